This is an optimization exercise on Yosys and OpenROAD, whose aim is a short achievable clock period and few clock cycles, not a production implementation. In this exercise RTL edits were held to simulation tests only and were not proved equivalent to the original. Order is by start time. A run may have started before the one above it ended, and the first run may already hold edits. The series may have gaps, and a smaller design here may also do less where the tests do not look. Power figures rest on the tool's default switching activity, not on a simulated workload.

**design/flow/config.mk**
```make
export PLATFORM = sky130hd
export DESIGN_NAME = CPU
export DESIGN_NICKNAME = CPU
export VERILOG_FILES = /design/flow/design.v
export SDC_FILE = /design/flow/constraint.sdc
export NUM_CORES = 4
export LEC_CHECK = 0
export CAP_MARGIN = 20
export CORE_MARGIN = 2
export CORE_UTILIZATION = 40
export SLEW_MARGIN = 20
```
**design/flow/constraint.sdc**
```tcl
create_clock -name core_clock -period 35.0 [get_ports {clk}]
set_input_delay 7.0000 -clock core_clock [delete_from_list [all_inputs] [get_ports {clk}]]
set_output_delay 7.0000 -clock core_clock [all_outputs]
set_load 0.01 [all_outputs]
```
**design/flow/design.v**
```verilog
`timescale 1ns / 1ps
module ALU(
    input  [15:0] A,
    input  [15:0] B,
    input  [6:0]  op,    
    output reg [15:0] result,
    output reg [15:0] hi,
    output reg [15:0] lo,
    output reg        zero_flag,
    output reg        sign_flag
);
    wire [3:0] opcode = op[6:3];
    wire [2:0] funct  = op[2:0];
    function automatic [15:0] ror16(input [15:0] value, input [3:0] shamt);
        ror16 = (shamt == 0) ? value : ((value >> shamt) | (value << (16 - shamt)));
    endfunction
    function automatic [15:0] rol16(input [15:0] value, input [3:0] shamt);
        rol16 = (shamt == 0) ? value : ((value << shamt) | (value >> (16 - shamt)));
    endfunction
    always @(*) begin
        hi = 16'b0;
        lo = 16'b0;
        result = 16'b0;
        case (opcode)
            4'b0000: begin   
                case (funct)
                    3'b000: result = A + B;                          
                    3'b001: result = A - B;                          
                    3'b010: {hi, lo} = A * B;                        
                    3'b011: if (B != 0) begin                        
                                 lo = A / B;
                                 hi = A % B;
                             end
                    3'b100: result = A & B;                          
                    3'b101: result = A | B;                          
                    3'b110: result = ~(A | B);                       
                    3'b111: result = A ^ B;                          
                endcase
            end
            4'b0001: begin   
                case (funct)
                    3'b000: result = $signed(A) + $signed(B);         
                    3'b001: result = $signed(A) - $signed(B);         
                    3'b010: {hi, lo} = $signed(A) * $signed(B);       
                    3'b011: if (B != 0) begin                         
                                 lo = $signed(A) / $signed(B);
                                 hi = $signed(A) % $signed(B);
                             end
                    3'b100: result = ($signed(A) < $signed(B));       
                    3'b101: result = (A == B);                        
                    3'b110: result = (A < B);                         
                    3'b111: result = A;                               
                endcase
            end
            4'b0010: begin   
                case (funct)
                    3'b000: result = B >> A[3:0];                     
                    3'b001: result = B << A[3:0];                     
                    3'b010: result = ror16(B, A[3:0]);                
                    3'b011: result = rol16(B, A[3:0]);                
                    default: result = 16'b0;
                endcase
            end
            4'b0011: result = $signed(A) + $signed(B);                
            4'b0100: result = ($signed(A) < $signed(B));              
            4'b0101: result = (A != B) ? 16'h0001 : 16'h0000;         
            4'b0110: result = ($signed(A) > 0) ? 16'h0001 : 16'h0000; 
            4'b1000,
            4'b1001: result = A + B;                                  
            default: result = A + B;
        endcase
        zero_flag = (result == 16'b0);
        sign_flag = result[15];
    end
endmodule
`timescale 1ns / 1ps
module ControlUnit(
    input  [15:0] instruction,
    output reg [6:0] alu_op,
    output reg       reg_write,
    output reg       mem_read,
    output reg       mem_write,
    output reg       branch_bneq,
    output reg       branch_bgtz,
    output reg       jump_abs,
    output reg       jump_reg,
    output reg [1:0] alu_src,
    output reg       mem_to_reg,
    output reg       mtsr_write,
    output reg [2:0] special_sel,
    output reg       mfsr_read,
    output reg       rd_is_dest,
    output reg       halt
);
    wire [3:0] opcode = instruction[15:12];
    wire [2:0] funct  = instruction[2:0];
    always @(*) begin
        alu_op       = 7'b0;
        reg_write    = 1'b0;
        mem_read     = 1'b0;
        mem_write    = 1'b0;
        branch_bneq  = 1'b0;
        branch_bgtz  = 1'b0;
        jump_abs     = 1'b0;
        jump_reg     = 1'b0;
        alu_src      = 2'b00;   
        mem_to_reg   = 1'b0;
        mtsr_write   = 1'b0;
        special_sel  = 3'b000;
        mfsr_read    = 1'b0;
        rd_is_dest   = 1'b1;
        halt         = 1'b0;
        case (opcode)
            4'b0000,
            4'b0001,
            4'b0010: begin
                alu_op     = {opcode, funct};
                reg_write  = (opcode != 4'b0001 || funct != 3'b111);   
                rd_is_dest = 1'b1;
                jump_reg   = (opcode == 4'b0001 && funct == 3'b111);
            end
            4'b0011,
            4'b0100: begin
                alu_op     = {opcode, 3'b000};
                reg_write  = 1'b1;
                rd_is_dest = 1'b0;      
                alu_src    = 2'b01;
            end
            4'b0101: begin
                alu_op      = {opcode, 3'b000};
                branch_bneq = 1'b1;
                rd_is_dest  = 1'b0;
            end
            4'b0110: begin
                alu_op      = {opcode, 3'b000};
                branch_bgtz = 1'b1;
                alu_src     = 2'b10;  
                rd_is_dest  = 1'b0;
            end
            4'b0111: begin
                jump_abs = 1'b1;
                rd_is_dest = 1'b0;
            end
            4'b1000: begin
                alu_op     = {opcode, 3'b000};
                mem_read   = 1'b1;
                mem_to_reg = 1'b1;
                reg_write  = 1'b1;
                rd_is_dest = 1'b0;    
                alu_src    = 2'b01;
            end
            4'b1001: begin
                alu_op     = {opcode, 3'b000};
                mem_write  = 1'b1;
                rd_is_dest = 1'b0;
                alu_src    = 2'b01;
            end
            4'b1010: begin
                reg_write   = 1'b1;
                rd_is_dest  = 1'b1;
                mfsr_read   = 1'b1;
                special_sel = funct;
            end
            4'b1011: begin
                mtsr_write  = 1'b1;
                rd_is_dest  = 1'b0;
                special_sel = funct;
            end
            4'b1111: begin
                halt = 1'b1;
            end
        endcase
    end
endmodule
`timescale 1ns / 1ps
module RegisterFile(
    input        clk,
    input        reset,
    input  [2:0] rs_addr,
    input  [2:0] rt_addr,
    input  [2:0] rd_addr,
    input        rd_write_en,
    input  [15:0] rd_write_data,
    input        mtsr_write_en,
    input  [2:0] mtsr_sel,
    input  [15:0] mtsr_data,
    input        hi_we,
    input        lo_we,
    input  [15:0] hi_data,
    input  [15:0] lo_data,
    input  [2:0]  special_sel,
    input  [15:0] pc_value,
    output [15:0] rs_data,
    output [15:0] rt_data,
    output reg [15:0] special_read_data
);
    reg [15:0] gpr [0:7];
    reg [15:0] ra_reg;
    reg [15:0] at_reg;
    reg [15:0] hi_reg;
    reg [15:0] lo_reg;
    integer i;
    always @(posedge clk or posedge reset) begin
        if (reset) begin
            for (i = 0; i < 8; i = i + 1) begin
                gpr[i] <= 16'h0000;
            end
            ra_reg <= 16'h0000;
            at_reg <= 16'h0000;
            hi_reg <= 16'h0000;
            lo_reg <= 16'h0000;
        end else begin
            if (rd_write_en && (rd_addr != 3'b000)) begin
                gpr[rd_addr] <= rd_write_data;
            end
            if (mtsr_write_en) begin
                case (mtsr_sel)
                    3'b010: ra_reg <= mtsr_data;
                    3'b011: at_reg <= mtsr_data;
                    3'b100: hi_reg <= mtsr_data;
                    3'b101: lo_reg <= mtsr_data;
                    default: ;
                endcase
            end
            if (hi_we) begin
                hi_reg <= hi_data;
            end
            if (lo_we) begin
                lo_reg <= lo_data;
            end
        end
    end
    assign rs_data = (rs_addr == 3'b000) ? 16'h0000 :
                     (rd_write_en && rd_addr == rs_addr) ? rd_write_data : gpr[rs_addr];
    assign rt_data = (rt_addr == 3'b000) ? 16'h0000 :
                     (rd_write_en && rd_addr == rt_addr) ? rd_write_data : gpr[rt_addr];
    always @(*) begin
        case (special_sel)
            3'b000: special_read_data = 16'h0000;      
            3'b001: special_read_data = pc_value;      
            3'b010: special_read_data = ra_reg;
            3'b011: special_read_data = at_reg;
            3'b100: special_read_data = hi_reg;
            3'b101: special_read_data = lo_reg;
            default: special_read_data = 16'h0000;
        endcase
    end
endmodule
`timescale 1ns / 1ps
module Datapath(
    input         clk,
    input         reset,
    input  [15:0] instruction,
    input  [6:0]  alu_op,
    input         reg_write,
    input         mem_read,
    input         mem_write,
    input         branch_bneq,
    input         branch_bgtz,
    input         jump_abs,
    input         jump_reg,
    input  [1:0]  alu_src,
    input         mem_to_reg,
    input         mtsr_write,
    input         mfsr_read,
    input  [2:0]  special_sel,
    input         rd_is_dest,
    input         halt_decode,
    output [15:0] dmem_addr,
    output [15:0] dmem_wdata,
    output        dmem_we,
    output        dmem_re,
    input  [15:0] dmem_rdata,
    output [15:0] id_instruction,
    output [15:0] pc_out,
    output        halt
);
    reg [15:0] pc_q;
    reg [15:0] IF_ID_instr;
    reg [15:0] IF_ID_pc_plus2;
    wire [15:0] pc_plus2 = pc_q + 16'd2;
    reg [3:0]  ID_EX_opcode;
    reg [2:0]  ID_EX_funct;
    reg [2:0]  ID_EX_rs_addr;
    reg [2:0]  ID_EX_rt_addr;
    reg [2:0]  ID_EX_rd_addr;
    reg [2:0]  ID_EX_dest_addr;
    reg [5:0]  ID_EX_imm6;
    reg [11:0] ID_EX_jump_addr;
    reg [15:0] ID_EX_rs_data;
    reg [15:0] ID_EX_rt_data;
    reg [6:0]  ID_EX_alu_op;
    reg [1:0]  ID_EX_alu_src;
    reg        ID_EX_reg_write;
    reg        ID_EX_mem_read;
    reg        ID_EX_mem_write;
    reg        ID_EX_branch_bneq;
    reg        ID_EX_branch_bgtz;
    reg        ID_EX_jump_abs;
    reg        ID_EX_jump_reg;
    reg        ID_EX_mem_to_reg;
    reg        ID_EX_mtsr_write;
    reg        ID_EX_mfsr_read;
    reg [2:0]  ID_EX_special_sel;
    reg [15:0] ID_EX_pc_plus2;
    reg        ID_EX_halt;
    reg [15:0] EX_MEM_result;
    reg [15:0] EX_MEM_rt_data;
    reg [2:0]  EX_MEM_dest_addr;
    reg        EX_MEM_reg_write;
    reg        EX_MEM_mem_read;
    reg        EX_MEM_mem_write;
    reg        EX_MEM_mem_to_reg;
    reg        EX_MEM_mtsr_write;
    reg [2:0]  EX_MEM_special_sel;
    reg [15:0] EX_MEM_special_bus;
    reg [15:0] MEM_WB_result;
    reg [15:0] MEM_WB_mem_data;
    reg [2:0]  MEM_WB_dest_addr;
    reg        MEM_WB_reg_write;
    reg        MEM_WB_mem_to_reg;
    reg        MEM_WB_mtsr_write;
    reg [2:0]  MEM_WB_special_sel;
    reg [15:0] MEM_WB_special_bus;
    wire [3:0] opcode_if = IF_ID_instr[15:12];
    wire [2:0] rs_if     = IF_ID_instr[11:9];
    wire [2:0] rt_if     = IF_ID_instr[8:6];
    wire [2:0] rd_if     = IF_ID_instr[5:3];
    wire [2:0] funct_if  = IF_ID_instr[2:0];
    wire [5:0] imm6_if   = IF_ID_instr[5:0];
    wire [11:0] jump_addr_if = IF_ID_instr[11:0];
    wire [15:0] rs_data;
    wire [15:0] rt_data;
    wire [15:0] special_read_data;
    wire [15:0] data_mem_rdata = dmem_rdata;
    wire [15:0] wb_data = MEM_WB_mem_to_reg ? MEM_WB_mem_data : MEM_WB_result;
    wire [15:0] forward_from_ex = EX_MEM_result;
    wire [15:0] forward_from_wb = wb_data;
    wire hit_ex_a = EX_MEM_reg_write && (EX_MEM_dest_addr == ID_EX_rs_addr) && (EX_MEM_dest_addr != 3'b000);
    wire hit_wb_a = MEM_WB_reg_write && (MEM_WB_dest_addr == ID_EX_rs_addr) && (MEM_WB_dest_addr != 3'b000);
    wire hit_ex_b = EX_MEM_reg_write && (EX_MEM_dest_addr == ID_EX_rt_addr) && (EX_MEM_dest_addr != 3'b000);
    wire hit_wb_b = MEM_WB_reg_write && (MEM_WB_dest_addr == ID_EX_rt_addr) && (MEM_WB_dest_addr != 3'b000);
    wire [15:0] alu_a =
        hit_ex_a ? forward_from_ex :
        hit_wb_a ? forward_from_wb :
        ID_EX_rs_data;
    wire [15:0] rt_forward =
        hit_ex_b ? forward_from_ex :
        hit_wb_b ? forward_from_wb :
        ID_EX_rt_data;
    wire [15:0] imm_ext = {{10{ID_EX_imm6[5]}}, ID_EX_imm6};
    wire [15:0] alu_b =
        (ID_EX_alu_src == 2'b00) ? rt_forward :
        (ID_EX_alu_src == 2'b01) ? imm_ext :
                                   16'h0000;   
    wire [15:0] alu_result;
    wire [15:0] alu_hi;
    wire [15:0] alu_lo;
    wire        zero_flag;
    wire        sign_flag;
    ALU alu_inst(
        .A(alu_a),
        .B(alu_b),
        .op(ID_EX_alu_op),
        .result(alu_result),
        .hi(alu_hi),
        .lo(alu_lo),
        .zero_flag(zero_flag),
        .sign_flag(sign_flag)
    );
    wire branch_taken = (ID_EX_branch_bneq && alu_result[0]) ||
                        (ID_EX_branch_bgtz && alu_result[0]);
    wire jump_taken   = ID_EX_jump_abs;
    wire jr_taken     = ID_EX_jump_reg;
    wire flush_pipe   = branch_taken || jump_taken || jr_taken || ID_EX_halt;
    wire [15:0] branch_target = ID_EX_pc_plus2 + {{9{ID_EX_imm6[5]}}, ID_EX_imm6, 1'b0};
    wire [15:0] jump_target   = {ID_EX_pc_plus2[15:13], ID_EX_jump_addr, 1'b0};
    wire [15:0] jr_target     = alu_a;
    wire [15:0] next_pc_seq = pc_plus2;
    wire [15:0] pc_next =
        jr_taken     ? jr_target   :
        jump_taken   ? jump_target :
        branch_taken ? branch_target :
                       next_pc_seq;
    wire load_stall = ID_EX_mem_read &&
                      ((ID_EX_dest_addr == rs_if) ||
                       (ID_EX_dest_addr == rt_if));
    reg halt_latched;
    always @(posedge clk or posedge reset) begin
        if (reset) begin
            pc_q              <= 16'h0000;
            IF_ID_instr       <= 16'h0000;
            IF_ID_pc_plus2    <= 16'h0000;
            ID_EX_opcode      <= 4'b0000;
            ID_EX_funct       <= 3'b000;
            ID_EX_rs_addr     <= 3'b000;
            ID_EX_rt_addr     <= 3'b000;
            ID_EX_rd_addr     <= 3'b000;
            ID_EX_dest_addr   <= 3'b000;
            ID_EX_imm6        <= 6'b000000;
            ID_EX_jump_addr   <= 12'h000;
            ID_EX_rs_data     <= 16'h0000;
            ID_EX_rt_data     <= 16'h0000;
            ID_EX_alu_op      <= 6'b000000;
            ID_EX_alu_src     <= 2'b00;
            ID_EX_reg_write   <= 1'b0;
            ID_EX_mem_read    <= 1'b0;
            ID_EX_mem_write   <= 1'b0;
            ID_EX_branch_bneq <= 1'b0;
            ID_EX_branch_bgtz <= 1'b0;
            ID_EX_jump_abs    <= 1'b0;
            ID_EX_jump_reg    <= 1'b0;
            ID_EX_mem_to_reg  <= 1'b0;
            ID_EX_mtsr_write  <= 1'b0;
            ID_EX_mfsr_read   <= 1'b0;
            ID_EX_special_sel <= 3'b000;
            ID_EX_pc_plus2    <= 16'h0000;
            ID_EX_halt        <= 1'b0;
            EX_MEM_result     <= 16'h0000;
            EX_MEM_rt_data    <= 16'h0000;
            EX_MEM_dest_addr  <= 3'b000;
            EX_MEM_reg_write  <= 1'b0;
            EX_MEM_mem_read   <= 1'b0;
            EX_MEM_mem_write  <= 1'b0;
            EX_MEM_mem_to_reg <= 1'b0;
            EX_MEM_mtsr_write <= 1'b0;
            EX_MEM_special_sel<= 3'b000;
            EX_MEM_special_bus<= 16'h0000;
            MEM_WB_result     <= 16'h0000;
            MEM_WB_mem_data   <= 16'h0000;
            MEM_WB_dest_addr  <= 3'b000;
            MEM_WB_reg_write  <= 1'b0;
            MEM_WB_mem_to_reg <= 1'b0;
            MEM_WB_mtsr_write <= 1'b0;
            MEM_WB_special_sel<= 3'b000;
            MEM_WB_special_bus<= 16'h0000;
            halt_latched      <= 1'b0;
        end else begin
            if (!halt_latched && !load_stall) begin
                pc_q <= pc_next;
            end
            if (!load_stall && !halt_latched) begin
                IF_ID_instr    <= flush_pipe ? 16'h0000 : instruction;
                IF_ID_pc_plus2 <= pc_plus2;
            end
            if (load_stall || flush_pipe || halt_latched) begin
                ID_EX_opcode      <= 4'b0000;
                ID_EX_funct       <= 3'b000;
                ID_EX_reg_write   <= 1'b0;
                ID_EX_mem_read    <= 1'b0;
                ID_EX_mem_write   <= 1'b0;
                ID_EX_branch_bneq <= 1'b0;
                ID_EX_branch_bgtz <= 1'b0;
                ID_EX_jump_abs    <= 1'b0;
                ID_EX_jump_reg    <= 1'b0;
                ID_EX_mem_to_reg  <= 1'b0;
                ID_EX_mtsr_write  <= 1'b0;
                ID_EX_mfsr_read   <= 1'b0;
                ID_EX_halt        <= 1'b0;
            end else begin
                ID_EX_opcode      <= opcode_if;
                ID_EX_funct       <= funct_if;
                ID_EX_rs_addr     <= rs_if;
                ID_EX_rt_addr     <= rt_if;
                ID_EX_rd_addr     <= rd_if;
                ID_EX_dest_addr   <= rd_is_dest ? rd_if : rt_if;
                ID_EX_rs_data     <= rs_data;
                ID_EX_rt_data     <= rt_data;
                ID_EX_imm6        <= imm6_if;
                ID_EX_jump_addr   <= jump_addr_if;
                ID_EX_alu_op      <= alu_op;
                ID_EX_alu_src     <= alu_src;
                ID_EX_reg_write   <= reg_write;
                ID_EX_mem_read    <= mem_read;
                ID_EX_mem_write   <= mem_write;
                ID_EX_branch_bneq <= branch_bneq;
                ID_EX_branch_bgtz <= branch_bgtz;
                ID_EX_jump_abs    <= jump_abs;
                ID_EX_jump_reg    <= jump_reg;
                ID_EX_mem_to_reg  <= mem_to_reg;
                ID_EX_mtsr_write  <= mtsr_write;
                ID_EX_mfsr_read   <= mfsr_read;
                ID_EX_special_sel <= special_sel;
                ID_EX_pc_plus2    <= IF_ID_pc_plus2;
                ID_EX_halt        <= halt_decode;
            end
            EX_MEM_result      <= ID_EX_mfsr_read ? special_read_data : alu_result;
            EX_MEM_rt_data     <= rt_forward;
            EX_MEM_dest_addr   <= ID_EX_dest_addr;
            EX_MEM_reg_write   <= ID_EX_reg_write;
            EX_MEM_mem_read    <= ID_EX_mem_read;
            EX_MEM_mem_write   <= ID_EX_mem_write;
            EX_MEM_mem_to_reg  <= ID_EX_mem_to_reg;
            EX_MEM_mtsr_write  <= ID_EX_mtsr_write;
            EX_MEM_special_sel <= ID_EX_special_sel;
            EX_MEM_special_bus <= rt_forward;
            MEM_WB_result      <= EX_MEM_result;
            MEM_WB_mem_data    <= data_mem_rdata;
            MEM_WB_dest_addr   <= EX_MEM_dest_addr;
            MEM_WB_reg_write   <= EX_MEM_reg_write;
            MEM_WB_mem_to_reg  <= EX_MEM_mem_to_reg;
            MEM_WB_mtsr_write  <= EX_MEM_mtsr_write;
            MEM_WB_special_sel <= EX_MEM_special_sel;
            MEM_WB_special_bus <= EX_MEM_special_bus;
            if (!halt_latched && ID_EX_halt) begin
                halt_latched <= 1'b1;
            end
        end
    end
    assign dmem_addr  = EX_MEM_result;
    assign dmem_wdata = EX_MEM_rt_data;
    assign dmem_we    = EX_MEM_mem_write;
    assign dmem_re    = EX_MEM_mem_read;
    wire ex_is_mul = (ID_EX_opcode == 4'b0000 || ID_EX_opcode == 4'b0001) && (ID_EX_funct == 3'b010);
    wire ex_is_div = (ID_EX_opcode == 4'b0000 || ID_EX_opcode == 4'b0001) && (ID_EX_funct == 3'b011);
    wire hi_lo_we  = ex_is_mul || ex_is_div;
    RegisterFile rf_inst(
        .clk(clk),
        .reset(reset),
        .rs_addr(rs_if),
        .rt_addr(rt_if),
        .rd_addr(MEM_WB_dest_addr),
        .rd_write_en(MEM_WB_reg_write),
        .rd_write_data(wb_data),
        .mtsr_write_en(ID_EX_mtsr_write),
        .mtsr_sel(ID_EX_special_sel),
        .mtsr_data(rt_forward),
        .hi_we(hi_lo_we),
        .lo_we(hi_lo_we),
        .hi_data(alu_hi),
        .lo_data(alu_lo),
        .special_sel(ID_EX_special_sel),
        .pc_value(ID_EX_pc_plus2),
        .rs_data(rs_data),
        .rt_data(rt_data),
        .special_read_data(special_read_data)
    );
    assign id_instruction = IF_ID_instr;
    assign pc_out = pc_q;
    assign halt   = halt_latched;
endmodule
`timescale 1ns / 1ps
module CPU (
    input         clk,
    input         reset,
    output [15:0] imem_addr,
    input  [15:0] imem_data,
    output [15:0] dmem_addr,
    output [15:0] dmem_wdata,
    output        dmem_we,
    output        dmem_re,
    input  [15:0] dmem_rdata,
    output        halt
);
    wire [15:0] pc;
    wire [15:0] id_instruction;
    wire [6:0] alu_op;
    wire       reg_write;
    wire       mem_read;
    wire       mem_write;
    wire       branch_bneq;
    wire       branch_bgtz;
    wire       jump_abs;
    wire       jump_reg;
    wire [1:0] alu_src;
    wire       mem_to_reg;
    wire       mtsr_write;
    wire       mfsr_read;
    wire [2:0] special_sel;
    wire       rd_is_dest;
    wire       halt_decode;
    assign imem_addr = pc;
    ControlUnit cu(
        .instruction(id_instruction),
        .alu_op(alu_op),
        .reg_write(reg_write),
        .mem_read(mem_read),
        .mem_write(mem_write),
        .branch_bneq(branch_bneq),
        .branch_bgtz(branch_bgtz),
        .jump_abs(jump_abs),
        .jump_reg(jump_reg),
        .alu_src(alu_src),
        .mem_to_reg(mem_to_reg),
        .mtsr_write(mtsr_write),
        .special_sel(special_sel),
        .mfsr_read(mfsr_read),
        .rd_is_dest(rd_is_dest),
        .halt(halt_decode)
    );
    Datapath dp(
        .clk(clk),
        .reset(reset),
        .instruction(imem_data),
        .alu_op(alu_op),
        .reg_write(reg_write),
        .mem_read(mem_read),
        .mem_write(mem_write),
        .branch_bneq(branch_bneq),
        .branch_bgtz(branch_bgtz),
        .jump_abs(jump_abs),
        .jump_reg(jump_reg),
        .alu_src(alu_src),
        .mem_to_reg(mem_to_reg),
        .mtsr_write(mtsr_write),
        .mfsr_read(mfsr_read),
        .special_sel(special_sel),
        .rd_is_dest(rd_is_dest),
        .halt_decode(halt_decode),
        .dmem_addr(dmem_addr),
        .dmem_wdata(dmem_wdata),
        .dmem_we(dmem_we),
        .dmem_re(dmem_re),
        .dmem_rdata(dmem_rdata),
        .id_instruction(id_instruction),
        .pc_out(pc),
        .halt(halt)
    );
endmodule
```
**design/flow/run.sh**
```bash
#!/bin/bash
# synth_recipe.tcl (not shown) runs the flow's synth.tcl, then flattens the netlist and writes it again
# the make line also repeats each setting of config.mk as NAME=value (left out here)
make -C /OpenROAD-flow-scripts/flow DESIGN_CONFIG=/design/flow/config.mk WORK_HOME=/design/flow/orfs CLKGATE_MAP_FILE= SYNTH_SCRIPT=/design/flow/synth_recipe.tcl finish
```
==> results of run 1 <==
## path summary, 6_finish.rpt
path	from	end	slack, ns	cells past startpoint
max	dp.EX_MEM_dest_addr[2]$_DFF_PP0_	dp.rf_inst.hi_reg[14]$_DFFE_PP0P_	1.35	177
min	dp.ID_EX_reg_write$_DFF_PP0_	dp.EX_MEM_reg_write$_DFF_PP0_	0.35	0
max reg2reg	dp.EX_MEM_dest_addr[2]$_DFF_PP0_	dp.rf_inst.hi_reg[14]$_DFFE_PP0P_	1.35	177
min reg2reg	dp.ID_EX_reg_write$_DFF_PP0_	dp.EX_MEM_reg_write$_DFF_PP0_	0.35	0
max in group asynchronous	reset	dp.ID_EX_rt_data[5]$_DFFE_PP0N_	25.95	4
min in group asynchronous	reset	dp.ID_EX_dest_addr[0]$_DFFE_PP0N_	6.90	2
## metrics by stage
stage                     setup WS, ns   util  hold WS (ns)  setup TNS [ns]  area (um2)
after global placement          -0.233  0.439         0.338           -1.24       60300
after floorplan                 0.0144      -         0.331               0       55500
after CTS                       0.0147  0.452         0.355               0       62100
after detailed placement         -1.13  0.439         0.336          -20.42       60300
final                             1.35  0.463         0.352               0       63600
after global routing            -0.400  0.463         0.358           -5.51       63600
## cell usage after synthesis, types with 41 or more instances
library cell / instances
or3_1: 67
inv_1: 563
nor3_1: 180
nor2_1: 650
nand2_1: 824
o211ai_1: 68
nor2b_1: 44
a21oi_1: 431
nand2b_1: 45
mux2i_1: 159
a211oi_1: 79
mux2_2: 77
ha_1: 498
dfrtp_1: 390
nand3_1: 113
xnor2_1: 217
a31oi_1: 80
o22ai_1: 71
clkbuf_1: 293
buf_1: 46
o21ai_0: 506
a21o_1: 104
fa_1: 371
xor2_1: 78
a22oi_1: 49
buf_2: 41
o21a_1: 145
## cell usage in the layout, fill, tap and decap left out, types with 45 or more instances in the layout
master / instances
fa_1: 370
ha_1: 487
xnor2_1: 206
buf_4: 433
inv_1: 558
mux2i_1: 147
nor2_1: 638
mux2_2: 77
o22ai_1: 69
clkdlybuf4s50_1: 84
clkbuf_16: 46
dfrtp_1: 377
o21a_1: 139
nor3_1: 162
a21oi_1: 400
nand3_1: 108
xor2_1: 75
o21ai_0: 464
a21o_1: 101
nand2b_1: 45
a31oi_1: 72
or3_1: 60
o211ai_1: 68
nand2_1: 818
a211oi_1: 69
a22oi_1: 48
## cell families (layout without fill, tap and decap cells)
kind of cell | after synthesis | in the layout | share of synthesized area
XOR/XNOR | 295 | 295 | 0.0466
flip-flops | 390 | 390 | 0.176
adder cells (fa/ha/maj) | 869 | 869 | 0.246
AO/OA/AOI/OAI | 2007 | 2007 | 0.238
AND/OR/NAND/NOR | 2151 | 2151 | 0.173
buffers and inverters | 968 | 1202 | 0.0672
multiplexers | 259 | 259 | 0.0537
## metal layers
metal  global-route usage  wire [um]  vias to the layer above
met1                0.444      96800                    27238
met2                0.506     103000                     3028
met5                    0         94                        -
li1                     -          -                    24924
met3               0.0629      24100                      737
met4                0.172      15600                       14
## layout make-up
class,instances,share of cell area
multi-input combinational,5581,0.683
sequential,390,0.154
clock inverter,18,0.00399
timing repair buffer,538,0.0690
tap,1794,0.0353
clock buffer,67,0.0209
inverter,579,0.0343
## worst reg2reg max path, delay by kind of cell, from the launching register on
| kind | cells | cell delay, ns |
|---|---|---|
| AOI/OAI and AO/OA | 84 | 15.77 |
| and+or+nand+nor | 55 | 8.77 |
| adders and majority gates | 15 | 4.29 |
| buffers and inverters | 17 | 2.64 |
| muxes | 5 | 1.40 |
| DFF | 1 | 0.45 |
| xor gates and xnor gates | 1 | 0.17 |
## repair_timing
item                                    4_1_cts  5_1_grt
pin swaps                                     5       79
endpoints found under the setup margin       31       32
gates resized for setup                      36      277
setup buffers                                 6       45
cloned                                        0        2
==> results.txt, run 1 <==
outcome complete, no violations; largest net degree at the start of global routing ~180; Initial DRC Count 6801; register area ~0.01 mm2; # hold bufs at CTS 0; worst-path maximum fanout 24; Final Setup Violations 0; fin crit share 0.962; area grow syn2layout 14.6%; Residual DRC 0; clock network latency to the later pin of the worst-skew pair between 0.6 and 0.7 ns; max incr delay on CP 0.61 ns; Mapped Cells 6939; CTS buffer count 46; drt via density about 6.2; ant diodes 0; Die H ~380 um; Reg with most FFs dp.rf_inst.gpr; CP Class flop to flop; critical path's slowest cell o211ai_1; Pins Over Slew Limit 0; # IOs 85; Yosys top cell area share 0.176; GPL Wtd Cong roughly 1.0; core box area around 0.14 mm2; Post-DP HPWL around 180 mm; Buf+Inv Stages, Crit Path 17; GRT Total Usage 0.331; Clock Tree Root clkbuf_16; sequential fraction of the synthesis area 0.176; Worst Tran Pin Value 1.19 ns; Yosys warnings 5; Worst setup SP type flop; die width 376 um; max reg flops 112; WP data required 35.47 ns; placed cell count 8828; vias in the first global route about 54000; min Tclk post-route around 34 ns; critical path capture point type flop; post-synth cell types about 110; Slew headroom 0.208; DR vias ~56000; routed wire length between 200 and 250 mm; Finished Layout Cells ~9000; nets 8039; Top FF cell, synth dfrtp_1; initial antenna violation count 7; share of cells above drive strength 1 0.135; mapped cell area 0.0555 mm2; Die ar. 0.142 mm2; Fillers 13613; first-pass GRT wire length around 360 mm; initial core utilization 0.404; PortBufs between 80 and 90; EDFF count, synth 0; remaining global-route overflow 0; Synth Register Bits just under 400; Post-Syn Nets approximately 7800; Worst-path clk slew around 0.06 ns; Clock Sinks between 300 and 400; Hold WC Path Type flop to flop; drt first pass iters 6; Synth area leaders dfrtp_1 (18%), fa_1 (13%), ha_1 (11%); Detail Route Antenna Nets 0; H-tree lvl count 2; clock tree buffer depth 3; WL/cell roughly 27 um; maxcap violations 0; multi-input gate area in the final layout between 0.04 and 0.05 mm2; CTS tree built; max frequency between 20 and 30 MHz; Syn Area/Cell approximately 8 um2; cell taking the most area after synthesis dfrtp_1; gate family responsible for the most delay along the worst path compound AO/OA/AOI/OAI gates; final-report hold violation count 0; Clock Skew about 0.042 ns; FFs w/ async S/R, synth 1.00; arrival time worst endpoint approximately 34 ns; Rows between 100 and 150
Testbench counts, summed over its fixed seeds: cycles 214,151.
Power of run 1 is not shown: default switching activity piles up to over one toggle a cycle in this logic, so the estimate is an artifact.
==> run 2: changes to the inputs <==
==> design/flow/design.v (replaced) <==
`timescale 1ns / 1ps
module CPU (
    input         clk,
    input         reset,
    output [15:0] imem_addr,
    input  [15:0] imem_data,
    output [15:0] dmem_addr,
    output [15:0] dmem_wdata,
    output        dmem_we,
    output        dmem_re,
    input  [15:0] dmem_rdata,
    output        halt
);
    reg [15:0] pc_q;
    reg [15:0] ir;
    reg        ir_v;
    reg [15:0] ir_pc2;
    reg [15:0] gpr [1:7];
    reg [15:0] ra_q, at_q, hi_q, lo_q;
    reg [15:0] m_addr, m_wdata;
    reg        m_we, m_re;
    reg [2:0]  m_ld_rt;
    reg        halt_q;
    reg        dv_busy;
    reg [1:0]  dv_cnt;
    reg        dv_qneg, dv_rneg, dv_bz;
    reg [15:0] dv_rem, dv_quo, dv_dvs;
    wire [3:0] op   = ir[15:12];
    wire [2:0] rs   = ir[11:9];
    wire [2:0] rt   = ir[8:6];
    wire [2:0] rd   = ir[5:3];
    wire [2:0] fn   = ir[2:0];
    wire [15:0] imm = {{10{ir[5]}}, ir[5:0]};
    wire [15:0] A = (rs == 3'd0) ? 16'h0000 : gpr[rs];
    wire [15:0] B = (rt == 3'd0) ? 16'h0000 : gpr[rt];
    wire is_r0   = (op == 4'h0);
    wire is_r1   = (op == 4'h1);
    wire is_sh_o = (op == 4'h2);
    wire is_addi = (op == 4'h3);
    wire is_slti = (op == 4'h4);
    wire is_bneq = (op == 4'h5);
    wire is_bgtz = (op == 4'h6);
    wire is_j    = (op == 4'h7);
    wire is_lh   = (op == 4'h8);
    wire is_sh   = (op == 4'h9);
    wire is_mfsr = (op == 4'hA);
    wire is_mtsr = (op == 4'hB);
    wire is_halt = (op == 4'hF);
    wire is_rr   = is_r0 | is_r1;
    wire is_mul  = is_rr & (fn == 3'd2);
    wire is_div  = is_rr & (fn == 3'd3);
    wire is_jr   = is_r1 & (fn == 3'd7);
    wire uses_rs = is_rr | is_sh_o | is_addi | is_slti | is_bneq | is_bgtz | is_lh | is_sh;
    wire uses_rt = (is_rr & ~is_jr) | is_sh_o | is_bneq | is_sh | is_mtsr;
    wire hilo_use = is_mul | is_div |
                    ((is_mfsr | is_mtsr) & (fn == 3'd4 || fn == 3'd5));
    wire ld_hazard = (m_ld_rt != 3'd0) &&
                     ((uses_rs && rs == m_ld_rt) || (uses_rt && rt == m_ld_rt));
    wire dv_hazard = dv_busy & hilo_use;
    wire x_stall   = ir_v & (ld_hazard | dv_hazard);
    wire x_go      = ir_v & ~ld_hazard & ~dv_hazard & ~halt_q;
    wire x_halt    = x_go & is_halt;
    wire [15:0] sum   = A + B;
    wire [15:0] diff  = A - B;
    wire [15:0] sumi  = A + imm;
    wire        slt_s = ($signed(A) < $signed(B));
    wire        slt_u = (A < B);
    wire        sltis = ($signed(A) < $signed(imm));
    reg [15:0] shres;
    always @(*) begin
        case (fn)
            3'd0: shres = B >> A[3:0];
            3'd1: shres = B << A[3:0];
            3'd2: shres = (B >> A[3:0]) | (B << (5'd16 - {1'b0, A[3:0]}));
            3'd3: shres = (B << A[3:0]) | (B >> (5'd16 - {1'b0, A[3:0]}));
            default: shres = 16'h0000;
        endcase
    end
    reg [15:0] special;
    always @(*) begin
        case (fn)
            3'd1: special = ir_pc2;
            3'd2: special = ra_q;
            3'd3: special = at_q;
            3'd4: special = hi_q;
            3'd5: special = lo_q;
            default: special = 16'h0000;
        endcase
    end
    reg [15:0] xres;
    always @(*) begin
        xres = 16'h0000;
        if (is_r0) begin
            case (fn)
                3'd0: xres = sum;
                3'd1: xres = diff;
                3'd4: xres = A & B;
                3'd5: xres = A | B;
                3'd6: xres = ~(A | B);
                3'd7: xres = A ^ B;
                default: xres = 16'h0000;
            endcase
        end else if (is_r1) begin
            case (fn)
                3'd0: xres = sum;
                3'd1: xres = diff;
                3'd4: xres = {15'h0, slt_s};
                3'd5: xres = {15'h0, A == B};
                3'd6: xres = {15'h0, slt_u};
                default: xres = 16'h0000;
            endcase
        end else if (is_sh_o) begin
            xres = shres;
        end else if (is_addi) begin
            xres = sumi;
        end else if (is_slti) begin
            xres = {15'h0, sltis};
        end else if (is_mfsr) begin
            xres = special;
        end
    end
    wire       x_wr   = is_r0 | (is_r1 & ~is_jr) | is_sh_o | is_addi | is_slti | is_mfsr;
    wire [2:0] x_dst  = (is_addi | is_slti) ? rt : rd;
    wire       x_wen  = x_go & x_wr & (x_dst != 3'd0);
    wire        msg = is_r1;
    wire [33:0] prod = $signed({msg & A[15], A}) * $signed({msg & B[15], B});
    wire        b_ne    = (A != B);
    wire        b_gt    = ~A[15] & (A != 16'h0000);
    wire [15:0] b_tgt   = ir_pc2 + {imm[14:0], 1'b0};
    wire [15:0] j_tgt   = {ir_pc2[15:13], ir[11:0], 1'b0};
    wire        b_take  = (is_bneq & b_ne) | (is_bgtz & b_gt);
    wire [15:0] x_next  = is_jr  ? A :
                          is_j   ? j_tgt :
                          b_take ? b_tgt : ir_pc2;
    wire        redirect = x_go & ~is_halt & (x_next != pc_q);
    wire [15:0] seq   = pc_q + 16'd2;
    wire [3:0]  f_op  = imem_data[15:12];
    wire        f_j   = (f_op == 4'h7);
    wire        f_br  = ((f_op == 4'h5) | (f_op == 4'h6)) & imem_data[5];
    wire [15:0] f_btg = seq + {{9{imem_data[5]}}, imem_data[5:0], 1'b0};
    wire [15:0] f_jtg = {seq[15:13], imem_data[11:0], 1'b0};
    wire [15:0] f_next = f_j ? f_jtg : f_br ? f_btg : seq;
    wire f_hold = halt_q | x_halt;
    wire        dsg   = is_r1;
    wire        a_neg = dsg & A[15];
    wire        b_neg = dsg & B[15];
    wire [15:0] a_abs = a_neg ? (16'h0000 - A) : A;
    wire [15:0] b_abs = b_neg ? (16'h0000 - B) : B;
    reg [15:0] st_rem, st_quo;
    reg [16:0] st_t;
    integer k;
    always @(*) begin
        st_rem = dv_rem;
        st_quo = dv_quo;
        for (k = 0; k < 4; k = k + 1) begin
            st_t   = {st_rem, st_quo[15]};
            st_quo = {st_quo[14:0], 1'b0};
            if (st_t >= {1'b0, dv_dvs}) begin
                st_t      = st_t - {1'b0, dv_dvs};
                st_quo[0] = 1'b1;
            end
            st_rem = st_t[15:0];
        end
    end
    wire dv_last = dv_busy & (dv_cnt == 2'd3);
    wire [15:0] dv_hi = dv_bz ? 16'h0000 : dv_rneg ? (16'h0000 - st_rem) : st_rem;
    wire [15:0] dv_lo = dv_bz ? 16'h0000 : dv_qneg ? (16'h0000 - st_quo) : st_quo;
    wire ld_wen = m_re & (m_ld_rt != 3'd0);
    integer i;
    always @(posedge clk or posedge reset) begin
        if (reset) begin
            pc_q    <= 16'h0000;
            ir      <= 16'h0000;
            ir_v    <= 1'b0;
            ir_pc2  <= 16'h0000;
            for (i = 1; i < 8; i = i + 1) gpr[i] <= 16'h0000;
            ra_q    <= 16'h0000;
            at_q    <= 16'h0000;
            hi_q    <= 16'h0000;
            lo_q    <= 16'h0000;
            m_addr  <= 16'h0000;
            m_wdata <= 16'h0000;
            m_we    <= 1'b0;
            m_re    <= 1'b0;
            m_ld_rt <= 3'd0;
            halt_q  <= 1'b0;
            dv_busy <= 1'b0;
            dv_cnt  <= 2'd0;
            dv_qneg <= 1'b0;
            dv_rneg <= 1'b0;
            dv_bz   <= 1'b0;
            dv_rem  <= 16'h0000;
            dv_quo  <= 16'h0000;
            dv_dvs  <= 16'h0000;
        end else begin
            if (f_hold) begin
                ir_v <= 1'b0;
            end else if (redirect) begin
                pc_q <= x_next;
                ir_v <= 1'b0;
            end else if (!x_stall) begin
                pc_q   <= f_next;
                ir     <= imem_data;
                ir_v   <= 1'b1;
                ir_pc2 <= seq;
            end
            for (i = 1; i < 8; i = i + 1) begin
                if (x_wen && x_dst == i)
                    gpr[i] <= xres;
                else if (ld_wen && m_ld_rt == i)
                    gpr[i] <= dmem_rdata;
            end
            m_we    <= x_go & is_sh;
            m_re    <= x_go & is_lh;
            m_ld_rt <= (x_go & is_lh) ? rt : 3'd0;
            if (x_go & (is_lh | is_sh)) begin
                m_addr  <= sumi;
                m_wdata <= B;
            end
            if (x_halt) halt_q <= 1'b1;
            if (x_go & is_mtsr) begin
                case (fn)
                    3'd2: ra_q <= B;
                    3'd3: at_q <= B;
                    3'd4: hi_q <= B;
                    3'd5: lo_q <= B;
                    default: ;
                endcase
            end
            if (x_go & is_mul) begin
                hi_q <= prod[31:16];
                lo_q <= prod[15:0];
            end
            if (x_go & is_div) begin
                dv_busy <= 1'b1;
                dv_cnt  <= 2'd0;
                dv_qneg <= a_neg ^ b_neg;
                dv_rneg <= a_neg;
                dv_bz   <= (B == 16'h0000);
                dv_rem  <= 16'h0000;
                dv_quo  <= a_abs;
                dv_dvs  <= b_abs;
            end else if (dv_busy) begin
                dv_cnt <= dv_cnt + 2'd1;
                dv_rem <= st_rem;
                dv_quo <= st_quo;
                if (dv_last) begin
                    dv_busy <= 1'b0;
                    hi_q    <= dv_hi;
                    lo_q    <= dv_lo;
                end
            end
        end
    end
    assign imem_addr  = pc_q;
    assign dmem_addr  = m_addr;
    assign dmem_wdata = m_wdata;
    assign dmem_we    = m_we;
    assign dmem_re    = m_re;
    assign halt       = halt_q;
endmodule
==> run 2 against run 1 <==
Compared with the run above: synthesized area decreased by 28%; via count decreased by 34%; sequential share of layout area increased by 2.9 points; final area decreased by 32%; non-clock buffer count decreased by 327.
==> results.txt, run 2 <==
Yosys top cell area share 0.199; GPL Wtd Cong 0.998; largest net degree at the start of global routing 142; critical path capture point type flop; Fin Hold WS 0.474 ns; TNS Setup 0 ns; Synth Register Bits around 320; Die ar. around 0.10 mm2; Rows approximately 120; sequential fraction of the synthesis area 0.199; DR vias 37139; initial core utilization 0.404; Clock Tree Root clkbuf_16; EDFF count, synth 0; die width about 320 um; met1 WL roughly 65 mm; largest family of logic cells by synthesized area adder cells; Slew headroom 0.210; PortBufs between 80 and 90; commonest non-fill, non-tap cell in the layout nand2_1; Setup Fix Bufs, Post-CTS 0; RSZ-0062 raised after global routing false; Clock Skew 0.0280 ns; arrival time worst endpoint 12.67 ns; Initial DRC Count between 4000 and 5000; mapped cell area around 0.040 mm2; mux share of post-synthesis cell area 0.0951; Top FF cell, synth dfrtp_1; Reg with most FFs gpr; worst-path maximum fanout 25; max frequency 82.2 MHz; Hold WC Path Type flop to flop; H-tree lvl count 2; Compound-Gate Fraction of Synth Area 0.202; FFs w/ async S/R, synth 1.00; Met3 Wirelength between 10 and 15 mm; Residual DRC 0; most frequent cells in the layout nand2_1 (551), nor2_1 (459), inv_1 (396); Fillers slightly below 10000; # hold bufs at CTS 0; adder-cell share of the synthesized area 0.230; cell taking the most area after synthesis dfrtp_1; final-report hold violation count 0; WL/cell roughly 26 um; initial antenna violation count 6; Worst setup SP type flop; WL met2 roughly 70 mm; Worst-path clk slew approximately 0.06 ns; post-route cell area approximately 0.044 mm2; Clock Sinks between 300 and 400; max incr delay on CP a little under 0.6 ns; area grow syn2layout 9.48%; Die H 319 um; multi-input gate area in the final layout slightly below 0.03 mm2; share of cells above drive strength 1 0.101; Pins Over Slew Limit 0; post-synth cell types a little over 100; Commonest cells post-synth nand2_1 (551), nor2_1 (461), inv_1 (397); clock network latency to the later pin of the worst-skew pair between 0.6 and 0.7 ns; drt via density between 6 and 7; top-count cell post-synth nand2_1; Post-Synth Simple-Gate Area 0.156; WP data required 35.51 ns; maxcap violations 0; critical path's slowest cell or4_1; register area 0.00794 mm2; Syn Area/Cell 8.29 um2; min Tclk post-route between 10 and 15 ns; Post-DP HPWL around 120 mm; Worst Tran Pin Value 1.18 ns; Highest Signal Layer met5; CP Class flop to flop; CTS buffer count a little over 40; area share of xor/xnor cells in the synthesized design 0.0464; remaining global-route overflow 0; CTS tree built; Mapped Cells approximately 4800; Post-Syn Nets roughly 5400; max reg flops 112; Detail Route Antenna Nets 0; first-pass GRT wire length 236 mm; drt first pass iters 6; Synth area leaders dfrtp_1 (20%), fa_1 (15%), ha_1 (8.3%); nets about 5300; # IOs 85; Yosys warnings 18; core box area approximately 0.1 mm2; routed wire length roughly 160 mm; GRT Total Usage 0.307; Final Setup Violations 0; clock tree buffer depth 3; vias in the first global route between 30000 and 40000; Critical Path Most Common Cell o21ai_0; post-place instance area roughly 0.042 mm2; Resized cells post-CTS 0; fin crit share 0.348; outcome complete, no violations
run 2: critical path: cells and delay by family (launching register included):
| kind | cells | cell delay [ns] |
|---|---|---|
| AO/OA/AOI/OAI | 22 | 5.21 |
| AND/OR/NAND/NOR | 10 | 2.70 |
| buffers and inverters | 8 | 1.69 |
| adder cells (fa/ha/maj) | 4 | 1.40 |
| multiplexers | 2 | 0.58 |
| flip-flops | 1 | 0.34 |
| XOR/XNOR | 1 | 0.10 |
run 2: kinds of logic (layout without fill, tap and decap cells):
logic type,Yosys count,in the layout
buffers and inverters,715,704
other,0,2
muxes,326,326
xor gates and xnor gates,210,210
AOI/OAI and AO/OA,1267,1267
adders and majority gates,555,555
DFF,317,317
and+or+nand+nor,1407,1407
run 2: layout make-up:
class,instances,share of cell area
timing repair buffer,211,0.0415
clock inverter,13,0.00420
tap,1287,0.0370
multi-input combinational,3765,0.670
clock buffer,61,0.0283
inverter,419,0.0364
sequential,317,0.182
antenna,2,0.000115
run 2: path summary, 6_finish.rpt:
check | start | endpoint | slack [ns] | depth (start not counted)
worst max-delay path | dv_dvs[11]$_DFFE_PP0P_ | lo_q[13]$_DFF_PP0_ | 22.84 | 47
worst min-delay path | m_addr[15]$_DFFE_PP0P_ | m_addr[15]$_DFFE_PP0P_ | 0.47 | 2
worst max register to register | dv_dvs[11]$_DFFE_PP0P_ | lo_q[13]$_DFF_PP0_ | 22.84 | 47
worst min register to register | m_addr[15]$_DFFE_PP0P_ | m_addr[15]$_DFFE_PP0P_ | 0.47 | 2
max in group asynchronous | reset | hi_q[10]$_DFF_PP0_ | 25.95 | 4
min in group asynchronous | reset | ir[5]$_DFFE_PP0P_ | 6.92 | 2
run 2: per-layer routing:
metal	vias up	global-route usage
met3	407	0.0539
met1	18303	0.413
met2	1808	0.474
met5	-	0
li1	16615	-
met4	6	0.158
run 2: metrics by stage:
step	utilization	setup slack [ns]	std cells
after floorplan	-	19.23	4797
after global placement	0.428	23.28	5998
after detailed placement	0.428	23.09	5998
after CTS	0.442	23.04	6072
after global routing	0.442	21.80	6073
final	0.442	22.84	6075
Testbench counts for the RTL of run 2, summed over its fixed seeds: cycles 191,309.
Power of run 2 is left out for the same reason.
==> run 3: changes to the inputs <==
==> design/flow/design.v (replaced) <==
`timescale 1ns / 1ps
module CPU (
    input         clk,
    input         reset,
    output [15:0] imem_addr,
    input  [15:0] imem_data,
    output [15:0] dmem_addr,
    output [15:0] dmem_wdata,
    output        dmem_we,
    output        dmem_re,
    input  [15:0] dmem_rdata,
    output        halt
);
    function automatic [17:0] ks17(input [16:0] a, input [16:0] b, input cin);
        reg [16:0] g, p, gn_, pn_;
        integer s, j;
        begin
            g = a & b;
            p = a ^ b;
            g[0] = g[0] | (p[0] & cin);
            gn_ = g;
            pn_ = p;
            for (s = 1; s < 17; s = s * 2) begin
                for (j = 16; j >= 0; j = j - 1) begin
                    if (j >= s) begin
                        gn_[j] = gn_[j] | (pn_[j] & gn_[j - s]);
                        pn_[j] = pn_[j] & pn_[j - s];
                    end
                end
            end
            ks17[0] = p[0] ^ cin;
            for (j = 1; j < 17; j = j + 1)
                ks17[j] = p[j] ^ gn_[j - 1];
            ks17[17] = gn_[16];
        end
    endfunction
    reg [15:0] pc_q;
    reg [15:0] ir;
    reg        ir_v;
    reg [15:0] ir_pc2;
    reg [15:0] gpr [1:7];
    reg [7:1]  gv;
    reg [15:0] ra_q, at_q, hi_q, lo_q;
    reg        ra_v, at_v, hi_v, lo_v;
    reg        hi_ng, lo_ng;       
    reg [15:0] m_addr, m_wdata;
    reg        m_we, m_re;
    reg [2:0]  m_ld_rt;
    reg        halt_q;
    reg        dv_busy;
    reg [2:0]  dv_cnt;
    reg        dv_qneg, dv_rneg;
    reg [15:0] dv_rem, dv_quo, dv_dvs;
    wire [3:0] op   = ir[15:12];
    wire [2:0] rs   = ir[11:9];
    wire [2:0] rt   = ir[8:6];
    wire [2:0] rd   = ir[5:3];
    wire [2:0] fn   = ir[2:0];
    wire [15:0] imm = {{10{ir[5]}}, ir[5:0]};
    wire [15:0] A = (rs != 3'd0 && gv[rs]) ? gpr[rs] : 16'h0000;
    wire [15:0] B = (rt != 3'd0 && gv[rt]) ? gpr[rt] : 16'h0000;
    wire is_r0   = (op == 4'h0);
    wire is_r1   = (op == 4'h1);
    wire is_sh_o = (op == 4'h2);
    wire is_addi = (op == 4'h3);
    wire is_slti = (op == 4'h4);
    wire is_bneq = (op == 4'h5);
    wire is_bgtz = (op == 4'h6);
    wire is_lh   = (op == 4'h8);
    wire is_sh   = (op == 4'h9);
    wire is_mfsr = (op == 4'hA);
    wire is_mtsr = (op == 4'hB);
    wire is_halt = (op == 4'hF);
    wire is_rr   = is_r0 | is_r1;
    wire is_mul  = is_rr & (fn == 3'd2);
    wire is_div  = is_rr & (fn == 3'd3);
    wire is_jr   = is_r1 & (fn == 3'd7);
    wire uses_rs = is_rr | is_sh_o | is_addi | is_slti | is_bneq | is_bgtz | is_lh | is_sh;
    wire uses_rt = (is_rr & ~is_jr) | is_sh_o | is_bneq | is_sh | is_mtsr;
    wire hilo_use = is_mul | is_div |
                    ((is_mfsr | is_mtsr) & (fn == 3'd4 || fn == 3'd5));
    wire ld_hazard = (m_ld_rt != 3'd0) &&
                     ((uses_rs && rs == m_ld_rt) || (uses_rt && rt == m_ld_rt));
    wire dv_hazard = dv_busy & hilo_use;
    wire x_stall   = ir_v & (ld_hazard | dv_hazard);
    wire x_go      = ir_v & ~ld_hazard & ~dv_hazard & ~halt_q;
    wire x_halt    = x_go & is_halt;
    wire [17:0] add_ab = ks17({1'b0, A}, {1'b0, B}, 1'b0);
    wire [17:0] sub_ab = ks17({1'b0, A}, {1'b1, ~B}, 1'b1);
    wire [17:0] add_ai = ks17({1'b0, A}, {1'b0, imm}, 1'b0);
    wire [17:0] sub_ai = ks17({1'b0, A}, {1'b1, ~imm}, 1'b1);
    wire [15:0] sum   = add_ab[15:0];
    wire [15:0] diff  = sub_ab[15:0];
    wire [15:0] sumi  = add_ai[15:0];
    wire        slt_u = sub_ab[16];
    wire        slt_s = (A[15] ^ B[15]) ? A[15] : sub_ab[15];
    wire        sltis = (A[15] ^ imm[15]) ? A[15] : sub_ai[15];
    reg [15:0] shres;
    always @(*) begin
        case (fn)
            3'd0: shres = B >> A[3:0];
            3'd1: shres = B << A[3:0];
            3'd2: shres = (B >> A[3:0]) | (B << (5'd16 - {1'b0, A[3:0]}));
            3'd3: shres = (B << A[3:0]) | (B >> (5'd16 - {1'b0, A[3:0]}));
            default: shres = 16'h0000;
        endcase
    end
    wire [17:0] hi_neg = ks17(17'h00000, {1'b1, ~hi_q}, 1'b1);
    wire [17:0] lo_neg = ks17(17'h00000, {1'b1, ~lo_q}, 1'b1);
    wire [15:0] hi_val = ~hi_v ? 16'h0000 : hi_ng ? hi_neg[15:0] : hi_q;
    wire [15:0] lo_val = ~lo_v ? 16'h0000 : lo_ng ? lo_neg[15:0] : lo_q;
    reg [15:0] special;
    always @(*) begin
        case (fn)
            3'd1: special = ir_pc2;
            3'd2: special = ra_v ? ra_q : 16'h0000;
            3'd3: special = at_v ? at_q : 16'h0000;
            3'd4: special = hi_val;
            3'd5: special = lo_val;
            default: special = 16'h0000;
        endcase
    end
    reg [15:0] xres;
    always @(*) begin
        xres = 16'h0000;
        if (is_r0) begin
            case (fn)
                3'd0: xres = sum;
                3'd1: xres = diff;
                3'd4: xres = A & B;
                3'd5: xres = A | B;
                3'd6: xres = ~(A | B);
                3'd7: xres = A ^ B;
                default: xres = 16'h0000;
            endcase
        end else if (is_r1) begin
            case (fn)
                3'd0: xres = sum;
                3'd1: xres = diff;
                3'd4: xres = {15'h0, slt_s};
                3'd5: xres = {15'h0, A == B};
                3'd6: xres = {15'h0, slt_u};
                default: xres = 16'h0000;
            endcase
        end else if (is_sh_o) begin
            xres = shres;
        end else if (is_addi) begin
            xres = sumi;
        end else if (is_slti) begin
            xres = {15'h0, sltis};
        end else if (is_mfsr) begin
            xres = special;
        end
    end
    wire       x_wr   = is_r0 | (is_r1 & ~is_jr) | is_sh_o | is_addi | is_slti | is_mfsr;
    wire [2:0] x_dst  = (is_addi | is_slti) ? rt : rd;
    wire       x_wen  = x_go & x_wr & (x_dst != 3'd0);
    wire        msg = is_r1;
    wire [33:0] prod = $signed({msg & A[15], A}) * $signed({msg & B[15], B});
    wire        b_ne     = (A != B);
    wire        b_gt     = ~A[15] & (A != 16'h0000);
    wire [17:0] b_sum    = ks17({1'b0, ir_pc2}, {1'b0, imm[14:0], 1'b0}, 1'b0);
    wire        b_take   = ((is_bneq & b_ne) | (is_bgtz & b_gt)) & (ir[5:0] != 6'd0);
    wire        jr_take  = is_jr & (A != ir_pc2);
    wire        redirect = x_go & (b_take | jr_take);
    wire [15:0] x_next   = is_jr ? A : b_sum[15:0];
    wire [15:0] seq    = pc_q + 16'd2;
    wire        f_isj  = (imem_data[15:12] == 4'h7);
    wire [15:0] f_next = f_isj ? {seq[15:13], imem_data[11:0], 1'b0} : seq;
    wire f_hold = halt_q | x_halt;
    wire f_adv  = ~f_hold & ~x_stall & ~redirect;
    wire ld_wen = m_re & (m_ld_rt != 3'd0);
    wire        dsg   = is_r1;
    wire        a_neg = dsg & A[15];
    wire        b_neg = dsg & B[15];
    wire [17:0] a_ng  = ks17(17'h00000, {1'b1, ~A}, 1'b1);
    wire [17:0] b_ng  = ks17(17'h00000, {1'b1, ~B}, 1'b1);
    wire [15:0] a_abs = a_neg ? a_ng[15:0] : A;
    wire [15:0] b_abs = b_neg ? b_ng[15:0] : B;
    wire        b_z   = (B == 16'h0000);
    reg  [7:0]  lt;
    reg  [17:0] cm;
    integer m;
    always @(*) begin
        for (m = 0; m < 8; m = m + 1) begin
            cm    = ks17({1'b0, a_abs >> (2 * m)}, {1'b1, ~b_abs}, 1'b1);
            lt[m] = cm[16];
        end
    end
    wire        dv_x  = b_z | lt[0];                 
    reg  [2:0]  dv_n;            
    reg  [15:0] dv_r0, dv_q0;
    always @(*) begin
        dv_n  = 3'd7;
        dv_r0 = 16'h0000;
        dv_q0 = a_abs;
        for (m = 7; m >= 1; m = m - 1) begin
            if (lt[m]) begin
                dv_n  = m - 1;
                dv_r0 = a_abs >> (2 * m);
                dv_q0 = a_abs << (16 - 2 * m);
            end
        end
    end
    reg [15:0] st_rem, st_quo;
    reg [16:0] st_t;
    reg [17:0] st_d;
    integer k;
    always @(*) begin
        st_rem = dv_rem;
        st_quo = dv_quo;
        for (k = 0; k < 2; k = k + 1) begin
            st_t   = {st_rem, st_quo[15]};
            st_quo = {st_quo[14:0], 1'b0};
            st_d   = ks17(st_t, {1'b1, ~dv_dvs}, 1'b1);
            if (st_d[17]) begin
                st_t      = st_d[16:0];
                st_quo[0] = 1'b1;
            end
            st_rem = st_t[15:0];
        end
    end
    wire dv_last = dv_busy & (dv_cnt == 3'd0);
    integer i;
    always @(posedge clk or posedge reset) begin
        if (reset) begin
            pc_q    <= 16'h0000;
            ir_v    <= 1'b0;
            gv      <= 7'h00;
            ra_v    <= 1'b0;
            at_v    <= 1'b0;
            hi_v    <= 1'b0;
            lo_v    <= 1'b0;
            m_we    <= 1'b0;
            m_re    <= 1'b0;
            m_ld_rt <= 3'd0;
            halt_q  <= 1'b0;
            dv_busy <= 1'b0;
        end else begin
            if (f_hold) begin
                ir_v <= 1'b0;
            end else if (redirect) begin
                ir_v <= 1'b0;
                pc_q <= x_next;
            end else if (!x_stall) begin
                ir_v <= 1'b1;
                pc_q <= f_next;
            end
            for (i = 1; i < 8; i = i + 1)
                if ((x_wen && x_dst == i) || (ld_wen && m_ld_rt == i))
                    gv[i] <= 1'b1;
            m_we    <= x_go & is_sh;
            m_re    <= x_go & is_lh;
            m_ld_rt <= (x_go & is_lh) ? rt : 3'd0;
            if (x_halt) halt_q <= 1'b1;
            if (x_go & is_mtsr) begin
                case (fn)
                    3'd2: ra_v <= 1'b1;
                    3'd3: at_v <= 1'b1;
                    3'd4: hi_v <= 1'b1;
                    3'd5: lo_v <= 1'b1;
                    default: ;
                endcase
            end
            if (x_go & (is_mul | is_div)) begin
                hi_v <= 1'b1;
                lo_v <= 1'b1;
            end
            if (x_go & is_div & ~dv_x)
                dv_busy <= 1'b1;
            else if (dv_last)
                dv_busy <= 1'b0;
        end
    end
    always @(posedge clk) begin
        if (f_adv) begin
            ir     <= imem_data;
            ir_pc2 <= seq;
        end
        for (i = 1; i < 8; i = i + 1) begin
            if (x_wen && x_dst == i)
                gpr[i] <= xres;
            else if (ld_wen && m_ld_rt == i)
                gpr[i] <= dmem_rdata;
        end
        m_addr  <= sumi;
        m_wdata <= B;
        if (x_go & is_mtsr) begin
            case (fn)
                3'd2: ra_q <= B;
                3'd3: at_q <= B;
                3'd4: begin hi_q <= B; hi_ng <= 1'b0; end
                3'd5: begin lo_q <= B; lo_ng <= 1'b0; end
                default: ;
            endcase
        end
        if (x_go & is_mul) begin
            hi_q  <= prod[31:16];
            lo_q  <= prod[15:0];
            hi_ng <= 1'b0;
            lo_ng <= 1'b0;
        end
        if (x_go & is_div) begin
            dv_qneg <= a_neg ^ b_neg;
            dv_rneg <= a_neg;
            dv_dvs  <= b_abs;
            if (dv_x) begin
                hi_q  <= b_z ? 16'h0000 : A;
                lo_q  <= 16'h0000;
                hi_ng <= 1'b0;
                lo_ng <= 1'b0;
            end else begin
                dv_cnt <= dv_n;
                dv_rem <= dv_r0;
                dv_quo <= dv_q0;
            end
        end else if (dv_busy) begin
            dv_cnt <= dv_cnt - 3'd1;
            dv_rem <= st_rem;
            dv_quo <= st_quo;
            if (dv_last) begin
                hi_q  <= st_rem;
                lo_q  <= st_quo;
                hi_ng <= dv_rneg;
                lo_ng <= dv_qneg;
            end
        end
    end
    assign imem_addr  = pc_q;
    assign dmem_addr  = m_addr;
    assign dmem_wdata = m_wdata;
    assign dmem_we    = m_we;
    assign dmem_re    = m_re;
    assign halt       = halt_q;
endmodule
==> design/flow/flow/run.sh (new file) <==
#!/bin/bash
# Standard ORFS layout (standard.sh, standard synthesis unchanged) with
# setup repair pushed further: the repair steps aim for this much setup
# slack at the design's clock period and constraints (SDC unchanged).
set -euo pipefail
export SETUP_SLACK_MARGIN=${SETUP_SLACK_MARGIN_OVERRIDE:-27}
bash standard.sh > standard.log 2>&1
==> design/flow/standard.sh (new file) <==
#!/bin/bash
# synth_recipe.tcl (not shown) runs the flow's synth.tcl, then flattens the netlist and writes it again
# the make line also repeats each setting of config.mk as NAME=value (left out here)
make -C /OpenROAD-flow-scripts/flow DESIGN_CONFIG=/design/flow/config.mk WORK_HOME=/design/flow/orfs CLKGATE_MAP_FILE= SYNTH_SCRIPT=/design/flow/synth_recipe.tcl "${@:-finish}"
--- a/design/flow/config.mk
+++ b/design/flow/config.mk
@@ -9,3 +9,3 @@
 export CORE_MARGIN = 2
-export CORE_UTILIZATION = 40
+export CORE_UTILIZATION = 30
 export SLEW_MARGIN = 20
removed: design/flow/run.sh
==> run 3 against run 2 <==
Compared with the run above: highest routed layer unchanged; synthesized area fell by 1.5%; worst hold slack got worse by 0.0097 ns; core utilization fell by 8.0 points; via count rose by 1.8%; worst setup slack improved by 3.8 ns; critical endpoint is now hi_q[15]$_DFF_P_.
==> results.txt, run 3 <==
outcome complete, no violations; max incr delay on CP 0.57 ns; largest net degree at the start of global routing slightly below 60; routed wire length 176 mm; critical path's slowest cell fa_1; drt first pass iters 6; final-report hold violation count 0; Critical Path Most Common Cell fa_1; Pins Over Slew Limit 0; Post-Syn Nets 5087; Rows approximately 130; Hold Crit Depth 1; RSZ-0062 raised after global routing true; area grow syn2layout 19.9%; GRT Total Usage 0.257; first-pass GRT wire length roughly 250 mm; Final Setup Violations 0; clock tree buffer depth 3; cell taking the most area after synthesis edfxtp_1; Hold WC Path Type flop to flop; WL/cell approximately 27 um; CTS buffer count 38; Top FF cell, synth edfxtp_1; vias in the first global route ~37000; sequential fraction of the synthesis area 0.232; CTS tree built; initial core utilization 0.302; Slew headroom 0.200; CP Class flop to flop; met3 Use GR 0.0626; WP data required around 36 ns; remaining global-route overflow 0; drt via density about 5.9; DR vias around 38000; VDD IR max 0.0000685 V; maxcap violations 0; commonest non-fill, non-tap cell in the layout nor2_1; Commonest cells post-synth nor2_1 (489), inv_1 (430), nand2_1 (390); Fillers around 13000; met1 Usage GRT 0.321; Clock Sinks 330; reg2reg path depth 30; PortBufs 84; Synth Register Bits 330; most frequent cells in the layout nor2_1 (449), inv_1 (402), nand2_1 (377); Clock Tree Root clkbuf_16; max frequency 119 MHz; Lkg Pwr roughly 19 nW; clock network latency to the later pin of the worst-skew pair 0.65 ns; worst-path maximum fanout 12; PD cells 89.0 mW/mm2; Yosys warnings 18; min Tclk post-route between 8 and 9 ns; # IOs 85; Die H 365 um; mapped cell area 0.0392 mm2; Worst setup SP type flop; max reg flops approximately 110; fin crit share 0.240; nets approximately 5300; share of cells above drive strength 1 0.183; most used routing layer met2; Post-DP HPWL between 100 and 150 mm; Mapped Cells between 4000 and 5000; initial antenna violation count 3; GPL Wtd Cong approximately 1; met2 Use GR 0.382; Reg with most FFs gpr; Yosys top cell area share 0.175; Detail Route Antenna Nets 0; post-synth cell types about 110; top-count cell post-synth nor2_1; core box area 0.130 mm2; Initial DRC Count 4973; EDFF count, synth roughly 230; Die ar. between 0.1 and 0.15 mm2; Worst Tran Pin Value between 1 and 1.5 ns; Worst-path clk slew 0.07 ns; FFs w/ async S/R, synth 0.106; Residual DRC 0; TNS Setup 0 ns; Synth area leaders edfxtp_1 (18%), fa_1 (15%), ha_1 (9.2%); Power Total between 0.004 and 0.005 W; Syn Area/Cell between 8 and 9 um2; H-tree lvl count 2; Clock Skew approximately 0.053 ns; arrival time worst endpoint around 9 ns; # hold bufs at CTS 0; die width 365 um; critical path capture point type flop
## run 3: layout make-up
class	count	area [um2]	area share
clock inverter	25	317	0.00674
multi-input combinational	3425	28300	0.602
antenna	1	2.50	0.0000533
sequential	330	9110	0.194
timing repair buffer	404	4190	0.0891
timing repair inverter	3	23.8	0.000506
inverter	460	1930	0.0410
tap	1742	2180	0.0464
clock buffer	45	977	0.0208
## run 3: what timing repair did
item	4_1_cts	5_1_grt
gates resized for setup	473	97
endpoints found under the setup margin	144	157
gates cloned	19	2
pin swaps	76	40
buffers inserted	161	34
## run 3: where the power goes
group | internal (W) | switching (W) | total (W)
clock network | 0.000236 | 0.000198 | 0.000434
logic | 0.00116 | 0.00200 | 0.00316
registers | 0.000515 | 0.0000790 | 0.000594
## run 3: per-stage QoR
step | instance area (um2) | hold slack (ns) | std cells | utilization | worst slack (ns)
after floorplan | 39900 | 0.430 | 4475 | - | 26.91
after global placement | 42400 | 0.445 | 6147 | 0.327 | 25.69
after detailed placement | 42400 | 0.447 | 6147 | 0.327 | 25.57
final | 47000 | 0.465 | 6435 | 0.362 | 26.60
after CTS | 46300 | 0.464 | 6397 | 0.357 | 26.66
after global routing | 47000 | 0.498 | 6434 | 0.362 | 26.37
## run 3: logic make-up after synthesis
family                     count (synthesis)  synth area share
and+or+nand+nor                         1263             0.145
muxes                                    244            0.0720
buffers and inverters                    720            0.0716
AOI/OAI and AO/OA                       1157             0.198
adders and majority gates                578             0.240
DFF                                      330             0.232
xor gates and xnor gates                 183            0.0411
## run 3: path summary, 6_finish.rpt
| path | start | to | slack (ns) |
|---|---|---|---|
| max in group asynchronous | reset | pc_q[11]$_DFFE_PP0P_ | 27.39 |
| min in group asynchronous | reset | pc_q[6]$_DFFE_PP0P_ | 6.90 |
| worst min-delay path | at_v$_DFFE_PP0P_ | at_v$_DFFE_PP0P_ | 0.46 |
| worst max register to register | ir[6]$_DFFE_PP_ | hi_q[15]$_DFF_P_ | 26.60 |
| worst max-delay path | ir[6]$_DFFE_PP_ | hi_q[15]$_DFF_P_ | 26.60 |
| worst min register to register | at_v$_DFFE_PP0P_ | at_v$_DFFE_PP0P_ | 0.46 |
## run 3: metal layers
metal | up-vias | wire length [um]
met5 | - | 27
met4 | 4 | 16500
met3 | 600 | 19500
met2 | 2400 | 73500
met1 | 18606 | 66000
li1 | 16197 | -
## run 3: worst max-delay path, delay by kind of cell, from the launching register on
kind,cells,cell delay (ns)
fa+ha+maj,8,3.71
compound gates,6,1.44
buf+inv,8,1.14
mux,2,0.70
simple gates,5,0.63
flops,1,0.48
xor+xnor,1,0.13
Testbench counts for the RTL of run 3, summed over its fixed seeds: cycles 196,437.
==> run 4: changes to the inputs <==
--- a/design/flow/design.v
+++ b/design/flow/design.v
@@ -40,2 +40,11 @@
     reg [15:0] ir_pc2;
+    reg [15:0] ir_pc;
+    reg        ir_pred;            
+    reg [1:0]  bt_v;
+    reg        bt_rr;
+    reg [15:0] bt_pc [0:1];
+    reg [15:0] bt_tg [0:1];
+    reg [2:0]  bt_rs [0:1];
+    reg [2:0]  bt_rt [0:1];
+    reg [1:0]  bt_bg;
     reg [15:0] gpr [1:7];
@@ -162,12 +171,42 @@
     wire [17:0] b_sum    = ks17({1'b0, ir_pc2}, {1'b0, imm[14:0], 1'b0}, 1'b0);
-    wire        b_take   = ((is_bneq & b_ne) | (is_bgtz & b_gt)) & (ir[5:0] != 6'd0);
+    wire        b_take   = (is_bneq & b_ne) | (is_bgtz & b_gt);
+    wire        b_fix    = (is_bneq | is_bgtz) & (b_take != ir_pred) & (ir[5:0] != 6'd0);
     wire        jr_take  = is_jr & (A != ir_pc2);
-    wire        redirect = x_go & (b_take | jr_take);
-    wire [15:0] x_next   = is_jr ? A : b_sum[15:0];
+    wire        redirect = x_go & (b_fix | jr_take);
+    wire [15:0] x_next   = is_jr ? A : b_take ? b_sum[15:0] : ir_pc2;
+    wire        bt_new   = x_go & (is_bneq | is_bgtz) & b_take & ~ir_pred & ir[5];
+    wire ld_wen = m_re & (m_ld_rt != 3'd0);
+    reg [15:0] gn [0:7];
+    reg [7:0]  gk;                  
+    integer p;
+    always @(*) begin
+        gn[0] = 16'h0000;
+        gk[0] = 1'b1;
+        for (p = 1; p < 8; p = p + 1) begin
+            if (x_wen && x_dst == p) begin
+                gn[p] = xres;
+                gk[p] = 1'b1;
+            end else begin
+                gn[p] = gv[p] ? gpr[p] : 16'h0000;
+                gk[p] = ~(ld_wen && m_ld_rt == p) & ~(x_go && is_lh && rt == p);
+            end
+        end
+    end
+    wire        bh0   = bt_v[0] & (bt_pc[0] == pc_q);
+    wire        bh1   = bt_v[1] & (bt_pc[1] == pc_q);
+    wire [2:0]  e_rs  = bh1 ? bt_rs[1] : bt_rs[0];
+    wire [2:0]  e_rt  = bh1 ? bt_rt[1] : bt_rt[0];
+    wire        e_bg  = bh1 ? bt_bg[1] : bt_bg[0];
+    wire [15:0] e_tg  = bh1 ? bt_tg[1] : bt_tg[0];
+    wire [15:0] e_a   = gn[e_rs];
+    wire [15:0] e_b   = gn[e_rt];
+    wire        e_tk  = e_bg ? (~e_a[15] & (e_a != 16'h0000)) : (e_a != e_b);
+    wire        e_kn  = gk[e_rs] & (e_bg | gk[e_rt]);
+    wire        f_pred = (bh0 | bh1) & e_kn & e_tk;
     wire [15:0] seq    = pc_q + 16'd2;
     wire        f_isj  = (imem_data[15:12] == 4'h7);
-    wire [15:0] f_next = f_isj ? {seq[15:13], imem_data[11:0], 1'b0} : seq;
+    wire [15:0] f_seq  = f_pred ? e_tg : seq;
+    wire [15:0] f_next = f_isj ? {seq[15:13], imem_data[11:0], 1'b0} : f_seq;
     wire f_hold = halt_q | x_halt;
     wire f_adv  = ~f_hold & ~x_stall & ~redirect;
-    wire ld_wen = m_re & (m_ld_rt != 3'd0);
     wire        dsg   = is_r1;
@@ -238,3 +277,9 @@
             dv_busy <= 1'b0;
+            bt_v    <= 2'b00;
+            bt_rr   <= 1'b0;
         end else begin
+            if (bt_new) begin
+                bt_v[bt_rr] <= 1'b1;
+                bt_rr       <= ~bt_rr;
+            end
             if (f_hold) begin
@@ -278,2 +323,4 @@
             ir_pc2 <= seq;
+            ir_pc  <= pc_q;
+            ir_pred <= f_pred;
         end
@@ -285,2 +332,9 @@
         end
+        if (bt_new) begin
+            bt_pc[bt_rr] <= ir_pc;
+            bt_tg[bt_rr] <= b_sum[15:0];
+            bt_rs[bt_rr] <= rs;
+            bt_rt[bt_rr] <= rt;
+            bt_bg[bt_rr] <= is_bgtz;
+        end
         m_addr  <= sumi;
==> run 4 against run 3 <==
Compared with the run above: clock skew is 0.036 ns higher; routed wire length is 40% higher; first-iteration DRC count is 48% higher; non-clock buffer count is 117 higher; register-to-register slack better by 0.12 ns; combinational power is 16% higher; synthesized cell count is 26% higher; worst hold slack worse by 0.024 ns; fmax is 0.40% higher; global-route usage is 3.4 points higher; flip-flop and latch count is 95 higher; critical endpoint is now dmem_we; largest power group unchanged.
==> results.txt, run 4 <==
outcome complete, no violations; Final Setup Violations 0; Worst R2R Start ir[10]$_DFFE_PP_; RSZ-0062 raised after global routing true; CTS tree built; hold path startpoint ir_pc[11]$_DFFE_PP_; Pins Over Slew Limit 0; Mapped Cells 5624; commonest non-fill, non-tap cell in the layout nand2_1; initial core utilization 0.302; DR vias just under 50000; PD cells roughly 87 mW/mm2; remaining global-route overflow 0; Yosys top cell area share 0.202; sw frac 0.541; multi-input gate area in the final layout approximately 0.034 mm2; Die H around 400 um; EDFF count, synth ~320; Synth Register Bits around 430; power share of the clock group 0.114; fin crit share 0.239; drt first pass iters 12; gate family responsible for the most delay along the worst path flip-flops; cell taking the most area after synthesis edfxtp_1; max frequency between 100 and 150 MHz; Clock Skew around 0.089 ns; Fillers between 15000 and 20000; Hold WC Path Type flop to flop; WL/cell a little over 30 um; sequential fraction of the synthesis area 0.250; Top FF cell, synth edfxtp_1; PortBufs 84; initial antenna violation count 10; internal power about 0.0023 W; largest registers gpr x112, bt_pc x32, bt_tg x30; CTS buffer count 51; mapped cell area 0.0477 mm2; FFs w/ async S/R, synth 0.0894; first-pass GRT wire length approximately 350 mm; Synth area leaders edfxtp_1 (20%), fa_1 (12%), ha_1 (7.6%); CP Launch Point m_we$_DFF_PP0_; Worst Tran Pin Value 1.28 ns; largest net degree at the start of global routing 55; clock tree buffer depth 3; Residual DRC 0; Worst-path clk slew 0.06 ns; H-tree lvl count 2; maxcap violations 0; Clock Tree Root clkbuf_16; crit-path cells buf_6; final-report hold violation count 0; core box area 0.158 mm2; nets 6473; Comb pwr share 0.729; Reg with most FFs gpr; critical path's slowest cell dfrtp_2; most frequent cells in the layout nand2_1 (639), nor2_1 (494), inv_1 (460); Psw between 0.002 and 0.003 W; Syn Area/Cell about 8.5 um2; # IOs 85; Rows about 150; die width 403 um; Post-DP HPWL between 150 and 200 mm; WP data required around 28 ns; routed wire length 245 mm; VDD IR max 0.0000532 V; critical path capture point type output port; max incr delay on CP between 0.5 and 0.6 ns; drt via density a little over 6; Yosys warnings 19; arrival time worst endpoint ~1.4 ns; min Tclk post-route around 8.4 ns; area grow syn2layout 21.7%; vias in the first global route approximately 47000; top-count cell post-synth nand2_1; Post-Syn Nets around 6200; post-synth cell types 130; Slew headroom 0.147; Commonest cells post-synth nand2_1 (653), nor2_1 (541), inv_1 (499); CP Class flop to output port; Die ar. approximately 0.16 mm2; share of cells above drive strength 1 0.191; Lkg Pwr ~23 nW; Clock Sinks 425; GRT Total Usage 0.291; register area ~0.012 mm2; Buf+Inv Stages, Crit Path 1; Detail Route Antenna Nets 0; GPL Wtd Cong 1.02; Initial DRC Count 7353; worst-path maximum fanout 1; max reg flops between 100 and 150; TNS Setup 0 ns; Worst setup SP type flop; Power Total between 0.005 and 0.006 W; Flop pwr share 0.157; clock network latency to the later pin of the worst-skew pair 0.71 ns
run 4: cell types whose count changed in the layout (fill, tap and decap cells not counted), moves of 29 or more:
cell | previous run | this run
a222oi_1 | 8 | 43
buf_4 | 237 | 330
buf_6 | 51 | 80
edfxtp_1 | 229 | 321
inv_1 | 402 | 460
mux2_2 | 116 | 36
nand2_1 | 377 | 639
nand3_1 | 59 | 128
nor2_1 | 449 | 494
o211ai_1 | 33 | 69
o21ai_0 | 178 | 323
run 4: layout make-up:
type	instances	share of cell area
tap	2072	0.0446
clock inverter	37	0.00767
timing repair buffer	521	0.0930
inverter	523	0.0375
multi-input combinational	4337	0.588
sequential	425	0.206
antenna	3	0.000129
clock buffer	59	0.0230
run 4: cells by family after synthesis:
kind of cell | synth area share
adders and majority gates | 0.198
xor gates and xnor gates | 0.0384
AOI/OAI and AO/OA | 0.231
muxes | 0.0368
DFF | 0.250
and+or+nand+nor | 0.174
buffers and inverters | 0.0730
run 4: final timing paths:
kind                                           to  slack (ns)  cells after the start
max                                       dmem_we       26.63                      1
min                        bt_pc[1][11]$_DFFE_PP_        0.44                      0
max reg2reg                   pc_q[5]$_DFFE_PP0P_       26.72                     28
min reg2reg                bt_pc[1][11]$_DFFE_PP_        0.44                      0
max in group asynchronous        at_v$_DFFE_PP0P_       27.59                      3
min in group asynchronous       gv[4]$_DFFE_PP0P_        6.85                      3
run 4: what timing repair did:
item                                    4_1_cts  5_1_grt
hold buffers                                  0        0
pin swaps                                    96       92
gates cloned                                 20        4
resized for setup                           652      195
endpoints found under the setup margin      214      159
buffers inserted                            175       66
run 4: power groups by stage:
stage               clock network [W]  registers, W  logic, W
floorplan                           0      0.000740   0.00195
global placement                    0      0.000804   0.00296
detailed placement                  0      0.000804   0.00297
CTS                          0.000583      0.000787   0.00339
global route                 0.000602      0.000798   0.00385
finish                       0.000577      0.000796   0.00368
run 4: per-layer routing:
metal	part of all wire	track usage	routed length, um	vias to the layer above
met4	0.078	0.178	19200	12
met1	0.38	0.373	93800	24043
li1	-	-	-	20712
met2	0.41	0.429	102000	3520
met5	0.00084	0	207	-
met3	0.12	0.0863	30400	1019
run 4: stage by stage:
stage	area [um2]	cells	hold WS, ns	utilization	setup WS [ns]
2_1_floorplan	48200	5624	0.421	-	26.92
3_3_place_gp	51400	7612	0.425	0.325	24.48
3_5_place_dp	51400	7612	0.430	0.325	24.36
4_1_cts	56700	7903	0.447	0.359	26.63
5_1_grt	58100	7974	0.456	0.367	26.57
6_report	58100	7977	0.441	0.367	26.63
Testbench counts for the RTL of run 4, summed over its fixed seeds: cycles 188,084.
==> run 5: changes to the inputs <==
--- a/design/flow/config.mk
+++ b/design/flow/config.mk
@@ -9,3 +9,3 @@
 export CORE_MARGIN = 2
-export CORE_UTILIZATION = 30
+export CORE_UTILIZATION = 50
 export SLEW_MARGIN = 20
==> run 5 against run 4 <==
Compared with the run above: die area shrank 40%; worst hold slack improved by 0.0056 ns; cell count fell by 9.8%.
==> results.txt, run 5 <==
PD cells around 89 mW/mm2; cell taking the most area after synthesis edfxtp_1; Critical path destination imem_addr[1]; Lkg Pwr 23.2 nW; largest registers gpr x112, bt_pc x32, bt_tg x30; Worst setup SP type flop; Slew headroom 0.184; sw frac 0.541; post-place instance area between 0.05 and 0.06 mm2; # IOs 85; Synth Register Bits approximately 430; outcome complete, no violations; Final Setup Violations 0; die width ~310 um; VDD IR max about 0.00006 V; final-report hold violation count 0; Pins Over Slew Limit 0; critical path capture point type output port; PortBufs 84; drt first pass iters 10; internal power approximately 0.0023 W; Clock Tree Root clkbuf_16; commonest non-fill, non-tap cell in the layout nand2_1; vias in the first global route between 40000 and 50000; Worst Tran Pin Value 1.19 ns; routed wire length 230 mm; Finished Layout Cells roughly 7000; placed cell count slightly below 7000; post-synth cell types 130; Clock Skew roughly 0.095 ns; Detail Route Antenna Nets 0; Residual DRC 0; Yosys top cell area share 0.202; GPL Wtd Cong between 1 and 1.5; first-pass GRT wire length 322 mm; maxcap violations 0; Commonest cells post-synth nand2_1 (653), nor2_1 (541), inv_1 (499); Top FF cell, synth edfxtp_1; TNS Setup 0 ns; Die ar. 0.0979 mm2; Die H 313 um; CTS buffer count 50; EDFF count, synth between 300 and 400; Psw approximately 0.0027 W; power share of the clock group 0.111; critical path's slowest cell dfrtp_2; max reg flops between 100 and 150; largest net degree at the start of global routing between 50 and 60; Clock Sinks around 430; r2r setup slk roughly 27 ns; Mapped Cells between 5000 and 6000; crit-path cells buf_6; worst r2r dst hi_q[14]$_DFF_P_; most frequent cells in the layout nand2_1 (642), nor2_1 (503), inv_1 (465); max frequency 120 MHz; Post-Syn Nets 6238; min Tclk post-route 8.30 ns; Initial DRC Count ~8300; FFs w/ async S/R, synth 0.0894; max incr delay on CP between 0.4 and 0.5 ns; DR vias slightly below 50000; initial core utilization 0.504; WL/cell around 32 um; sequential fraction of the synthesis area 0.250; Flop pwr share 0.156; CTS tree built; instance count on the critical path 1; mapped cell area between 0.04 and 0.05 mm2; Synth area leaders edfxtp_1 (20%), fa_1 (12%), ha_1 (7.6%); Comb pwr share 0.733; arrival time worst endpoint 1.30 ns; Rows roughly 110; core box area between 0.09 and 0.1 mm2; Post-DP HPWL about 160 mm; Syn Area/Cell approximately 8.5 um2; drt via density ~6.9; H-tree lvl count 2; initial antenna violation count 10; Worst R2R Start ir[7]$_DFFE_PP_; Reg with most FFs gpr; worst-path maximum fanout 2; GRT Total Usage 0.449; reg2reg path depth 31; fin crit share 0.237; gate family responsible for the most delay along the worst path flip-flops; RSZ-0062 raised after global routing true; share of cells above drive strength 1 0.187; area grow syn2layout 19.2%; CP Launch Point pc_q[1]$_DFFE_PP0P_; clock tree buffer depth 3; Hold WC Path Type flop to flop; top-count cell post-synth nand2_1; Power Total roughly 0.005 W; post-route cell area approximately 0.057 mm2; Buf+Inv Stages, Crit Path 1; remaining global-route overflow 0; CP Class flop to output port; Worst-path clk slew roughly 0.07 ns; clock network latency to the later pin of the worst-skew pair ~0.7 ns; nets around 6500; WP data required approximately 28 ns; Yosys warnings 19
==> run 5: cell counts after synthesis <==
No cell type changed its count.
==> run 5: what timing repair did <==
action | in CTS | in global routing
cloned | 18 | 12
setup endpoints to repair | 215 | 152
pin swaps | 55 | 95
gates resized for setup | 532 | 233
buffers inserted | 150 | 110
hold buffers | 0 | 0
==> run 5: cell families after synthesis <==
kind of cell	after synthesis	synth area share
DFF	425	0.250
muxes	151	0.0368
AOI/OAI and AO/OA	1606	0.231
xor gates and xnor gates	209	0.0384
adders and majority gates	580	0.198
buffers and inverters	866	0.0730
and+or+nand+nor	1787	0.174
==> run 5: how the worst min path moves through the flow <==
stage / startpoint / endpoint / slack (ns) / depth (start not counted)
floorplan: ir_pc[10]$_DFFE_PP_ / bt_pc[0][10]$_DFFE_PP_ / 0.42 / 0
global placement: ir_pc[9]$_DFFE_PP_ / bt_pc[1][9]$_DFFE_PP_ / 0.42 / 0
detailed placement: ir_pc[3]$_DFFE_PP_ / bt_pc[1][3]$_DFFE_PP_ / 0.43 / 0
CTS: ir_pc[1]$_DFFE_PP_ / bt_pc[1][1]$_DFFE_PP_ / 0.44 / 0
global route: ir_pc[13]$_DFFE_PP_ / bt_pc[1][13]$_DFFE_PP_ / 0.46 / 0
finish: ir_pc[1]$_DFFE_PP_ / bt_pc[1][1]$_DFFE_PP_ / 0.45 / 0
==> run 5: area by class of cell <==
cell class | count | area, um2
Clock inverter | 27 | 344
Antenna cell | 7 | 17.5
Fill cell | 8461 | 37800
Clock buffer | 67 | 1360
Multi-Input combinational cell | 4340 | 34000
Tap cell | 1265 | 1580
Inverter | 523 | 2170
Timing Repair Buffer | 536 | 5410
Sequential cell | 425 | 12000
Timing Repair inverter | 2 | 16.3
==> run 5: power by group through the flow <==
| stage | combinational [W] | sequential [W] | clock [W] |
|---|---|---|---|
| floorplan | 0.00195 | 0.000740 | 0 |
| global placement | 0.00291 | 0.000795 | 0 |
| detailed placement | 0.00292 | 0.000795 | 0 |
| CTS | 0.00326 | 0.000777 | 0.000559 |
| global route | 0.00384 | 0.000789 | 0.000577 |
| finish | 0.00370 | 0.000787 | 0.000558 |
==> run 5: through the flow <==
stage / setup WS, ns / hold WS [ns] / utilization
floorplan: 26.92 / 0.421 / -
global placement: 24.56 / 0.423 / 0.531
detailed placement: 24.48 / 0.433 / 0.531
CTS: 26.67 / 0.443 / 0.578
global route: 26.56 / 0.456 / 0.600
finish: 26.70 / 0.446 / 0.600
==> run 5: layer usage <==
metal  vias to the layer above  track usage  wire length [um]
met4                        10        0.235             16200
met5                         -      0.00242                65
met1                     23746        0.602             85700
met3                      1041        0.152             35900
li1                      20725            -                 -
met2                      4015        0.639             92500
==> run 6: changes to the inputs <==
--- a/design/flow/design.v
+++ b/design/flow/design.v
@@ -58,2 +58,4 @@
     reg        halt_q;
+    reg        mu_busy;
+    reg [16:0] mu_a, mu_b;
     reg        dv_busy;
@@ -92,3 +94,3 @@
                      ((uses_rs && rs == m_ld_rt) || (uses_rt && rt == m_ld_rt));
-    wire dv_hazard = dv_busy & hilo_use;
+    wire dv_hazard = (dv_busy | mu_busy) & hilo_use;
     wire x_stall   = ir_v & (ld_hazard | dv_hazard);
@@ -167,3 +169,3 @@
     wire        msg = is_r1;
-    wire [33:0] prod = $signed({msg & A[15], A}) * $signed({msg & B[15], B});
+    wire [33:0] prod = $signed(mu_a) * $signed(mu_b);
     wire        b_ne     = (A != B);
@@ -277,2 +279,3 @@
             dv_busy <= 1'b0;
+            mu_busy <= 1'b0;
             bt_v    <= 2'b00;
@@ -313,2 +316,3 @@
             end
+            mu_busy <= x_go & is_mul;
             if (x_go & is_div & ~dv_x)
@@ -351,2 +355,6 @@
         if (x_go & is_mul) begin
+            mu_a <= {msg & A[15], A};
+            mu_b <= {msg & B[15], B};
+        end
+        if (mu_busy) begin
             hi_q  <= prod[31:16];
--- a/design/flow/config.mk
+++ b/design/flow/config.mk
@@ -9,3 +9,3 @@
 export CORE_MARGIN = 2
-export CORE_UTILIZATION = 50
+export CORE_UTILIZATION = 40
 export SLEW_MARGIN = 20
==> run 6 against run 5 <==
Compared with the run above: still clean on timing, DRC and antenna; clock skew down 0.065 ns; die area up 28%; worst hold slack worse by 0.0033 ns; largest power group unchanged.
==> results.txt, run 6 <==
outcome complete, no violations; Clock Tree Root clkbuf_16; Reg with most FFs gpr; Buf+Inv Stages, Crit Path 1; Yosys warnings 19; # IOs 85; Worst Tran Pin Value about 1.2 ns; CTS buffer count 53; Rows between 100 and 150; VDD IR max 0.0000579 V; Post-Syn Nets 6300; largest registers gpr x112, bt_pc x32, bt_tg x30; H-tree lvl count 2; remaining global-route overflow 0; WL/cell 29.1 um; share of cells above drive strength 1 0.131; PortBufs 84; Worst setup SP type flop; most frequent cells in the layout nand2_1 (664), inv_1 (456), nor2_1 (400); CTS tree built; crit-path cells buf_6; cell taking the most area after synthesis edfxtp_1; first-pass GRT wire length around 310 mm; sequential fraction of the synthesis area 0.265; critical path's slowest cell dfrtp_2; worst-path maximum fanout 2; critical path capture point type output port; Pins Over Slew Limit 0; final-report hold violation count 0; mapped cell area 0.0489 mm2; clock network latency to the later pin of the worst-skew pair between 0.6 and 0.7 ns; Syn Area/Cell around 8.6 um2; Lkg Pwr approximately 22 nW; Initial DRC Count between 6000 and 7000; Power Total 0.00450 W; die width 354 um; Final Util 0.460; GPL Wtd Cong roughly 1.0; TNS Setup 0 ns; arrival time worst endpoint 1.29 ns; Detail Route Antenna Nets 0; area grow syn2layout 14.2%; Met3 Wirelength approximately 23 mm; met1 WL 84.0 mm; Residual DRC 0; Final Setup Violations 0; min Tclk post-route around 8.3 ns; routed wire length between 200 and 250 mm; drt first pass iters 8; commonest non-fill, non-tap cell in the layout nand2_1; max incr delay on CP around 0.46 ns; EDFF count, synth between 300 and 400; initial core utilization 0.403; top-count cell post-synth nand2_1; GRT Total Usage 0.334; PD cells 80.6 mW/mm2; WL met2 approximately 95 mm; Post-DP HPWL between 150 and 200 mm; max frequency 121 MHz; # hold bufs at CTS 0; Highest Signal Layer met5; maxcap violations 0; core box area approximately 0.12 mm2; Clock Sinks 460; clock tree buffer depth 3; Synth Register Bits 460; Die H ~350 um; FFs w/ async S/R, synth 0.0848; Top FF cell, synth edfxtp_1; largest net degree at the start of global routing 64; Slew headroom 0.158; fin crit share 0.237; post-route cell area ~0.056 mm2; nets 6382; Worst-path clk slew ~0.06 ns; WP data required between 20 and 30 ns; Hold WC Path Type flop to flop; gate family responsible for the most delay along the worst path flip-flops; CP Class flop to output port; DR vias 47855; initial antenna violation count 7; Mapped Cells ~5700; Clock Skew around 0.03 ns; max reg flops ~110; Yosys top cell area share 0.218; post-synth cell types between 100 and 150; Die ar. 0.125 mm2; drt via density ~6.4; post-place instance area slightly above 0.05 mm2; RSZ-0062 raised after global routing true; Fillers 11859; Synth area leaders edfxtp_1 (22%), fa_1 (12%), ha_1 (7.5%); vias in the first global route roughly 45000; Commonest cells post-synth nand2_1 (684), inv_1 (470), nor2_1 (411)
[run 6: cells by family (layout without fill, tap and decap cells)]
family	Yosys count	count (layout)	share of synthesized area
and+or+nand+nor	1867	1869	0.181
adders and majority gates	585	585	0.194
AOI/OAI and AO/OA	1565	1565	0.221
DFF	460	460	0.265
other	0	3	0
xor gates and xnor gates	208	208	0.0372
buffers and inverters	835	956	0.0667
muxes	161	161	0.0354
[run 6: metal layers]
| metal | track usage | vias to the layer above |
|---|---|---|
| li1 | - | 20698 |
| met1 | 0.437 | 23284 |
| met2 | 0.518 | 3133 |
| met3 | 0.0751 | 738 |
| met4 | 0.170 | 2 |
| met5 | 0 | - |
[run 6: through the flow]
| step | worst slack, ns | std cells | hold WS (ns) |
|---|---|---|---|
| floorplan | 26.84 | 5681 | 0.421 |
| global placement | 25.15 | 7196 | 0.426 |
| detailed placement | 24.95 | 7196 | 0.430 |
| CTS | 26.69 | 7345 | 0.443 |
| global route | 26.68 | 7429 | 0.460 |
| finish | 26.71 | 7432 | 0.443 |
[run 6: report_power, final]
part           total [W]  internal, W  switching, W
registers       0.000834     0.000725      0.000109
logic            0.00308      0.00103       0.00205
clock network   0.000585     0.000329      0.000256
total            0.00450      0.00208       0.00242
[run 6: cell type report]
class	count	area (um2)	area share
multi-input cells	4388	33700	0.604
flip-flops and latches	460	13000	0.233
repair buffers	382	3460	0.0620
well taps	1625	2030	0.0364
inverters	477	1830	0.0328
clock buffers	67	1430	0.0256
clock inverters	29	353	0.00631
diodes	3	7.51	0.000134
repair inverters	1	5.00	0.0000896
[run 6: final timing paths]
kind,startpoint,endpoint,slack (ns),cells after the start
worst max-delay path,halt_q$_DFFE_PP0P_,halt,26.71,1
worst min-delay path,ir_pc[7]$_DFFE_PP_,bt_pc[0][7]$_DFFE_PP_,0.44,0
worst max register to register,ir[7]$_DFFE_PP_,pc_q[3]$_DFFE_PP0P_,27.05,25
worst min register to register,ir_pc[7]$_DFFE_PP_,bt_pc[0][7]$_DFFE_PP_,0.44,0
max in group asynchronous,reset,mu_busy$_DFF_PP0_,27.60,3
min in group asynchronous,reset,bt_rr$_DFFE_PP0P_,6.85,3
[run 6: timing repair]
item                                    CTS  global route
gates cloned                              7             7
pin swaps                                14            37
resized for setup                       381           144
buffers inserted                         46            77
endpoints found under the setup margin  212           158
Testbench counts for the RTL of run 6, summed over its fixed seeds: cycles 188,951.
==> run 7: changes to the inputs <==
--- a/design/flow/flow/run.sh
+++ b/design/flow/flow/run.sh
@@ -5,3 +5,3 @@
 set -euo pipefail
-export SETUP_SLACK_MARGIN=${SETUP_SLACK_MARGIN_OVERRIDE:-27}
+export SETUP_SLACK_MARGIN=${SETUP_SLACK_MARGIN_OVERRIDE:-27.5}
 bash standard.sh > standard.log 2>&1
--- a/design/flow/config.mk
+++ b/design/flow/config.mk
@@ -9,3 +9,3 @@
 export CORE_MARGIN = 2
-export CORE_UTILIZATION = 40
+export CORE_UTILIZATION = 50
 export SLEW_MARGIN = 20
==> run 7 against run 6 <==
Compared with the run above: still clean on timing, DRC and antenna; clock skew up 0.010 ns; sequential share of layout area decreased by 0.11 points; critical path depth rose by 1; register-to-register slack worse by 0.04 ns; final area rose by 0.44%; clock power grew 4.1%; critical path type unchanged; critical endpoint is now imem_addr[3]; largest cell class unchanged; highest routed layer unchanged.
==> results.txt, run 7 <==
Final Setup Violations 0; Die H 317 um; initial antenna violation count 4; CP Class flop to output port; Commonest cells post-synth nand2_1 (684), inv_1 (470), nor2_1 (411); Hold Crit Depth 0; core box area roughly 0.097 mm2; Worst-path clk slew 0.06 ns; outcome complete, no violations; drt via density between 6 and 7; reg2reg path depth 42; vias in the first global route between 40000 and 50000; initial core utilization 0.505; Reg with most FFs gpr; # IOs 85; Hold WC Path Type flop to flop; Clock Tree Root clkbuf_16; worst-path maximum fanout 2; Synth area leaders edfxtp_1 (22%), fa_1 (12%), ha_1 (7.5%); max frequency 120 MHz; maxcap violations 0; first-pass GRT wire length approximately 310 mm; commonest non-fill, non-tap cell in the layout nand2_1; largest net degree at the start of global routing 65; Worst Tran Pin Value 1.25 ns; remaining global-route overflow 0; Slew headroom 0.157; Residual DRC 0; share of cells above drive strength 1 0.140; final-report hold violation count 0; met3 Use GR 0.0967; Post-Syn Nets 6300; met1 Usage GRT 0.544; Critical Path Most Common Cell buf_6; post-synth cell types between 100 and 150; WHS Endpoint bt_pc[1][7]$_DFFE_PP_; PortBufs between 80 and 90; clock network latency to the later pin of the worst-skew pair around 0.69 ns; Clock Sinks 460; VDD IR max approximately 0.000058 V; FFs w/ async S/R, synth 0.0848; gate family responsible for the most delay along the worst path flip-flops; min Tclk post-route ~8.3 ns; register area 0.0130 mm2; Post-DP HPWL 155 mm; Lkg Pwr 22.5 nW; Syn Area/Cell 8.62 um2; WP data required around 28 ns; top-count cell post-synth nand2_1; RSZ-0062 raised after global routing true; H-tree lvl count 2; worst r2r dst pc_q[15]$_DFFE_PP0P_; die width about 320 um; r2r setup slk 27.01 ns; CTS buffer count 53; Yosys warnings 19; DR vias roughly 48000; Initial DRC Count approximately 7000; TNS Setup 0 ns; max reg flops approximately 110; EDFF count, synth ~360; most frequent cells in the layout nand2_1 (659), inv_1 (457), nor2_1 (400); max incr delay on CP ~0.38 ns; CTS tree built; hold path startpoint ir_pc[7]$_DFFE_PP_; mapped cell area between 0.04 and 0.05 mm2; arrival time worst endpoint around 1.3 ns; GRT Total Usage 0.425; crit-path cells buf_6, buf_6; critical path capture point type output port; Die ar. 0.100 mm2; Yosys top cell area share 0.218; fin crit share 0.237; nets roughly 6400; Worst R2R Start ir[10]$_DFFE_PP_; drt first pass iters 9; routed wire length roughly 220 mm; cell taking the most area after synthesis edfxtp_1; Rows about 110; Fillers 8776; clock tree buffer depth 3; Clock Skew between 0.04 and 0.05 ns; Detail Route Antenna Nets 0; Buf+Inv Stages, Crit Path 2; PD cells between 80 and 90 mW/mm2; Pins Over Slew Limit 0; largest registers gpr x112, bt_pc x32, bt_tg x30; sequential fraction of the synthesis area 0.265; critical path's slowest cell dfrtp_1; met2 Use GR 0.655; area grow syn2layout 14.7%; GPL Wtd Cong roughly 1.1; Top FF cell, synth edfxtp_1; most used routing layer met2; multi-input gate area in the final layout ~0.034 mm2; Synth Register Bits 460; Worst setup SP type flop; Mapped Cells about 5700; Fin Hold WS approximately 0.45 ns; WL/cell slightly above 30 um
==> run 7: cell counts after synthesis <==
Identical to the previous run, type by type.
==> run 7: cells by family after synthesis <==
| family | synth area share |
|---|---|
| fa+ha+maj | 0.194 |
| flops | 0.265 |
| xor+xnor | 0.0372 |
| compound gates | 0.221 |
| buf+inv | 0.0667 |
| simple gates | 0.181 |
| mux | 0.0354 |
==> run 7: area by class of cell <==
type,count,share of cell area
antenna,4,0.000178
tap,1276,0.0284
clock inverter,38,0.00939
timing repair buffer,406,0.0683
inverter,477,0.0327
multi-input combinational,4390,0.605
clock buffer,62,0.0242
sequential,460,0.232
timing repair inverter,1,0.0000892
==> run 7: how the worst max path moves through the flow <==
| stage | from | endpoint | cells after the start |
|---|---|---|---|
| 2_1_floorplan | imem_data[13] | pc_q[3]$_DFFE_PP0P_ | 7 |
| 3_3_place_gp | ir[10]$_DFFE_PP_ | pc_q[15]$_DFFE_PP0P_ | 41 |
| 3_5_place_dp | ir[10]$_DFFE_PP_ | pc_q[15]$_DFFE_PP0P_ | 41 |
| 4_1_cts | pc_q[3]$_DFFE_PP0P_ | imem_addr[3] | 2 |
| 5_1_grt | pc_q[3]$_DFFE_PP0P_ | imem_addr[3] | 2 |
| 6_report | pc_q[3]$_DFFE_PP0P_ | imem_addr[3] | 2 |
==> run 7: through the flow <==
stage / instance area [um2] / power (W) / utilization / worst slack, ns / std cells
2_1_floorplan: 49100 / 0.00251 / - / 26.84 / 5681
6_report: 56100 / 0.00455 / 0.580 / 26.69 / 7114
3_3_place_gp: 51500 / 0.00352 / 0.531 / 25.26 / 6843
5_1_grt: 56100 / 0.00472 / 0.579 / 26.65 / 7110
4_1_cts: 55300 / 0.00437 / 0.571 / 26.67 / 7063
3_5_place_dp: 51500 / 0.00353 / 0.531 / 25.14 / 6843
==> run 7: repair_timing <==
action,4_1_cts,5_1_grt
cloned,11,3
endpoints found under the hold margin,0,0
pin swaps,38,35
buffers inserted,109,42
resized for setup,501,81
hold buffers,0,0
setup endpoints to repair,318,232
==> run 7: power by group <==
part | total [W] | switching (W) | internal, W
registers | 0.000832 | 0.000107 | 0.000725
logic | 0.00311 | 0.00206 | 0.00105
clock network | 0.000609 | 0.000253 | 0.000356
==> run 7: metal layers <==
metal	wire length, um	vias up
met5	76	-
met3	23400	817
met4	16000	6
li1	-	20753
met2	94700	3217
met1	82300	23551
==> run 8: changes to the inputs <==
--- a/design/flow/design.v
+++ b/design/flow/design.v
@@ -42,2 +42,3 @@
     reg        ir_pred;            
+    reg        ir_hit;             
     reg [1:0]  bt_v;
@@ -178,3 +179,3 @@
     wire [15:0] x_next   = is_jr ? A : b_take ? b_sum[15:0] : ir_pc2;
-    wire        bt_new   = x_go & (is_bneq | is_bgtz) & b_take & ~ir_pred & ir[5];
+    wire        bt_new   = x_go & (is_bneq | is_bgtz) & b_take & ~ir_hit & ir[5];
     wire ld_wen = m_re & (m_ld_rt != 3'd0);
@@ -210,3 +211,10 @@
     wire [15:0] f_seq  = f_pred ? e_tg : seq;
-    wire [15:0] f_next = f_isj ? {seq[15:13], imem_data[11:0], 1'b0} : f_seq;
+    wire        f_hit  = bh0 | bh1;
+    wire        f_bt   = ((imem_data[15:12] == 4'h5) | (imem_data[15:12] == 4'h6)) &
+                         imem_data[5] & ~(f_hit & e_kn);
+    wire [7:0]  f_blo  = {1'b0, seq[6:0]} + {1'b0, imem_data[5:0], 1'b0};
+    wire [8:0]  seq_hm = seq[15:7] - 9'd1;
+    wire [15:0] f_btg  = {f_blo[7] ? seq[15:7] : seq_hm, f_blo[6:0]};
+    wire [15:0] f_next = f_isj ? {seq[15:13], imem_data[11:0], 1'b0} :
+                         f_bt  ? f_btg : f_seq;
     wire f_hold = halt_q | x_halt;
@@ -328,3 +336,4 @@
             ir_pc  <= pc_q;
-            ir_pred <= f_pred;
+            ir_pred <= f_pred | f_bt;
+            ir_hit  <= f_hit;
         end
--- a/design/flow/flow/run.sh
+++ b/design/flow/flow/run.sh
@@ -5,3 +5,3 @@
 set -euo pipefail
-export SETUP_SLACK_MARGIN=${SETUP_SLACK_MARGIN_OVERRIDE:-27.5}
+export SETUP_SLACK_MARGIN=${SETUP_SLACK_MARGIN_OVERRIDE:-27}
 bash standard.sh > standard.log 2>&1
--- a/design/flow/config.mk
+++ b/design/flow/config.mk
@@ -9,3 +9,3 @@
 export CORE_MARGIN = 2
-export CORE_UTILIZATION = 50
+export CORE_UTILIZATION = 40
 export SLEW_MARGIN = 20
==> run 8 against run 7 <==
Compared with the run above: core utilization is 12 points lower; die area rose by 25%; clock skew increased by 0.040 ns; via count down 1.2%; routed wire length down 2.8%; count of clock-buffer cells in the layout up 4.
==> results.txt, run 8 <==
Clock Tree Root clkbuf_16; Flop pwr share 0.183; Worst setup SP type input pin; Residual DRC 0; Final Util 0.459; Worst R2R Start ir[9]$_DFFE_PP_; most frequent cells in the layout nand2_1 (632), inv_1 (444), nor2_1 (425); FFs w/ async S/R, synth 0.0846; max reg flops between 100 and 150; Commonest cells post-synth nand2_1 (638), inv_1 (454), nor2_1 (433); CTS buffer count 54; EDFF count, synth between 300 and 400; GPL Wtd Cong 1.01; WP data required between 30 and 40 ns; top-count cell post-synth nand2_1; worst r2r dst pc_q[5]$_DFFE_PP0P_; remaining global-route overflow 0; fin crit share 0.262; WL/cell between 20 and 30 um; worst-path maximum fanout 3; # hold bufs at CTS 0; sw frac 0.534; max frequency approximately 110 MHz; power share of the clock group 0.136; Synth Register Bits approximately 460; Worst Tran Pin Value roughly 1.2 ns; Pins Over Slew Limit 0; largest net degree at the start of global routing just under 70; Hold WC Path Type flop to flop; # IOs 85; final-report hold violation count 0; initial antenna violation count 8; core box area about 0.12 mm2; clock tree buffer depth 3; Clock Sinks approximately 460; Fin Hold WS approximately 0.43 ns; Hold Crit Depth 0; outcome complete, no violations; VDD IR max approximately 0.000063 V; Initial DRC Count roughly 6700; min Tclk post-route about 9.2 ns; commonest non-fill, non-tap cell in the layout nand2_1; Lkg Pwr roughly 22 nW; Clock Skew approximately 0.08 ns; Fillers roughly 12000; Comb pwr share 0.682; placed cell count 7220; critical path capture point type flop; PD cells ~84 mW/mm2; Finished Layout Cells 7458; Post-DP HPWL 150 mm; Yosys top cell area share 0.218; drt via density between 6 and 7; H-tree lvl count 2; Mapped Cells approximately 5700; drt first pass iters 11; RSZ-0062 raised after global routing true; hold path startpoint ir_pc[13]$_DFFE_PP_; sequential fraction of the synthesis area 0.265; Yosys warnings 19; clock network latency to the later pin of the worst-skew pair 0.72 ns; Power Total around 0.0047 W; DR vias between 40000 and 50000; first-pass GRT wire length slightly above 300 mm; reg2reg path depth 25; nets 6414; Die ar. roughly 0.13 mm2; CTS tree built; largest registers gpr x112, bt_pc x32, bt_tg x30; share of cells above drive strength 1 0.128; cell taking the most area after synthesis edfxtp_1; TNS Setup 0 ns; Rows ~130; internal power approximately 0.0022 W; CP Class input pin to flop; initial core utilization 0.403; r2r setup slk roughly 27 ns; Worst-path clk slew ~0.06 ns; Psw roughly 0.0025 W; PortBufs 84; Slew headroom 0.180; mapped cell area slightly below 0.05 mm2; WHS Endpoint bt_pc[1][13]$_DFFE_PP_; die width 354 um; Reg with most FFs gpr; Post-Syn Nets between 6000 and 7000; routed wire length 210 mm; Final Setup Violations 0; Die H about 350 um; Synth area leaders edfxtp_1 (22%), fa_1 (12%), ha_1 (7.8%); vias in the first global route about 46000; GRT Total Usage 0.323; arrival time worst endpoint approximately 10 ns; area grow syn2layout 14.0%; maxcap violations 0; post-synth cell types 116; Syn Area/Cell between 8 and 9 um2; Top FF cell, synth edfxtp_1; Detail Route Antenna Nets 0
run 8: what timing repair did:
| action | in CTS | in global routing |
|---|---|---|
| setup buffers | 53 | 72 |
| gates cloned | 1 | 7 |
| setup endpoints to repair | 238 | 150 |
| pin swaps | 29 | 30 |
| hold endpoints to repair | 0 | 0 |
| resized for setup | 376 | 123 |
run 8: power by group through the flow:
stage | logic, W | clock network, W | registers (W)
floorplan | 0.00182 | 0 | 0.000807
global placement | 0.00281 | 0 | 0.000865
detailed placement | 0.00282 | 0 | 0.000866
CTS | 0.00294 | 0.000641 | 0.000847
global route | 0.00335 | 0.000659 | 0.000860
finish | 0.00319 | 0.000634 | 0.000854
run 8: per-stage QoR:
stage	setup slack (ns)	instance area, um2
2_1_floorplan	25.42	49200
3_3_place_gp	24.53	51900
3_5_place_dp	24.50	51900
4_1_cts	25.95	54700
5_1_grt	25.70	55900
6_report	25.82	55900
run 8: worst max-delay path, cell delays in order:
cell      delay [ns]
buf_8           0.10
ha_4            0.15
fa_2            0.35
a21oi_2         0.15
nor2_1          0.06
nor2_1          0.15
o21bai_1        0.11
a21oi_2         0.22
buf_4           0.16
nand2_4         0.05
or3_4           0.40
buf_4           0.15
buf_6           0.10
xnor2_1         0.12
nand2_1         0.12
o311ai_1        0.11
o211ai_1        0.15
o211ai_1        0.13
run 8: cell families after synthesis:
family / Yosys count / synth area share
flip-flops: 461 / 0.265
AND/OR/NAND/NOR: 1858 / 0.181
XOR/XNOR: 215 / 0.0386
AO/OA/AOI/OAI: 1591 / 0.218
multiplexers: 164 / 0.0350
buffers and inverters: 807 / 0.0660
adder cells (fa/ha/maj): 596 / 0.197
run 8: layout make-up:
class	count	area, um2	area share
Multi-Input combinational cell	4424	33600	0.601
Sequential cell	461	13000	0.233
Timing Repair Buffer	379	3460	0.0619
Tap cell	1625	2030	0.0364
Inverter	464	1780	0.0318
Clock buffer	66	1450	0.0259
Clock inverter	36	531	0.00949
Antenna cell	3	7.51	0.000134
run 8: worst max-delay path by stage:
stage                            start              endpoint  slack, ns  depth (start not counted)
after floorplan           imem_data[0]  pc_q[15]$_DFFE_PP0P_      25.42                         15
after global placement    imem_data[0]  pc_q[15]$_DFFE_PP0P_      24.53                         17
after detailed placement  imem_data[0]  pc_q[15]$_DFFE_PP0P_      24.50                         16
after CTS                 imem_data[0]  pc_q[14]$_DFFE_PP0P_      25.95                         17
after global routing      imem_data[0]  pc_q[14]$_DFFE_PP0P_      25.70                         17
final                     imem_data[0]  pc_q[12]$_DFFE_PP0P_      25.82                         18
run 8: per-layer routing:
metal | vias to the layer above | share of wire | GRT usage
met3 | 776 | 0.098 | 0.0552
li1 | 20655 | - | -
met2 | 2946 | 0.45 | 0.515
met1 | 23386 | 0.39 | 0.419
met5 | - | 0 | 0
met4 | 0 | 0.067 | 0.175
Testbench counts for the RTL of run 8, summed over its fixed seeds: cycles 185,761.
==> run 9: changes to the inputs <==
--- a/design/flow/flow/run.sh
+++ b/design/flow/flow/run.sh
@@ -5,3 +5,3 @@
 set -euo pipefail
-export SETUP_SLACK_MARGIN=${SETUP_SLACK_MARGIN_OVERRIDE:-27}
+export SETUP_SLACK_MARGIN=${SETUP_SLACK_MARGIN_OVERRIDE:-27.5}
 bash standard.sh > standard.log 2>&1
--- a/design/flow/config.mk
+++ b/design/flow/config.mk
@@ -9,3 +9,3 @@
 export CORE_MARGIN = 2
-export CORE_UTILIZATION = 40
+export CORE_UTILIZATION = 50
 export SLEW_MARGIN = 20
==> run 9 against run 8 <==
Compared with the run above: first-iteration DRC count is 4.3% lower; critical path type unchanged; count of clock-buffer cells in the layout is 2 higher; flip-flop and latch count stayed put; synthesized cell count stayed put; core utilization is 13 points higher; worst setup slack better by 0.073 ns; still clean on timing, DRC and antenna; final area is 1.6% higher.
==> results.txt, run 9 <==
Clock Skew between 0.08 and 0.09 ns; nets 6521; clock network latency to the later pin of the worst-skew pair between 0.7 and 0.8 ns; reg2reg path depth 26; arrival time worst endpoint 9.75 ns; DR vias 48605; WL/cell approximately 30 um; crit-path cells buf_8, ha_4, fa_2, a21oi_2, nor2_1, nor2_2, o21bai_1, a21oi_2, buf_4, nand2_4, or3_4, buf_4, xnor2_1, nand2_1, o311ai_1, o211ai_1, o211ai_1; sequential fraction of the synthesis area 0.265; critical path capture point type flop; multi-input gate area in the final layout 0.0341 mm2; outcome complete, no violations; mux share of post-synthesis cell area 0.0350; largest net degree at the start of global routing 69; final-report hold violation count 0; drt first pass iters 7; Syn Area/Cell 8.61 um2; worst-path maximum fanout 2; Yosys warnings 19; PD cells approximately 85 mW/mm2; dpl ws about 25 ns; min Tclk post-route 9.11 ns; max frequency roughly 110 MHz; Worst R2R Start ir[10]$_DFFE_PP_; sw frac 0.536; GPL Wtd Cong 1.03; area share of xor/xnor cells in the synthesized design 0.0386; Synth Register Bits ~460; Detail Route Antenna Nets 0; initial antenna violation count 3; core box area just under 0.1 mm2; Pins Over Slew Limit 0; post-synth cell types between 100 and 150; Residual DRC 0; RSZ-0062 raised after global routing true; Hold WC Path Type flop to flop; clock tree buffer depth 3; Die ar. between 0.1 and 0.15 mm2; # hold bufs at CTS 0; Final Setup Violations 0; Post-Syn Nets between 6000 and 7000; cell taking the most area after synthesis edfxtp_1; Post-Synth Simple-Gate Area 0.181; VDD IR max roughly 0.000053 V; Clock Tree Root clkbuf_16; EDFF count, synth around 360; Initial DRC Count ~6400; drt via density roughly 6.7; initial core utilization 0.505; Slew headroom 0.221; Commonest cells post-synth nand2_1 (638), inv_1 (454), nor2_1 (433); Post-DP HPWL 150 mm; mapped cell area ~0.049 mm2; hold path startpoint ir_pc[13]$_DFFE_PP_; CTS tree built; Worst-path clk slew around 0.070 ns; Yosys top cell area share 0.218; die width ~320 um; max incr delay on CP between 0.4 and 0.5 ns; area grow syn2layout 15.8%; Lkg Pwr approximately 23 nW; share of cells above drive strength 1 0.155; fin crit share 0.260; GRT Total Usage 0.414; critical path's slowest cell or3_4; adder-cell share of the synthesized area 0.197; vias in the first global route around 46000; worst r2r dst pc_q[3]$_DFFE_PP0P_; remaining global-route overflow 0; most frequent cells in the layout nand2_1 (629), inv_1 (437), nor2_1 (420); Clock Sinks 461; WP data required 35.64 ns; CP Launch Point imem_data[0]; Compound-Gate Fraction of Synth Area 0.218; FFs w/ async S/R, synth 0.0846; Power Total 0.00481 W; largest registers gpr x112, bt_pc x32, bt_tg x30; Reg with most FFs gpr; H-tree lvl count 2; Worst setup SP type input pin; register area roughly 0.013 mm2; Comb pwr share 0.701; first-pass GRT wire length 307 mm; Flop pwr share 0.179; power share of the clock group 0.120; CP Class input pin to flop; TNS Setup 0 ns; CTS buffer count 54; gate family responsible for the most delay along the worst path compound AO/OA/AOI/OAI gates; Die H about 320 um; # IOs between 80 and 90; Buf+Inv Stages, Crit Path 3; PortBufs between 80 and 90; Fillers around 8800; Rows between 100 and 150; Worst Tran Pin Value about 1.2 ns; largest family of logic cells by synthesized area compound AO/OA/AOI/OAI gates; fin worst setup slack ~26 ns; Psw 0.00258 W; Mapped Cells about 5700; Hold Crit Depth 0; maxcap violations 0; r2r setup slk about 27 ns; max reg flops around 110; internal power around 0.0022 W; Top FF cell, synth edfxtp_1; commonest non-fill, non-tap cell in the layout nand2_1; top-count cell post-synth nand2_1; instance count on the critical path 17; Synth area leaders edfxtp_1 (22%), fa_1 (12%), ha_1 (7.8%); routed wire length between 200 and 250 mm; WHS Endpoint bt_pc[0][13]$_DFFE_PP_
## run 9: power groups by stage
stage | clock, W | combinational [W] | sequential [W]
6_report | 0.000579 | 0.00337 | 0.000859
3_5_place_dp | 0 | 0.00283 | 0.000869
4_1_cts | 0.000583 | 0.00303 | 0.000851
2_1_floorplan | 0 | 0.00183 | 0.000807
5_1_grt | 0.000602 | 0.00351 | 0.000862
3_3_place_gp | 0 | 0.00282 | 0.000867
## run 9: worst max-delay path by stage
| stage | to |
|---|---|
| 2_1_floorplan | pc_q[15]$_DFFE_PP0P_ |
| 3_3_place_gp | pc_q[15]$_DFFE_PP0P_ |
| 3_5_place_dp | pc_q[15]$_DFFE_PP0P_ |
| 4_1_cts | pc_q[14]$_DFFE_PP0P_ |
| 5_1_grt | pc_q[15]$_DFFE_PP0P_ |
| 6_report | pc_q[12]$_DFFE_PP0P_ |
## run 9: metrics by stage
stage	instance area, um2	std cells	utilization	hold WS, ns
6_report	56800	7214	0.585	0.444
5_1_grt	56800	7213	0.585	0.450
4_1_cts	55200	7127	0.569	0.445
3_5_place_dp	51500	6879	0.531	0.431
3_3_place_gp	51500	6878	0.531	0.425
2_1_floorplan	49200	5692	-	0.421
## run 9: final cells by class
cell class	instances	area share
diodes	1	0.0000441
repair buffers	485	0.0791
multi-input cells	4425	0.600
well taps	1276	0.0281
flip-flops and latches	461	0.230
clock buffers	68	0.0258
clock inverters	34	0.00575
inverters	464	0.0317
## run 9: timing repair
item | 4_1_cts | 5_1_grt
setup buffers | 140 | 74
gates cloned | 6 | 12
resized for setup | 478 | 177
pin swaps | 57 | 62
endpoints found under the setup margin | 300 | 175
## run 9: kinds of logic after synthesis
group,Yosys count
AO/OA/AOI/OAI,1591
XOR/XNOR,215
adder cells (fa/ha/maj),596
buffers and inverters,807
flip-flops,461
multiplexers,164
AND/OR/NAND/NOR,1858
## run 9: layer usage
metal  vias up  global-route usage  part of all wire
met4         4               0.246             0.074
li1      20860                   -                 -
met2      3321               0.650              0.44
met5         -                   0           0.00013
met3       858              0.0762              0.11
met1     23562               0.535              0.38

[static timing again, ports no longer ideal]
No port has a modelled driver above. Below, the same layouts with a new extraction and two added sets of constraints.
Step 1 (the two cells are an assumption about what drives the block):
set clk [get_ports {clk}]
set_driving_cell -lib_cell sky130_fd_sc_hd__clkbuf_16 $clk
set_driving_cell -lib_cell sky130_fd_sc_hd__buf_2 [delete_from_list [all_inputs] $clk]
Step 2, shift: input delay + t, output delay - t, t = (earliest + latest rising clock arrival at the registers) / 2. This alone moves slack from input paths to output paths.
Slacks: ideal ports / drivers / drivers and shift; pairs: ideal ports / drivers.
| run | t, ns | setup slack, ns | worst data-port slew with drivers (ns) | cell pins on the clock port's net |
|---|---|---|---|---|
| run 1 | 0.647 | 1.347 / 1.347 / 1.347 | 0.06 | 1 |
| run 2 | 0.686 | 22.837 / 22.837 / 22.837 | 0.09 | 1 |
| run 3 | 0.701 | 26.598 / 26.598 / 26.357 | 0.07 | 1 |
| run 4 | 0.736 | 26.631 / 26.557 / 26.389 | 0.07 | 1 |
| run 5 | 0.726 | 26.698 / 26.626 / 26.324 | 0.05 | 1 |
| run 6 | 0.748 | 26.708 / 26.631 / 26.466 | 0.08 | 1 |
| run 7 | 0.747 | 26.694 / 26.618 / 26.637 | 0.06 | 1 |
| run 8 | 0.758 | 25.822 / 25.850 / 25.093 | 0.06 | 1 |
| run 9 | 0.766 | 25.894 / 25.929 / 25.163 | 0.06 | 1 |
After both steps setup and hold are still met in every run listed. The setup slack of run 9, which loses most, moves by +0.035 ns with the drivers and by -0.731 ns with both steps.
